From an optimization exercise on the open Yosys and OpenROAD flow, aimed at small area, a short achievable clock period and few clock cycles; shortcuts taken in it are not production practice.
Only simulation tests tie the RTL to the original design; equivalence was not proved.
Runs are listed by start time; runs that overlapped did not see each other's results, and the first one shown may already differ from the original design.
Some runs may be left out. An edit can pass the tests and still lose a function that they never use.
Power and IR drop assume default switching activity.

`flow/design.v`:
```
module ffCalc (
	input clk,					 
	input strobe,				 
	input [3:0] token,			 
	output ready,				 
	output [3:0] answer			 
);
	parameter token_ADD	= 4'hA;
	parameter token_SUB	= 4'hB;
	parameter token_MUL	= 4'hC;
	parameter token_DIV	= 4'hD;
	parameter token_EQU	= 4'hE;
	parameter token_CLR	= 4'hF;
	parameter pend_ADD = 2'd0;  
	parameter pend_SUB = 2'd1;  
	parameter pend_MUL = 2'd2;  
	parameter pend_DIV = 2'd3;  
	reg [3:0] sum;
	reg [3:0] term;
	reg neg;
	reg [3:0] digit;
	reg [1:0] pend;
	reg has_op;
	wire clear = strobe & (token_CLR==token);
	wire is_number = ~token[3] | (token[2:1]==2'b00);
	wire is_op = token[3] & (token[2:1]!=2'b00);  
	wire is_func = is_op & ~(token[2] & token[1]);  
	wire [3:0] total = neg ? (sum - term) : (sum + term);
	reg [3:0] folded;
	always @* begin
		case (pend)
			pend_MUL : folded = term * digit;
			pend_DIV : folded = (digit == 4'd0) ? 4'hF : term / digit;
			default  : folded = digit;
		endcase
	end
	always @(posedge clk) begin
		if (strobe) digit <= token;
	end
	always @(posedge clk) begin
		if (clear) begin
			sum <= 4'd0;
			term <= 4'd0;
			neg <= 1'b0;
			pend <= pend_ADD;
			has_op <= 1'b0;
		end else if (strobe) begin
			if (is_number) begin
				if (~pend[1]) begin
					sum <= total;
					neg <= pend[0];
				end
			end else if (is_op) begin
				term <= folded;
				pend <= token[1:0] + 2'd2;  
				if (is_func) has_op <= 1'b1;
			end
		end
	end
	assign ready = 1'b1;
	assign answer = has_op ? total : 4'd0;
endmodule
```
`flow/run.sh`:
```
#!/bin/bash
# synth_recipe.tcl (not shown) runs the flow's synth.tcl, then flattens the netlist and writes it again
# the make line also repeats each setting of config.mk as NAME=value (left out here)
make -C /OpenROAD-flow-scripts/flow DESIGN_CONFIG=/design/flow/config.mk WORK_HOME=/design/flow/orfs CLKGATE_MAP_FILE= SYNTH_SCRIPT=/design/flow/synth_recipe.tcl finish
```
`flow/config.mk`:
```
export PLATFORM = sky130hd
export DESIGN_NAME = ffCalc
export DESIGN_NICKNAME = ffCalc
export VERILOG_FILES = /design/flow/design.v
export SDC_FILE = /design/flow/constraint.sdc
export NUM_CORES = 4
export LEC_CHECK = 0
export CAP_MARGIN = 20
export CORE_MARGIN = 2
export CORE_UTILIZATION = 40
export SLEW_MARGIN = 20
```
`flow/constraint.sdc`:
```
create_clock -name core_clock -period 6.0 [get_ports {clk}]
set_input_delay 1.2000 -clock core_clock [delete_from_list [all_inputs] [get_ports {clk}]]
set_output_delay 1.2000 -clock core_clock [all_outputs]
set_load 0.01 [all_outputs]
```
==> out/metrics.yaml, run 1 <==
drc_errors: 0
grtUsageTotal: 0.1604
synth_compound_area_frac: 0.1731
hold_viol: 0
synthMuxAreaShare: 0.04933
fmax_mhz: 224.0
grt-ovfl-total: 0
syn-num-nets: 186
synth_top_family_by_area: "adder cells"
skew_ps: 1.755
worst_pin_slew_ps: 586.1
drtPass1Iterations: 4
mostFrequentLayoutCell: "ha_1"
max_stage_delay_ps: 600
fill_cells: 329
synth_area_sq_um: 1395
clk-insertion-delay-late_ps: 290
cts.sinks: 16
core_sq_um: 3337
drtIter0Drc: 21
grt_max_degree: 11
leakage_nw: 0.6992
via_per_inst: 5.441
diodes: 0
ios: 11
whs_ps: 531.4
mostFrequentLayoutCells: "ha_1 (24), inv_1 (14), nor2_1 (14), dfxtp_1 (12)"
worstSetupStartpointType: "flop"
wirelength_mm: 2.910
postSynthAreaPerCell_sq_um: 9.001
die_h_um: 63.06
fin_nets: 197
synthAdderAreaFrac: 0.2296
cp.required_ps: 6180
rsz0062_at_grt: "no"
ys.flop_type: "dfxtp_1"
cp.arrival_ps: 4640
crit_path_end_kind: "flop"
grt_pass1_wl_mm: 5.037
start_util: 0.4181
area_delta_synth_final_pct: 12.02
seq_area_sq_um: 360.3
cts_tree: "built"
synthXorXnorAreaFrac: 0.09148
async_flop_share: 0
finalSetupViolCount: 0
totalPowerFinal_mw: 0.6786
final_antenna_net_count: 0
yosysWarnings: 1
die_w_um: 63.06
synth_cells: 155
hold_buffers: 0
dr_total_vias: 1148
cts_buffer_depth: 2
cp_common_cell: "ha_1"
htreeDepth: 1
cts_resized: 0
path_class: "flop to flop"
multi_input_area_sq_um: 965.9
ys_seq_elements: 16
io_buffers: 9
synth_cell_types: 39
gp_congestion: 0.8705
row_count: 21
drive_above_1_share: 0.06061
holdCritStartpoint: "sum[0]$_SDFFE_PP0P_"
peakVddDrop_mv: 0.3513
status: "complete, no violations"
p_per_area_nw_per_um2: 434.2
setup-tns-final_ps: 0
final_util: 0.4683
slowest_stage: "edfxtp_1"
wl_per_cell_um: 13.79
synth-edff-count: 4
timing.rr.start: "digit[0]$_DFFE_PP_"
synthSimpleGateAreaFrac: 0.1462
slew_headroom: 0.6085
placed_area_sq_um: 1526
seq_area_frac_synth: 0.2583
cp_max_fo: 10
crit_path_start: "digit[0]$_DFFE_PP_"
postCtsSetupRepairBufs: 0
antenna_found_initial: 0
worstPathCellList: "inv_1, ha_1, a21oi_1, ha_1, o21a_1, o211ai_1, o21ai_0, ha_1, o21a_1, o21ai_0, a21oi_1, mux2_2, ha_1, a2111oi_0, or3_1, a21oi_1"
grt_pass1_vias: 1094
cts_buffers: 3
path_clk_slew_ps: 100
clock_tree.root_cell: "clkbuf_4"
drv_slew: 0
dieArea_sq_um: 3976
post-route-period-util: 0.7439
finalInstanceArea_sq_um: 1563
period_minus_slack_ps: 4463
hp-class: "flop to flop"
post-dp-hpwl_mm: 2.335
drv_cap: 0
[area by class of cell]
type,count,area share
multi-input cells,122,0.6181
flip-flops and latches,16,0.2306
repair buffers,9,0.05765
well taps,46,0.03683
inverters,14,0.03363
clock buffers,4,0.02322
[synthesized netlist by cell type, types with 2 or more instances]
cell | n | area, sq um
a211oi_1 | 2 | 15.01
a21o_1 | 2 | 15.01
a21oi_1 | 9 | 45.04
a221oi_1 | 3 | 26.28
a31oi_1 | 3 | 18.77
and2_1 | 3 | 18.77
dfxtp_1 | 12 | 240.2
edfxtp_1 | 4 | 120.1
ha_1 | 24 | 300.3
inv_1 | 14 | 52.55
mux2_2 | 3 | 33.78
mux2i_1 | 2 | 20.02
nand2_1 | 11 | 41.29
nor2_1 | 14 | 52.55
nor2b_1 | 4 | 25.02
o211ai_1 | 2 | 15.01
o21a_1 | 3 | 22.52
o21ai_0 | 8 | 40.04
or3_1 | 2 | 12.51
xnor2_1 | 11 | 96.34
[critical path: cells and delay by family (launching register included)]
family                   cells  cell delay [ps]
AO/OA/AOI/OAI                9             1800
multiplexers                 1              380
buffers and inverters        1              160
flip-flops                   1              600
adder cells (fa/ha/maj)      4             1220
AND/OR/NAND/NOR              1              170
[state kept, by name (all words and copies together), names as in the netlist]
register,count
digit,4
sum,4
term,4
pend,2
has_op,1
neg,1
[through the flow]
step	std cells	setup slack (ps)
2_1_floorplan	155	2004
3_3_place_gp	207	1789
3_5_place_dp	207	1585
4_1_cts	211	1545
5_1_grt	211	1103
6_report	211	1537
[per-layer routing]
| layer | up-vias | GRT usage | share of wire |
|---|---|---|---|
| li1 | 569 | - | - |
| met1 | 539 | 0.2133 | 0.47 |
| met2 | 34 | 0.2699 | 0.47 |
| met3 | 6 | 0.02321 | 0.052 |
| met4 | 0 | 0.04444 | 0.011 |
| met5 | - | 0 | 0 |
[report_power, final]
part           leakage [nW]  switching (mW)  internal [mW]
registers             0.140          0.0355          0.140
clock network        0.0210          0.0351         0.0370
logic                 0.538           0.195          0.235
total                 0.699           0.266          0.413
[logic make-up after synthesis]
kind of cell,count (synthesis)
mux,6
fa+ha+maj,25
buf+inv,17
flops,16
other cells,1
simple gates,40
compound gates,37
xor+xnor,13
[worst paths after layout]
path | depth (start not counted) | endpoint | slack, ps
max | 16 | term[0]$_SDFFE_PP0P_ | 1540
min | 2 | sum[0]$_SDFFE_PP0P_ | 530
min reg2reg | 2 | sum[0]$_SDFFE_PP0P_ | 530
max reg2reg | 16 | term[0]$_SDFFE_PP0P_ | 1540
Testbench counts, summed over its fixed seeds: cycles 35,318.
==> inputs of run 2 (changes only) <==
--- a/flow/design.v
+++ b/flow/design.v
@@ -18,24 +18,19 @@
 	reg [3:0] sum;
 	reg [3:0] term;
 	reg neg;
-	reg [3:0] digit;
 	reg [1:0] pend;
 	reg has_op;
 	wire clear = strobe & (token_CLR==token);
 	wire is_number = ~token[3] | (token[2:1]==2'b00);
-	wire is_op = token[3] & (token[2:1]!=2'b00);  
-	wire is_func = is_op & ~(token[2] & token[1]);  
+	wire is_func = token[3] & (token[2:1]!=2'b00) & ~(token[2] & token[1]);  
 	wire [3:0] total = neg ? (sum - term) : (sum + term);
 	reg [3:0] folded;
 	always @* begin
 		case (pend)
-			pend_MUL : folded = term * digit;
-			pend_DIV : folded = (digit == 4'd0) ? 4'hF : term / digit;
-			default  : folded = digit;
+			pend_MUL : folded = term * token;
+			pend_DIV : folded = (token == 4'd0) ? 4'hF : term / token;
+			default  : folded = token;
 		endcase
-	end
-	always @(posedge clk) begin
-		if (strobe) digit <= token;
 	end
 	always @(posedge clk) begin
 		if (clear) begin
@@ -46,14 +41,14 @@
 			has_op <= 1'b0;
 		end else if (strobe) begin
 			if (is_number) begin
+				term <= folded;
 				if (~pend[1]) begin
 					sum <= total;
 					neg <= pend[0];
 				end
-			end else if (is_op) begin
-				term <= folded;
+			end else if (is_func) begin
 				pend <= token[1:0] + 2'd2;  
-				if (is_func) has_op <= 1'b1;
+				has_op <= 1'b1;
 			end
 		end
 	end
==> out/metrics.yaml, run 2 <==
synth_area_sq_um: 1315  # -5.7%
grt_pass1_vias: 1081  # -1.2%
period_minus_slack_ps: 5139  # +675.5 ps
placed_area_sq_um: 1438  # -5.8%
slew_headroom: 0.6552  # +0.04678
synth-edff-count: 0  # -4
cts_resized: 0  # unchanged
seq_area_frac_synth: 0.1827  # -0.07561
wl_per_cell_um: 13.76  # -0.21%
fin_nets: 198  # +0.51%
cp.required_ps: 6170  # about the same
finalNonFillerCells: 211  # unchanged
ys_seq_elements: 12  # -4
drt-met1-wl_mm: 1.405  # +2.6%
drc_errors: 0  # unchanged
io_buffers: 9  # unchanged
skew_ps: 4.169  # +2.414 ps
cts_tree: "built"
yosysTopAreaCellShare: 0.2188  # +0.003593
path_clk_slew_ps: 90  # about the same
fmax_mhz: 194.6  # -13%
cts.sinks: 12  # -4
dp_worst_setup_slack_ps: 593.6  # -991.6 ps
mostFrequentLayoutCells: "ha_1 (23), nor2_1 (16), inv_1 (14)"
path_class: "primary input to flop"
post-dp-hpwl_mm: 2.323  # -0.52%
via_per_inst: 5.336  # -1.9%
drv_slew: 0  # unchanged
rsz0062_at_grt: "no"
yosysWarnings: 1  # unchanged
yosysTopAreaCell: "ha_1"
ios: 11  # unchanged
die_w_um: 61.34  # -2.7%
worst_pin_slew_ps: 515.5  # -70.59 ps
dr_wl_met2_mm: 1.350  # -0.37%
synth_common_cells: "ha_1 (23), nor2_1 (16), inv_1 (14)"
start_util: 0.4272  # +0.009163
yosysMostFrequentCell: "ha_1"
diodes: 0  # unchanged
status: "complete, no violations"
yosys-top-cells-area: "ha_1 (22%), dfxtp_1 (18%), xnor2_1 (8.0%)"
async_flop_share: 0  # unchanged
final_antenna_net_count: 0  # unchanged
cts_buffers: 3  # unchanged
gp_congestion: 0.7719  # -11%
antenna_found_initial: 0  # unchanged
grt-ovfl-total: 0  # unchanged
p_per_area_nw_per_um2: 449.3  # +3.5%
r2r_cells: 14  # -2
drtPass1Iterations: 4  # unchanged
cp.arrival_ps: 5310  # +670 ps
worstHoldPathCells: 2  # unchanged
dieArea_sq_um: 3762  # -5.4%
hold_buffers: 0  # unchanged
mostFrequentLayoutCell: "ha_1"
drtIter0Drc: 26  # +24%
area_delta_synth_final_pct: 12.08  # about the same
htreeDepth: 1  # unchanged
hold_viol: 0  # unchanged
drv_cap: 0  # unchanged
core_sq_um: 3078  # -7.8%
finalInstanceArea_sq_um: 1474  # -5.7%
totalPowerFinal_mw: 0.6623  # -2.4%
hp-class: "flop to flop"
grt_pass1_wl_mm: 5.064  # +0.54%
dr_total_vias: 1126  # -1.9%
drive_above_1_share: 0.09581  # +0.03520
ys.flop_type: "dfxtp_1"
post-route-period-util: 0.8565  # +0.1126
dr.max_layer_used: "met4"
postCtsSetupRepairBufs: 0  # unchanged
worstSetupStartpointType: "primary input"
clk-insertion-delay-late_ps: 290  # about the same
setup-tns-final_ps: 0  # unchanged
grtUsageTotal: 0.1832  # +0.02279
wl_met3_um: 106  # -30%
wirelength_mm: 2.904  # -0.21%
leakage_nw: 0.6426  # -8.1%
peakVddDrop_mv: 0.2639  # -25%
clock_tree.root_cell: "clkbuf_4"
postSynthAreaPerCell_sq_um: 8.430  # -6.3%
crit_path_end_kind: "flop"
cp_max_fo: 10  # unchanged
post-place-cells: 207  # unchanged
synth_cells: 156  # +0.65%
syn-num-nets: 186  # unchanged
cts_buffer_depth: 2  # unchanged
reg.largest.list: "sum x4, term x4, pend x2"
row_count: 20  # -4.8%
die_h_um: 61.34  # -2.7%
grt_max_degree: 12  # +1
finalSetupViolCount: 0  # unchanged
synth_cell_types: 41  # +5.1%
setup_ws_ps: 861.0  # -675.5 ps
run 2: changes by cell type in the layout (fill, tap and decap cells not counted), sizes merged, moves of 3 or more:
cell	delta
nor2	+3
a21oi	+4
o21ai	+3
edfxtp	-4
run 2: final timing paths:
| kind | slack (ps) | end | from |
|---|---|---|---|
| min reg2reg | 500 | sum[2]$_SDFFE_PP0P_ | sum[2]$_SDFFE_PP0P_ |
| min | 500 | sum[2]$_SDFFE_PP0P_ | sum[2]$_SDFFE_PP0P_ |
| max | 860 | term[0]$_SDFFE_PP0P_ | token[2] |
| max reg2reg | 2110 | term[0]$_SDFFE_PP0P_ | term[3]$_SDFFE_PP0P_ |
run 2: where the power goes:
part           switching (mW)  internal, mW  leakage (nW)
Clock                  0.0330        0.0370        0.0210
Sequential             0.0354         0.110         0.101
Combinational           0.210         0.237         0.521
Total                   0.278         0.384         0.643
run 2: cells by family after synthesis:
| kind of cell | count (synthesis) | share of synthesized area |
|---|---|---|
| mux | 5 | 0.04186 |
| compound gates | 39 | 0.1903 |
| other cells | 1 | 0.002852 |
| xor+xnor | 14 | 0.1037 |
| flops | 12 | 0.1827 |
| fa+ha+maj | 24 | 0.2341 |
| buf+inv | 18 | 0.06850 |
| simple gates | 43 | 0.1760 |
run 2: critical path, stage by stage:
cell and delay (ps):
clkdlybuf4s50_1 790, nor3_4 90, a21oi_1 160, a21oi_1 70, ha_1 320, o21ai_0 120
a211oi_2 360, mux2_2 390, ha_1 300, o21ai_0 120, a21oi_2 260, mux2_2 370
ha_1 260, o311ai_0 370, a21oi_1 110
run 2: per-layer routing:
layer | vias to the layer above | GRT usage
met4 | 0 | 0.07295
li1 | 568 | -
met5 | - | 0
met1 | 527 | 0.2532
met3 | 5 | 0.01891
met2 | 26 | 0.2933
run 2: layout make-up:
type	count	area, sq um
multi-input combinational	126	984.7
fill	313	1604
timing repair buffer	11	105.1
sequential	12	240.2
clock buffer	4	36.28
inverter	14	52.55
tap	44	55.05
run 2: stage by stage:
| stage | utilization | hold WS (ps) |
|---|---|---|
| after floorplan | - | 458.0 |
| after global placement | 0.4671 | 479.7 |
| after detailed placement | 0.4671 | 484.1 |
| after CTS | 0.4789 | 498.0 |
| after global routing | 0.4789 | 521.8 |
| final | 0.4789 | 495.5 |
Testbench counts for the RTL of run 2, summed over its fixed seeds: cycles 35,318.
==> inputs of run 3 (changes only) <==
--- a/flow/design.v
+++ b/flow/design.v
@@ -3,7 +3,7 @@
 	input strobe,				 
 	input [3:0] token,			 
 	output ready,				 
-	output [3:0] answer			 
+	output reg [3:0] answer		 
 );
 	parameter token_ADD	= 4'hA;
 	parameter token_SUB	= 4'hB;
@@ -23,13 +23,174 @@
 	wire clear = strobe & (token_CLR==token);
 	wire is_number = ~token[3] | (token[2:1]==2'b00);
 	wire is_func = token[3] & (token[2:1]!=2'b00) & ~(token[2] & token[1]);  
-	wire [3:0] total = neg ? (sum - term) : (sum + term);
+	wire [4:0] total5 = {sum, 1'b1} + {term ^ {4{neg}}, neg};
+	wire [3:0] total = total5[4:1];
+	function [3:0] mul3(input [3:0] t);
+		case (t)
+			4'd0: mul3 = 4'd0;
+			4'd1: mul3 = 4'd3;
+			4'd2: mul3 = 4'd6;
+			4'd3: mul3 = 4'd9;
+			4'd4: mul3 = 4'd12;
+			4'd5: mul3 = 4'd15;
+			4'd6: mul3 = 4'd2;
+			4'd7: mul3 = 4'd5;
+			4'd8: mul3 = 4'd8;
+			4'd9: mul3 = 4'd11;
+			4'd10: mul3 = 4'd14;
+			4'd11: mul3 = 4'd1;
+			4'd12: mul3 = 4'd4;
+			4'd13: mul3 = 4'd7;
+			4'd14: mul3 = 4'd10;
+			4'd15: mul3 = 4'd13;
+		endcase
+	endfunction
+	function [3:0] mul5(input [3:0] t);
+		case (t)
+			4'd0: mul5 = 4'd0;
+			4'd1: mul5 = 4'd5;
+			4'd2: mul5 = 4'd10;
+			4'd3: mul5 = 4'd15;
+			4'd4: mul5 = 4'd4;
+			4'd5: mul5 = 4'd9;
+			4'd6: mul5 = 4'd14;
+			4'd7: mul5 = 4'd3;
+			4'd8: mul5 = 4'd8;
+			4'd9: mul5 = 4'd13;
+			4'd10: mul5 = 4'd2;
+			4'd11: mul5 = 4'd7;
+			4'd12: mul5 = 4'd12;
+			4'd13: mul5 = 4'd1;
+			4'd14: mul5 = 4'd6;
+			4'd15: mul5 = 4'd11;
+		endcase
+	endfunction
+	function [3:0] mul7(input [3:0] t);
+		case (t)
+			4'd0: mul7 = 4'd0;
+			4'd1: mul7 = 4'd7;
+			4'd2: mul7 = 4'd14;
+			4'd3: mul7 = 4'd5;
+			4'd4: mul7 = 4'd12;
+			4'd5: mul7 = 4'd3;
+			4'd6: mul7 = 4'd10;
+			4'd7: mul7 = 4'd1;
+			4'd8: mul7 = 4'd8;
+			4'd9: mul7 = 4'd15;
+			4'd10: mul7 = 4'd6;
+			4'd11: mul7 = 4'd13;
+			4'd12: mul7 = 4'd4;
+			4'd13: mul7 = 4'd11;
+			4'd14: mul7 = 4'd2;
+			4'd15: mul7 = 4'd9;
+		endcase
+	endfunction
+	function [3:0] div3(input [3:0] t);
+		case (t)
+			4'd0: div3 = 4'd0;
+			4'd1: div3 = 4'd0;
+			4'd2: div3 = 4'd0;
+			4'd3: div3 = 4'd1;
+			4'd4: div3 = 4'd1;
+			4'd5: div3 = 4'd1;
+			4'd6: div3 = 4'd2;
+			4'd7: div3 = 4'd2;
+			4'd8: div3 = 4'd2;
+			4'd9: div3 = 4'd3;
+			4'd10: div3 = 4'd3;
+			4'd11: div3 = 4'd3;
+			4'd12: div3 = 4'd4;
+			4'd13: div3 = 4'd4;
+			4'd14: div3 = 4'd4;
+			4'd15: div3 = 4'd5;
+		endcase
+	endfunction
+	function [3:0] div5(input [3:0] t);
+		case (t)
+			4'd0: div5 = 4'd0;
+			4'd1: div5 = 4'd0;
+			4'd2: div5 = 4'd0;
+			4'd3: div5 = 4'd0;
+			4'd4: div5 = 4'd0;
+			4'd5: div5 = 4'd1;
+			4'd6: div5 = 4'd1;
+			4'd7: div5 = 4'd1;
+			4'd8: div5 = 4'd1;
+			4'd9: div5 = 4'd1;
+			4'd10: div5 = 4'd2;
+			4'd11: div5 = 4'd2;
+			4'd12: div5 = 4'd2;
+			4'd13: div5 = 4'd2;
+			4'd14: div5 = 4'd2;
+			4'd15: div5 = 4'd3;
+		endcase
+	endfunction
+	function [3:0] div6(input [3:0] t);
+		case (t)
+			4'd0: div6 = 4'd0;
+			4'd1: div6 = 4'd0;
+			4'd2: div6 = 4'd0;
+			4'd3: div6 = 4'd0;
+			4'd4: div6 = 4'd0;
+			4'd5: div6 = 4'd0;
+			4'd6: div6 = 4'd1;
+			4'd7: div6 = 4'd1;
+			4'd8: div6 = 4'd1;
+			4'd9: div6 = 4'd1;
+			4'd10: div6 = 4'd1;
+			4'd11: div6 = 4'd1;
+			4'd12: div6 = 4'd2;
+			4'd13: div6 = 4'd2;
+			4'd14: div6 = 4'd2;
+			4'd15: div6 = 4'd2;
+		endcase
+	endfunction
+	function [3:0] div7(input [3:0] t);
+		case (t)
+			4'd0: div7 = 4'd0;
+			4'd1: div7 = 4'd0;
+			4'd2: div7 = 4'd0;
+			4'd3: div7 = 4'd0;
+			4'd4: div7 = 4'd0;
+			4'd5: div7 = 4'd0;
+			4'd6: div7 = 4'd0;
+			4'd7: div7 = 4'd1;
+			4'd8: div7 = 4'd1;
+			4'd9: div7 = 4'd1;
+			4'd10: div7 = 4'd1;
+			4'd11: div7 = 4'd1;
+			4'd12: div7 = 4'd1;
+			4'd13: div7 = 4'd1;
+			4'd14: div7 = 4'd2;
+			4'd15: div7 = 4'd2;
+		endcase
+	endfunction
+	wire [3:0] digit = token;
+	reg [3:0] prod;
+	reg [3:0] quot;
+	always @* begin
+		if (digit[3]) begin
+			prod = digit[0] ? {term[3] ^ term[0], term[2:0]} : {term[0], 3'd0};
+			quot = digit[0] ? {3'd0, term[3] & (term[2:0] != 3'd0)} : {3'd0, term[3]};
+		end else begin
+			case (digit[2:0])
+				3'd0 : begin prod = 4'd0;                quot = 4'hF; end  
+				3'd1 : begin prod = term;                quot = term; end
+				3'd2 : begin prod = {term[2:0], 1'b0};   quot = {1'b0, term[3:1]}; end
+				3'd3 : begin prod = mul3(term);          quot = div3(term); end
+				3'd4 : begin prod = {term[1:0], 2'd0};   quot = {2'd0, term[3:2]}; end
+				3'd5 : begin prod = mul5(term);          quot = div5(term); end
+				3'd6 : begin prod = {mul3(term), 1'b0};  quot = div6(term); end
+				default : begin prod = mul7(term);       quot = div7(term); end
+			endcase
+		end
+	end
 	reg [3:0] folded;
 	always @* begin
 		case (pend)
-			pend_MUL : folded = term * token;
-			pend_DIV : folded = (token == 4'd0) ? 4'hF : term / token;
-			default  : folded = token;
+			pend_MUL : folded = prod;
+			pend_DIV : folded = quot;
+			default  : folded = digit;
 		endcase
 	end
 	always @(posedge clk) begin
@@ -52,6 +213,8 @@
 			end
 		end
 	end
+	always @(posedge clk) begin
+		answer <= has_op ? total : 4'd0;
+	end
 	assign ready = 1'b1;
-	assign answer = has_op ? total : 4'd0;
 endmodule
--- a/flow/config.mk
+++ b/flow/config.mk
@@ -5,6 +5,7 @@
 export SDC_FILE = /design/flow/constraint.sdc
 export NUM_CORES = 4
 export LEC_CHECK = 0
+export ABC_AREA = 1
 export CAP_MARGIN = 20
 export CORE_MARGIN = 2
 export CORE_UTILIZATION = 40
==> out/metrics.yaml, run 3 <==
cts_buffer_depth: 2  # unchanged
yosys-top-cells-area: "dfxtp_1 (22%), nand2_1 (14%), nand3_1 (9.5%)"
async_flop_share: 0  # unchanged
slew_headroom: 0.5502  # -0.1050
mostFrequentLayoutCell: "nand2_1"
timing.rr.start: "term[0]$_SDFFE_PP0P_"
drv_slew: 0  # unchanged
yosysTopAreaCellShare: 0.2181  # -0.0007813
grt_pass1_wl_mm: 6.320  # +25%
fill_cells: 393  # +26%
yosysTopAreaCell: "dfxtp_1"
synth-edff-count: 0  # unchanged
clock_tree.root_cell: "clkbuf_8"
rsz0062_at_grt: "no"
dr.max_layer_used: "met4"
start_util: 0.4074  # -0.01988
die_h_um: 64.60  # +5.3%
post-route-period-util: 0.4756  # -0.3809
p_int_mw: 0.3748  # -2.4%
core_sq_um: 3606  # +17%
cts_tree: "built"
wl_met3_um: 248  # +130%
period_minus_slack_ps: 2853  # -2286 ps
peakVddDrop_mv: 0.1593  # -40%
finalSetupViolCount: 0  # unchanged
synth_cells: 239  # +53%
synthSimpleGateAreaFrac: 0.3680  # +0.1919
whs_ps: 506.0  # +10.47 ps
ys_seq_elements: 16  # +4
drtPass1Iterations: 4  # unchanged
crit_path_end_kind: "flop"
status: "complete, no violations"
skew_ps: 4.063  # -0.1057 ps
hold_viol: 0  # unchanged
pwr-share-seq: 0.306  # +0.087
clk-insertion-delay-late_ps: 250  # -40 ps
yosysWarnings: 1  # unchanged
area_delta_synth_final_pct: 11.41
gp_congestion: 0.9252  # +20%
worst_pin_slew_ps: 673.8  # +158.3 ps
io_buffers: 9  # unchanged
synth_area_sq_um: 1469  # +12%
yosysMostFrequentCell: "nand2_1"
cts_resized: 0  # unchanged
wl_per_cell_um: 12.74  # -7.4%
cts_buffers: 3  # unchanged
grt_pass1_vias: 1426  # +32%
fin_nets: 261  # +32%
grtUsageTotal: 0.1889  # +0.005788
synthAdderAreaFrac: 0.07666  # -0.1574
drv_cap: 0  # unchanged
diodes: 0  # unchanged
wirelength_mm: 3.734  # +29%
p_per_area_nw_per_um2: 421.2  # -6.3%
cp.required_ps: 6200  # +30 ps
setup-tns-final_ps: 0  # unchanged
max_stage_delay_ps: 730  # -60 ps
htreeDepth: 1  # unchanged
path_clk_slew_ps: 70  # -20 ps
drc_errors: 0  # unchanged
postSynthAreaPerCell_sq_um: 6.146  # -27%
drive_above_1_share: 0.06122  # -0.03458
p_comb_frac: 0.556  # -0.119
synth_common_cells: "nand2_1 (54), nand3_1 (28), nor2_1 (28)"
cp.arrival_ps: 3050  # -2260 ps
synthMuxAreaShare: 0  # -0.04186
hold_buffers: 0  # unchanged
seq_area_frac_synth: 0.2181  # +0.03537
synthXorXnorAreaFrac: 0.05366  # -0.05005
p_clk_frac: 0.139  # +0.033
synth_compound_area_frac: 0.1789  # -0.01142
synth_cell_types: 30  # -27%
drtIter0Drc: 119  # +360%
drt-met1-wl_mm: 1.742  # +24%
row_count: 22  # +10%
die_w_um: 64.60  # +5.3%
grt_max_degree: 21  # +9
post-dp-hpwl_mm: 2.743  # +18%
reg.largest.list: "answer x4, sum x4, term x4"
dieArea_sq_um: 4173  # +11%
ys.flop_type: "dfxtp_1"
hold-path-endpoint: "sum[1]$_SDFFE_PP0P_"
worstSetupStartpointType: "primary input"
r2r_cells: 14  # unchanged
slowest_stage: "clkdlybuf4s50_1"
cp_max_fo: 13  # +3
worstPathCellList: "clkdlybuf4s50_1, inv_1, nor2_1, nand3_1, nand3_1, nand2_1, nand2_1, nand2_1, nand4_1, nand2_1, inv_1"
leakage_nw: 0.7858  # +22%
grt-ovfl-total: 0  # unchanged
final_antenna_net_count: 0  # unchanged
path_class: "primary input to flop"
cts.sinks: 16  # +4
fmax_mhz: 350.5  # +80%
p_sw_frac: 0.4562  # +0.03614
worstHoldPathCells: 2  # unchanged
via_per_inst: 5.358  # +0.41%
holdCritStartpoint: "sum[1]$_SDFFE_PP0P_"
antenna_found_initial: 0  # unchanged
postCtsSetupRepairBufs: 0  # unchanged
syn-num-nets: 254  # +37%
dr_total_vias: 1570  # +39%
ios: 11  # unchanged
mostFrequentLayoutCells: "nand2_1 (54), nand3_1 (28), nor2_1 (28), inv_1 (27), dfxtp_1 (16)"
r2r_end: "term[3]$_SDFFE_PP0P_"
r2r_setup_slack_ps: 3870  # +1760 ps
dr_wl_met2_mm: 1.727  # +28%
cp_common_cell: "nand2_1"
synth_top_family_by_area: "simple AND/OR/NAND/NOR gates"
hp-class: "flop to flop"
power.switching_mw: 0.3145  # +13%
[run 3: cell count changes after synthesis, moves of 6 or more]
cell and delta:
inv_1 +13, o211ai_1 +6, nand3_1 +26, xor2_1 +6, nor2_1 +12, ha_1 -14
xnor2_1 -10, nand2_1 +45, buf_2 +6
[run 3: worst max-delay path by stage]
stage | from | end | slack (ps)
after floorplan | token[2] | term[0]$_SDFFE_PP0P_ | 3860
after global placement | token[0] | term[3]$_SDFFE_PP0P_ | 2980
after detailed placement | token[0] | term[3]$_SDFFE_PP0P_ | 2950
after CTS | token[0] | term[3]$_SDFFE_PP0P_ | 3220
after global routing | token[0] | term[3]$_SDFFE_PP0P_ | 2960
final | token[0] | term[3]$_SDFFE_PP0P_ | 3150
[run 3: per-layer routing]
metal  vias up  GRT usage
met2        56     0.3099
met4         0    0.04255
met5         -          0
li1        804          -
met3         2    0.03646
met1       708     0.2567
[run 3: final cells by class]
| cell class | count | area (sq um) | share of cell area |
|---|---|---|---|
| multi-input combinational | 186 | 998.5 | 0.6101 |
| sequential | 16 | 320.3 | 0.1957 |
| inverter | 30 | 112.6 | 0.06881 |
| timing repair buffer | 9 | 90.09 | 0.05505 |
| tap | 48 | 60.06 | 0.03670 |
| clock buffer | 4 | 55.05 | 0.03364 |
[run 3: stage by stage]
stage	total power [mW]	cells	utilization	instance area (sq um)	setup WS, ps
global route	0.7618	293	0.4539	1637	2961
floorplan	0.4976	239	-	1469	3859
finish	0.6893	293	0.4539	1637	3147
detailed placement	0.5922	289	0.4386	1582	2955
global placement	0.5929	289	0.4386	1582	2977
CTS	0.6933	293	0.4539	1637	3218
[run 3: kinds of logic after synthesis]
logic type,count (synthesis)
AOI/OAI and AO/OA,44
xor gates and xnor gates,9
adders and majority gates,9
buffers and inverters,37
DFF,16
other,1
and+or+nand+nor,123
[run 3: worst max-delay path, delay by kind of cell]
kind	cells	cell delay, ps
buffers and inverters	3	1030
AND/OR/NAND/NOR	8	800
[run 3: power by group through the flow]
| stage | Clock (mW) | Combinational [mW] | Sequential, mW |
|---|---|---|---|
| floorplan | 0 | 0.312 | 0.186 |
| global placement | 0 | 0.380 | 0.213 |
| detailed placement | 0 | 0.380 | 0.212 |
| CTS | 0.0993 | 0.384 | 0.210 |
| global route | 0.102 | 0.443 | 0.217 |
| finish | 0.0956 | 0.383 | 0.211 |
Testbench counts for the RTL of run 3, summed over its fixed seeds: cycles 35,318.
==> inputs of run 4 (changes only) <==
==> flow/design.v (replaced) <==
module ffCalc (
	input clk,					 
	input strobe,				 
	input [3:0] token,			 
	output ready,				 
	output reg [3:0] answer		 
);
	parameter token_ADD	= 4'hA;
	parameter token_SUB	= 4'hB;
	parameter token_MUL	= 4'hC;
	parameter token_DIV	= 4'hD;
	parameter token_EQU	= 4'hE;
	parameter token_CLR	= 4'hF;
	parameter pend_NEW   = 2'd0;  
	parameter pend_FIRST = 2'd1;  
	parameter pend_MUL   = 2'd2;  
	parameter pend_DIV   = 2'd3;  
	reg [3:0] term;
	reg neg;
	reg [1:0] pend;
	wire clear = strobe & (token_CLR==token);
	wire is_number = ~token[3] | (token[2:1]==2'b00);
	wire is_equal = (token_EQU==token);
	wire is_addsub = (token[3:1]==3'b101);  
	wire is_first = (pend_FIRST==pend);
	wire [4:0] total5 = {answer, 1'b1} + {term ^ {4{neg}}, neg};
	wire [3:0] total = total5[4:1];
	wire [3:0] prod;
	wire [3:0] quot;
	FoldMul fold_mul(.term(term), .digit(token), .prod(prod));
	FoldDiv fold_div(.term(term), .digit(token), .quot(quot));
	reg [3:0] folded;
	always @* begin
		case (pend)
			pend_MUL : folded = prod;
			pend_DIV : folded = quot;
			default  : folded = token;
		endcase
	end
	always @(posedge clk) begin
		if (strobe & token[3] & (token[2] | token[1]))  
			pend <= {~token[1], token[2] & token[0]};
	end
	always @(posedge clk) begin
		if (strobe & is_number) term <= folded;
	end
	always @(posedge clk) begin
		if (clear) neg <= 1'b0;
		else if (strobe & is_addsub) neg <= token[0];  
	end
	always @(posedge clk) begin
		if (clear | (strobe & is_equal & is_first)) answer <= 4'd0;
		else if (strobe & (is_addsub | is_equal)) answer <= total;
	end
	assign ready = 1'b1;
endmodule
module FoldMul (
	input [3:0] term,
	input [3:0] digit,
	output [3:0] prod
);
	assign prod = term * digit;
endmodule
module FoldDiv (
	input [3:0] term,
	input [3:0] digit,
	output reg [3:0] quot
);
	function [3:0] div3(input [3:0] t);
		case (t)
			4'd0: div3 = 4'd0;
			4'd1: div3 = 4'd0;
			4'd2: div3 = 4'd0;
			4'd3: div3 = 4'd1;
			4'd4: div3 = 4'd1;
			4'd5: div3 = 4'd1;
			4'd6: div3 = 4'd2;
			4'd7: div3 = 4'd2;
			4'd8: div3 = 4'd2;
			4'd9: div3 = 4'd3;
			4'd10: div3 = 4'd3;
			4'd11: div3 = 4'd3;
			4'd12: div3 = 4'd4;
			4'd13: div3 = 4'd4;
			4'd14: div3 = 4'd4;
			4'd15: div3 = 4'd5;
		endcase
	endfunction
	function [3:0] div5(input [3:0] t);
		case (t)
			4'd0: div5 = 4'd0;
			4'd1: div5 = 4'd0;
			4'd2: div5 = 4'd0;
			4'd3: div5 = 4'd0;
			4'd4: div5 = 4'd0;
			4'd5: div5 = 4'd1;
			4'd6: div5 = 4'd1;
			4'd7: div5 = 4'd1;
			4'd8: div5 = 4'd1;
			4'd9: div5 = 4'd1;
			4'd10: div5 = 4'd2;
			4'd11: div5 = 4'd2;
			4'd12: div5 = 4'd2;
			4'd13: div5 = 4'd2;
			4'd14: div5 = 4'd2;
			4'd15: div5 = 4'd3;
		endcase
	endfunction
	function [3:0] div6(input [3:0] t);
		case (t)
			4'd0: div6 = 4'd0;
			4'd1: div6 = 4'd0;
			4'd2: div6 = 4'd0;
			4'd3: div6 = 4'd0;
			4'd4: div6 = 4'd0;
			4'd5: div6 = 4'd0;
			4'd6: div6 = 4'd1;
			4'd7: div6 = 4'd1;
			4'd8: div6 = 4'd1;
			4'd9: div6 = 4'd1;
			4'd10: div6 = 4'd1;
			4'd11: div6 = 4'd1;
			4'd12: div6 = 4'd2;
			4'd13: div6 = 4'd2;
			4'd14: div6 = 4'd2;
			4'd15: div6 = 4'd2;
		endcase
	endfunction
	function [3:0] div7(input [3:0] t);
		case (t)
			4'd0: div7 = 4'd0;
			4'd1: div7 = 4'd0;
			4'd2: div7 = 4'd0;
			4'd3: div7 = 4'd0;
			4'd4: div7 = 4'd0;
			4'd5: div7 = 4'd0;
			4'd6: div7 = 4'd0;
			4'd7: div7 = 4'd1;
			4'd8: div7 = 4'd1;
			4'd9: div7 = 4'd1;
			4'd10: div7 = 4'd1;
			4'd11: div7 = 4'd1;
			4'd12: div7 = 4'd1;
			4'd13: div7 = 4'd1;
			4'd14: div7 = 4'd2;
			4'd15: div7 = 4'd2;
		endcase
	endfunction
	always @* begin
		if (digit[3]) begin
			quot = digit[0] ? {3'd0, term[3] & (term[2:0] != 3'd0)} : {3'd0, term[3]};
		end else begin
			case (digit[2:0])
				3'd0 : quot = 4'hF;  
				3'd1 : quot = term;
				3'd2 : quot = {1'b0, term[3:1]};
				3'd3 : quot = div3(term);
				3'd4 : quot = {2'd0, term[3:2]};
				3'd5 : quot = div5(term);
				3'd6 : quot = div6(term);
				default : quot = div7(term);
			endcase
		end
	end
endmodule
==> flow/flow/run.sh (new file) <==
#!/bin/bash
# Layout flow: the standard synthesis, then the combinational logic is
# mapped again with an area-oriented ABC script (registers, their names and
# cell types are kept), then the standard layout from floorplan to finish,
# with the port buffers made of buf_2 cells.
set -euo pipefail
WORK=$(pwd)
RES=$WORK/orfs/results/$FLOW_PLATFORM/ffCalc/base
LIB=$FLOW_HOME/platforms/sky130hd/lib/sky130_fd_sc_hd__tt_025C_1v80.lib

# 1. standard synthesis
bash standard.sh $RES/1_2_yosys.v > $WORK/1_synth.log 2>&1
cp $RES/1_2_yosys.v $WORK/1_2_yosys.standard.v

# 2. re-map the combinational logic
DONT_USE=$(sed -n 's/^export DONT_USE_CELLS += //p; /^    sky130/p' $FLOW_HOME/platforms/sky130hd/config.mk | tr -d '\\' | tr -s ' \n' ' ')
DU_ARGS=""
for c in $DONT_USE; do DU_ARGS="$DU_ARGS -dont_use $c"; done
cat > $WORK/remap.ys <<EOT
read_liberty -ignore_miss_func $LIB
blackbox sky130_fd_sc_hd__dfxtp_1 sky130_fd_sc_hd__edfxtp_1
read_verilog $WORK/1_2_yosys.standard.v
hierarchy -top $FLOW_TOP
flatten
opt_clean
abc -liberty $LIB $DU_ARGS -script $WORK/flow/area.abc
opt_clean -purge
rename -hide w:*.*
hilomap -singleton -hicell sky130_fd_sc_hd__conb_1 HI -locell sky130_fd_sc_hd__conb_1 LO
stat -liberty $LIB
write_verilog -noattr -nohex -nodec $WORK/1_2_yosys.remap.v
EOT
yosys -s $WORK/remap.ys > $WORK/2_remap.log 2>&1
if grep -q 'assign .* >> ' $WORK/1_2_yosys.remap.v; then echo "remap left unmapped logic" >&2; exit 1; fi
cp $WORK/1_2_yosys.remap.v $RES/1_2_yosys.v
touch $RES/1_2_yosys.v

# 3. standard layout from the re-mapped netlist
bash standard.sh "BUFFER_PORTS_ARGS=-buffer_cell sky130_fd_sc_hd__buf_2" finish > $WORK/3_layout.log 2>&1
==> flow/flow/area.abc (new file) <==
strash
&get -n
&fraig -x
&put
scorr
dc2
strash
dc2
strash
&get -n
&dch -f
&nf -R 1000
&put
==> flow/standard.sh (new file) <==
#!/bin/bash
# synth_recipe.tcl (not shown) runs the flow's synth.tcl, then flattens the netlist and writes it again
# the make line also repeats each setting of config.mk as NAME=value (left out here)
make -C /OpenROAD-flow-scripts/flow DESIGN_CONFIG=/design/flow/config.mk WORK_HOME=/design/flow/orfs CLKGATE_MAP_FILE= SYNTH_SCRIPT=/design/flow/synth_recipe.tcl "${@:-finish}"
--- a/flow/config.mk
+++ b/flow/config.mk
@@ -7,6 +7,8 @@
 export LEC_CHECK = 0
 export ABC_AREA = 1
 export CAP_MARGIN = 20
-export CORE_MARGIN = 2
-export CORE_UTILIZATION = 40
+export CORE_AREA = 2.3 2.72 62.56 62.56
+export DIE_AREA = 0 0 64.6 64.6
+export SETUP_SLACK_MARGIN = 3.4
 export SLEW_MARGIN = 20
+export SYNTH_HIERARCHICAL = 1
removed: flow/run.sh
==> out/metrics.yaml, run 4 <==
status: "complete, no violations"
r2r_cells: 8  # -6
cp.arrival_ps: 2580  # -470 ps
slowest_stage: "a221o_1"
cp_common_cell: "xnor2_1"
critPathTopFamily: "compound AO/OA/AOI/OAI gates"
reg.largest.list: "answer x4, term x4, pend x2"
cts_buffer_depth: 2  # unchanged
clock_tree.root_cell: "clkbuf_8"
die_w_um: 64.60  # unchanged
start_util: 0.2647  # -0.1426
finalNonFillerCells: 192  # -34%
row_count: 22  # unchanged
grtUsageTotal: 0.1256  # -0.06335
wirelength_mm: 2.470  # -34%
path_class: "primary input to flop"
cts_buffers: 3  # unchanged
antenna_found_initial: 0  # unchanged
p_per_area_nw_per_um2: 275.9  # -34%
drc_errors: 0  # unchanged
dr_total_vias: 1004  # -36%
fmax_mhz: 383.8  # +9.5%
synth_area_sq_um: 954.7  # -35%
ios: 11  # unchanged
skew_ps: 7.306  # +3.243 ps
postSynthAreaPerCell_sq_um: 7.401  # +20%
hp-class: "flop to flop"
r2r_setup_slack_ps: 3690  # -180 ps
grt_max_degree: 18  # -14%
mostFrequentLayoutCell: "nand2_1"
worstPathCellList: "buf_6, nand4_1, nand3_1, nand2_2, a31oi_1, a221oi_2, xnor2_1, xnor2_1, a221o_1"
die_h_um: 64.60  # unchanged
mostFrequentLayoutCells: "nand2_1 (23), nor2_1 (14), a21oi_1 (10), xnor2_1 (10), o21ai_0 (9)"
dieArea_sq_um: 4173  # unchanged
worst_pin_slew_ps: 610.7  # -63.05 ps
grt-ovfl-total: 0  # unchanged
worstHoldPathCells: 2  # unchanged
fill_cells: 393  # unchanged
area_delta_synth_final_pct: 20.31
hold_viol: 0  # unchanged
cts.sinks: 11  # -5
seq_area_sq_um: 280.3  # -12%
grt_pass1_wl_mm: 4.084  # -35%
r2r_end: "term[3]$_DFFE_PP_"
syn-num-nets: 135  # -47%
final_antenna_net_count: 0  # unchanged
period_minus_slack_ps: 2605  # -248.0 ps
drive_above_1_share: 0.1181  # +0.05683
worstSetupStartpointType: "primary input"
gp_congestion: 0.8416  # -9.0%
crit_path_end_kind: "flop"
synth_cells: 129  # -46%
rsz0062_at_grt: "yes"
multi_input_area_sq_um: 656.9  # -34%
max_stage_delay_ps: 300  # -430 ps
crit_buf_inv: 1  # -2
drtIter0Drc: 55  # -54%
io_buffers: 9  # unchanged
post-dp-hpwl_mm: 1.732  # -37%
hold_buffers: 0  # unchanged
yosysWarnings: 8  # +7
post-route-period-util: 0.4342  # -0.04134
path_clk_slew_ps: 50  # -20 ps
fin_nets: 151  # -42%
cp_max_fo: 14  # +1
drtPass1Iterations: 4  # unchanged
cts_tree: "built"
hold-path-endpoint: "answer[3]$_SDFFE_PP0P_"
setup-tns-final_ps: 0  # unchanged
post-place-cells: 186  # -36%
wl_per_cell_um: 12.86  # +0.95%
slew_headroom: 0.5928  # +0.04265
peakVddDrop_mv: 0.08153  # -49%
timing.rr.start: "term[0]$_DFFE_PP_"
via_per_inst: 5.229  # -2.4%
drv_slew: 0  # unchanged
clk-insertion-delay-late_ps: 240  # about the same
drv_cap: 0  # unchanged
core_sq_um: 3606  # unchanged
cp.required_ps: 5980  # -220 ps
holdCritStartpoint: "answer[3]$_SDFFE_PP0P_"
leakage_nw: 0.4054  # -48%
finalSetupViolCount: 0  # unchanged
diodes: 0  # unchanged
grt_pass1_vias: 855  # -40%
htreeDepth: 1  # unchanged
## run 4: repair_timing
| item | 4_1_cts | 5_1_grt |
|---|---|---|
| pin swaps | 5 | 2 |
| endpoints found under the setup margin | 2 | 2 |
| setup buffers | 2 | 0 |
| hold endpoints to repair | 0 | 0 |
| resized for setup | 9 | 0 |
## run 4: worst max path at each step
stage	cells after the start	slack [ps]	start	to
finish	9	3390	token[1]	term[3]$_DFFE_PP_
global route	9	3260	token[1]	term[3]$_DFFE_PP_
CTS	9	3420	token[2]	term[3]$_DFFE_PP_
detailed placement	8	2940	token[2]	term[3]$_DFFE_PP_
global placement	9	2950	token[0]	term[0]$_DFFE_PP_
floorplan	8	3350	token[2]	term[3]$_DFFE_PP_
## run 4: area by class of cell
type	instances	share of cell area
Inverter	7	0.02397
Tap cell	48	0.05229
Sequential cell	11	0.2440
Timing Repair Buffer	11	0.06863
Multi-Input combinational cell	111	0.5719
Clock buffer	4	0.03922
## run 4: where the power goes
group	switching (mW)	internal [mW]	total, mW
Combinational	0.0626	0.0617	0.124
Clock	0.0266	0.0466	0.0732
Sequential	0.0243	0.0951	0.119
## run 4: per-stage QoR
step	utilization	cell area, sq um	setup WS, ps	power (mW)	hold slack (ps)
global route	0.3185	1149	3258	0.3393	533.0
global placement	0.2939	1060	2948	0.2410	484.0
detailed placement	0.2939	1060	2942	0.2426	490.5
finish	0.3185	1149	3395	0.3169	493.1
CTS	0.3185	1149	3418	0.3191	499.4
floorplan	-	954.7	3348	0.2099	506.5
## run 4: per-layer routing
metal / routed length (um) / vias up / track usage
met4: 63 / 0 / 0.05585
li1: - / 511 / -
met3: 121 / 6 / 0.02083
met1: 1257 / 453 / 0.1853
met2: 1027 / 34 / 0.1771
met5: 0 / - / 0
## run 4: tightest hold or removal path, delay by kind of cell (launching register included)
| family | cells | cell delay (ps) |
|---|---|---|
| AO/OA/AOI/OAI | 1 | 60 |
| AND/OR/NAND/NOR | 1 | 50 |
| flip-flops | 1 | 330 |
Testbench counts for the RTL of run 4, summed over its fixed seeds: cycles 35,318.
==> inputs of run 5 (changes only) <==
==> flow/flow/area.abc (replaced) <==
strash
&get -n
&fraig -x
&put
scorr
dc2
strash
dc2
strash
&get -n
&dch -f
&nf -R 1000
&put
&get -n
&dch -f
&nf
&put
--- a/flow/config.mk
+++ b/flow/config.mk
@@ -9,6 +9,6 @@
 export CAP_MARGIN = 20
 export CORE_AREA = 2.3 2.72 62.56 62.56
 export DIE_AREA = 0 0 64.6 64.6
-export SETUP_SLACK_MARGIN = 3.4
+export SETUP_SLACK_MARGIN = 3.5
 export SLEW_MARGIN = 20
 export SYNTH_HIERARCHICAL = 1
==> out/metrics.yaml, run 5 <==
clock_tree.root_cell: "clkbuf_8"
fill_cells: 386  # -1.8%
worstPathCellList: "buf_4, and4_4, a21o_1, o221ai_2, xnor2_1, xnor2_1, o21ai_0"
die_h_um: 64.60  # unchanged
status: "complete, no violations"
post-route-period-util: 0.4000  # -0.03424
peakVddDrop_mv: 0.08336  # +2.3%
cts_buffers: 3  # unchanged
wirelength_mm: 2.306  # -6.6%
whs_ps: 532.6  # +39.49 ps
postSynthAreaPerCell_sq_um: 7.766  # +4.9%
pwr-share-seq: 0.380  # +0.003
drv_slew: 0  # unchanged
p_clk_frac: 0.233  # +0.002
grt_util_met3: 0.02083  # unchanged
grt_use_met2: 0.2083  # +0.03125
hold-path-endpoint: "answer[0]$_SDFFE_PP0P_"
io_buffers: 9  # unchanged
drtIter0Drc: 57  # +3.6%
cp.arrival_ps: 2370  # -210 ps
p_comb_frac: 0.387  # -0.005
drv_cap: 0  # unchanged
grt_pass1_vias: 892  # +4.3%
clk-insertion-delay-late_ps: 230  # about the same
cts_buffer_depth: 2  # unchanged
die_w_um: 64.60  # unchanged
timing.rr.start: "term[2]$_DFFE_PP_"
hold_buffers: 0  # unchanged
syn-num-nets: 127  # -5.9%
slowest_stage: "and4_4"
dr_total_vias: 956  # -4.8%
leakage_nw: 0.3820  # -5.8%
ios: 11  # unchanged
wl_per_cell_um: 12.67  # -1.5%
synth_area_sq_um: 939.7  # -1.6%
totalPowerFinal_mw: 0.3097  # -2.3%
finalInstanceArea_sq_um: 1120  # -2.5%
r2r_end: "term[3]$_DFFE_PP_"
postCtsSetupRepairBufs: 0  # -2
skew_ps: 5.667  # -1.639 ps
row_count: 22  # unchanged
grt_max_degree: 19  # +1
cp_max_fo: 16  # +2
post-dp-hpwl_mm: 1.656  # -4.4%
area_delta_synth_final_pct: 19.17
hp-class: "flop to flop"
period_minus_slack_ps: 2400  # -205.5 ps
cts.sinks: 11  # unchanged
antenna_found_initial: 0  # unchanged
dieArea_sq_um: 4173  # unchanged
p_sw_frac: 0.3448  # -0.01350
holdCritStartpoint: "answer[0]$_SDFFE_PP0P_"
p_per_area_nw_per_um2: 276.5  # +0.24%
path_class: "primary input to flop"
grt-ovfl-total: 0  # unchanged
max_stage_delay_ps: 260  # -40 ps
placed_area_sq_um: 1045  # -1.4%
worstSetupStartpointType: "primary input"
mostFrequentLayoutCell: "nand2_1"
grtUsageTotal: 0.1136  # -0.01196
fmax_mhz: 416.7  # +8.6%
p_int_mw: 0.2029  # -0.22%
crit_path_end_kind: "flop"
final_antenna_net_count: 0  # unchanged
diodes: 0  # unchanged
start_util: 0.2606  # -0.004164
via_per_inst: 5.253  # +0.45%
path_clk_slew_ps: 50  # about the same
htreeDepth: 1  # unchanged
r2r_setup_slack_ps: 3930  # +240 ps
drtPass1Iterations: 4  # unchanged
finalSetupViolCount: 0  # unchanged
setup-tns-final_ps: 0  # unchanged
rsz0062_at_grt: "yes"
r2r_cells: 6  # -2
yosysWarnings: 8  # unchanged
cp.required_ps: 5970  # about the same
drive_above_1_share: 0.1194  # +0.001347
mostFrequentLayoutCells: "nand2_1 (20), a21oi_1 (13), nor2_1 (10), xnor2_1 (10), o21ai_0 (9)"
worstHoldPathCells: 2  # unchanged
fin_nets: 141  # -6.6%
hold_viol: 0  # unchanged
cts_tree: "built"
gp_congestion: 0.8186  # -2.7%
drc_errors: 0  # unchanged
met1_usage: 0.1378  # -0.04748
synth_cells: 121  # -6.2%
reg.largest.list: "answer x4, term x4, pend x2"
cp_common_cell: "xnor2_1"
busiest_layer: "met2"
power.switching_mw: 0.1068  # -6.0%
grt_pass1_wl_mm: 3.801  # -6.9%
core_sq_um: 3606  # unchanged
-- run 5: worst max path at each step --
stage / cells past startpoint / slack, ps / to / start
global route: 7 / 3490 / term[0]$_DFFE_PP_ / token[0]
finish: 7 / 3600 / term[3]$_DFFE_PP_ / token[2]
global placement: 7 / 3340 / term[3]$_DFFE_PP_ / token[1]
CTS: 7 / 3520 / term[3]$_DFFE_PP_ / token[1]
floorplan: 6 / 3630 / term[3]$_DFFE_PP_ / token[1]
detailed placement: 7 / 3230 / term[3]$_DFFE_PP_ / token[1]
-- run 5: layout make-up --
type                    instances  area (sq um)  share of cell area
well taps                      48         60.06             0.05363
flip-flops and latches         11         280.3              0.2503
clock buffers                   4         45.04             0.04022
inverters                       4         15.01             0.01341
repair buffers                  9         53.80             0.04804
multi-input cells             106         665.6              0.5944
-- run 5: timing repair --
action,CTS,global route
setup endpoints to repair,1,1
pin swaps,0,1
cloned,0,0
gates resized for setup,2,5
-- run 5: stage by stage --
stage,utilization,setup slack [ps],instances
4_1_cts,0.3036,3522,182
3_3_place_gp,0.2897,3338,178
6_report,0.3105,3600,182
3_5_place_dp,0.2897,3232,178
5_1_grt,0.3105,3492,182
2_1_floorplan,-,3633,121
-- run 5: power by group through the flow --
stage | clock network, mW | registers [mW] | logic [mW]
final | 0.0723 | 0.118 | 0.120
after global routing | 0.0770 | 0.120 | 0.133
after CTS | 0.0732 | 0.118 | 0.117
after detailed placement | 0 | 0.119 | 0.116
after global placement | 0 | 0.117 | 0.113
after floorplan | 0 | 0.118 | 0.0858
-- run 5: critical path, delay by kind of cell --
kind	cells	cell delay, ps
simple gates	1	260
buf+inv	1	170
compound gates	3	380
xor+xnor	2	350
-- run 5: routing by layer --
layer	share of wire	wire length (um)	up-vias
met5	0	0	-
met1	0.44	1017	451
li1	-	-	473
met3	0.056	130	2
met4	0.0065	15	0
met2	0.50	1143	30
==> inputs of run 6 (changes only) <==
--- a/flow/flow/run.sh
+++ b/flow/flow/run.sh
@@ -36,4 +36,4 @@
 touch $RES/1_2_yosys.v
 
 # 3. standard layout from the re-mapped netlist
-bash standard.sh "BUFFER_PORTS_ARGS=-buffer_cell sky130_fd_sc_hd__buf_2" finish > $WORK/3_layout.log 2>&1
+bash standard.sh "BUFFER_PORTS_ARGS=-buffer_cell sky130_fd_sc_hd__buf_1" finish > $WORK/3_layout.log 2>&1
--- a/flow/config.mk
+++ b/flow/config.mk
@@ -8,6 +8,7 @@
 export ABC_AREA = 1
 export CAP_MARGIN = 20
 export CORE_AREA = 2.3 2.72 62.56 62.56
+export CTS_BUF_LIST = sky130_fd_sc_hd__clkbuf_2
 export DIE_AREA = 0 0 64.6 64.6
 export SETUP_SLACK_MARGIN = 3.5
 export SLEW_MARGIN = 20
==> out/metrics.yaml, run 6 <==
status: "complete, no violations"
dieArea_sq_um: 4173  # unchanged
area_delta_synth_final_pct: 13.58
finalSetupViolCount: 0  # unchanged
finalNonFillerCells: 182  # unchanged
drtPass1Iterations: 4  # unchanged
die_h_um: 64.60  # unchanged
dr_total_vias: 916  # -4.2%
setup_ws_ps: 3616  # +15.85 ps
p_clk_frac: 0.152  # -0.081
die_w_um: 64.60  # unchanged
p_comb_frac: 0.417  # +0.030
mostFrequentLayoutCells: "nand2_1 (20), a21oi_1 (13), nor2_1 (10), xnor2_1 (10), o21ai_0 (9)"
final_antenna_net_count: 0  # unchanged
wl_per_cell_um: 12.14  # -4.2%
synth_cells: 121  # unchanged
cts_buffers: 3  # unchanged
fmax_mhz: 419.4  # +0.66%
slew_headroom: 0.6566
antenna_found_initial: 0  # unchanged
start_util: 0.2606  # unchanged
final_util: 0.2960  # -0.01457
postCtsSetupRepairBufs: 0  # unchanged
leakage_nw: 0.3537  # -7.4%
yosysWarnings: 8  # unchanged
pwr-share-seq: 0.431  # +0.051
drv_slew: 0  # unchanged
grt_max_degree: 19  # unchanged
row_count: 22  # unchanged
skew_ps: 13.49  # +7.827 ps
whs_ps: 546.8  # +14.15 ps
peakVddDrop_mv: 0.07440  # -11%
crit_path_end_kind: "flop"
setup-tns-final_ps: 0  # unchanged
hp-class: "flop to flop"
drtIter0Drc: 38  # -33%
core_sq_um: 3606  # unchanged
ios: 11  # unchanged
drv_cap: 0  # unchanged
postSynthAreaPerCell_sq_um: 7.766  # unchanged
p_sw_frac: 0.3719  # +0.02712
wl_met3_um: 84  # -35%
mostFrequentLayoutCell: "nand2_1"
grtUsageTotal: 0.1176  # +0.003989
multi_input_area_sq_um: 646.9  # -2.8%
post-place-cells: 178  # unchanged
cts_buffer_depth: 2  # unchanged
path_class: "primary input to flop"
hold_viol: 0  # unchanged
grt-ovfl-total: 0  # unchanged
p_int_mw: 0.1703  # -16%
drc_errors: 0  # unchanged
synth_area_sq_um: 939.7  # unchanged
fill_cells: 376  # -2.6%
post-route-period-util: 0.3973  # -0.002642
dr_wl_met2_mm: 1.039  # -9.1%
via_per_inst: 5.033  # -4.2%
seq_area_sq_um: 280.3  # unchanged
dp_worst_setup_slack_ps: 2962  # -270.0 ps
grt_pass1_vias: 829  # -7.1%
placed_area_sq_um: 1033  # -1.1%
reg.largest.list: "answer x4, term x4, pend x2"
crit_end: "term[3]$_DFFE_PP_"
r2r_cells: 6  # unchanged
fin_nets: 141  # unchanged
clock_tree.root_cell: "clkbuf_2"
totalPowerFinal_mw: 0.2711  # -12%
post-dp-hpwl_mm: 1.577  # -4.8%
finalInstanceArea_sq_um: 1067  # -4.7%
drt-met1-wl_mm: 1.085  # +6.7%
rsz0062_at_grt: "no"
crit_path_start: "token[1]"
cts_tree: "built"
wirelength_mm: 2.210  # -4.2%
p_per_area_nw_per_um2: 254.0  # -8.1%
power.switching_mw: 0.1008  # -5.6%
grt_pass1_wl_mm: 3.960  # +4.2%
cts.sinks: 11  # unchanged
diodes: 0  # unchanged
hold_buffers: 0  # unchanged
gp_congestion: 0.7885  # -3.7%
io_buffers: 9  # unchanged
cp.arrival_ps: 2370  # about the same
cp_max_fo: 18  # +2
htreeDepth: 1  # unchanged
dr.max_layer_used: "met3"
r2r_end: "term[3]$_DFFE_PP_"
syn-num-nets: 127  # unchanged
cp.required_ps: 5990  # +20 ps
path_clk_slew_ps: 120  # +70 ps
drive_above_1_share: 0.05970  # -0.05970
r2r_setup_slack_ps: 3950  # +20 ps
worstSetupStartpointType: "primary input"
period_minus_slack_ps: 2384  # -15.85 ps
worst_pin_slew_ps: 515.1
timing.rr.start: "term[2]$_DFFE_PP_"
clk-insertion-delay-late_ps: 250  # +20 ps
run 6: changes by cell type in the layout (fill, tap and decap cells not counted), moves of 3 or more:
cell	change
buf_2	-7
buf_1	+6
clkbuf_2	+4
clkbuf_4	+3
clkbuf_8	-3
run 6: worst min-delay path by stage:
stage                                 from                endpoint  slack, ps  cells after the start
floorplan           answer[0]$_SDFFE_PP0P_  answer[0]$_SDFFE_PP0P_        550                      2
global placement    answer[3]$_SDFFE_PP0P_  answer[3]$_SDFFE_PP0P_        520                      1
detailed placement  answer[3]$_SDFFE_PP0P_  answer[3]$_SDFFE_PP0P_        530                      1
CTS                 answer[0]$_SDFFE_PP0P_  answer[0]$_SDFFE_PP0P_        550                      2
global route        answer[3]$_SDFFE_PP0P_  answer[3]$_SDFFE_PP0P_        590                      1
finish              answer[3]$_SDFFE_PP0P_  answer[3]$_SDFFE_PP0P_        550                      1
run 6: per-layer routing:
layer,vias up,track usage
met5,-,0
met4,0,0.02660
met3,0,0.01042
met2,26,0.1862
met1,417,0.1729
li1,473,-
run 6: critical path, stage by stage:
cell and delay [ps]:
clkbuf_4 220, and4_4 270, a21o_1 120, xor2_1 220, a21oi_1 110, xnor2_1 150
o21ai_0 80
run 6: timing repair:
item / CTS / global route
endpoints found under the setup margin: 4 / 3
gates resized for setup: 3 / 6
pin swaps: 0 / 1
hold endpoints to repair: 0 / 0
run 6: layout make-up:
type	instances	share of cell area
Inverter	4	0.01407
Multi-Input combinational cell	106	0.6061
Sequential cell	11	0.2626
Clock buffer	4	0.01876
Tap cell	48	0.05627
Timing Repair Buffer	9	0.04220
run 6: power by group through the flow:
stage	logic (mW)	registers, mW	clock network, mW
after floorplan	0.0858	0.118	0
after global placement	0.111	0.118	0
after detailed placement	0.112	0.119	0
after CTS	0.113	0.117	0.0419
after global routing	0.131	0.120	0.0451
final	0.113	0.117	0.0412
==> inputs of run 7 (changes only) <==
--- a/flow/flow/run.sh
+++ b/flow/flow/run.sh
@@ -2,7 +2,7 @@
 # Layout flow: the standard synthesis, then the combinational logic is
 # mapped again with an area-oriented ABC script (registers, their names and
 # cell types are kept), then the standard layout from floorplan to finish,
-# with the port buffers made of buf_2 cells.
+# with the port buffers made of buf_1 cells.
 set -euo pipefail
 WORK=$(pwd)
 RES=$WORK/orfs/results/$FLOW_PLATFORM/ffCalc/base
--- a/flow/config.mk
+++ b/flow/config.mk
@@ -10,6 +10,6 @@
 export CORE_AREA = 2.3 2.72 62.56 62.56
 export CTS_BUF_LIST = sky130_fd_sc_hd__clkbuf_2
 export DIE_AREA = 0 0 64.6 64.6
-export SETUP_SLACK_MARGIN = 3.5
+export SETUP_SLACK_MARGIN = 3.6
 export SLEW_MARGIN = 20
 export SYNTH_HIERARCHICAL = 1
==> out/metrics.yaml, run 7 <==
pwr-share-seq: 0.429  # -0.002
htreeDepth: 1  # unchanged
p_clk_frac: 0.151  # about the same
dieArea_sq_um: 4173  # unchanged
wl_per_cell_um: 12.23  # +0.68%
fin_nets: 141  # unchanged
cts_tree: "built"
hold_buffers: 0  # unchanged
peakVddDrop_mv: 0.06859  # -7.8%
reg.largest.list: "answer x4, term x4, pend x2"
hold_viol: 0  # unchanged
fmax_mhz: 429.4  # +2.4%
gp_congestion: 0.7885  # unchanged
die_h_um: 64.60  # unchanged
max_stage_delay_ps: 260  # about the same
cts.sinks: 11  # unchanged
power.switching_mw: 0.1013  # +0.45%
drtIter0Drc: 42  # +11%
p_sw_frac: 0.3716  # -0.0003840
mostFrequentLayoutCells: "nand2_1 (20), a21oi_1 (13), nor2_1 (10), xnor2_1 (10), o21ai_0 (9)"
die_w_um: 64.60  # unchanged
cp.required_ps: 5990  # about the same
synth_area_sq_um: 939.7  # unchanged
core_sq_um: 3606  # unchanged
grt_pass1_vias: 845  # +1.9%
post-route-period-util: 0.3882  # -0.009193
area_delta_synth_final_pct: 15.71
synth_cells: 121  # unchanged
period_minus_slack_ps: 2329  # -55.16 ps
mostFrequentLayoutCell: "nand2_1"
final_antenna_net_count: 0  # unchanged
leakage_nw: 0.3596  # +1.7%
drive_above_1_share: 0.07463  # +0.01493
p_comb_frac: 0.421  # +0.004
postCtsSetupRepairBufs: 0  # unchanged
grt-ovfl-total: 0  # unchanged
wirelength_mm: 2.225  # +0.68%
ios: 11  # unchanged
drv_slew: 0  # unchanged
fill_cells: 377  # +0.27%
skew_ps: 14.34  # +0.8470 ps
grtUsageTotal: 0.1191  # +0.001466
worst_pin_slew_ps: 517.4  # +2.310 ps
p_per_area_nw_per_um2: 250.7  # -1.3%
grt_max_degree: 19  # unchanged
slew_headroom: 0.6551  # -0.001540
status: "complete, no violations"
io_buffers: 9  # unchanged
drc_errors: 0  # unchanged
slowest_stage: "and4_4"
cp.arrival_ps: 2320  # -50 ps
start_util: 0.2606  # unchanged
syn-num-nets: 127  # unchanged
whs_ps: 546.8  # +0.001000 ps
path_clk_slew_ps: 120  # about the same
post-dp-hpwl_mm: 1.577  # unchanged
setup_ws_ps: 3671  # +55.16 ps
setup-tns-final_ps: 0  # unchanged
path_class: "primary input to flop"
drtPass1Iterations: 4  # unchanged
cts_buffer_depth: 2  # unchanged
grt_pass1_wl_mm: 3.995  # +0.88%
via_per_inst: 5.115  # +1.6%
clock_tree.root_cell: "clkbuf_2"
hp-class: "flop to flop"
worstSetupStartpointType: "primary input"
dr_total_vias: 931  # +1.6%
p_int_mw: 0.1713  # +0.61%
dp_worst_setup_slack_ps: 2962  # unchanged
clk-insertion-delay-late_ps: 250  # about the same
rsz0062_at_grt: "yes"
crit_path_end_kind: "flop"
diodes: 0  # unchanged
antenna_found_initial: 0  # unchanged
row_count: 22  # unchanged
cp_max_fo: 18  # unchanged
cts_buffers: 3  # unchanged
postSynthAreaPerCell_sq_um: 7.766  # unchanged
cp_common_cell: "xnor2_1"
worstPathCellList: "buf_6, and4_4, a21o_1, o221ai_1, xnor2_1, xnor2_1, o21ai_0"
finalSetupViolCount: 0  # unchanged
drv_cap: 0  # unchanged
yosysWarnings: 8  # unchanged
[run 7: area by class of cell]
class	count	area (sq um)	share of cell area
well taps	48	60.06	0.05524
multi-input cells	106	659.4	0.6064
inverters	4	15.01	0.01381
flip-flops and latches	11	280.3	0.2578
repair buffers	9	52.55	0.04833
clock buffers	4	20.02	0.01841
[run 7: metrics by stage]
stage | area [sq um] | std cells | power [mW] | utilization
after global routing | 1087 | 182 | 0.2983 | 0.3015
final | 1087 | 182 | 0.2726 | 0.3015
after detailed placement | 1033 | 178 | 0.2308 | 0.2866
after global placement | 1033 | 178 | 0.2289 | 0.2866
after CTS | 1062 | 182 | 0.2722 | 0.2946
after floorplan | 939.7 | 121 | 0.2039 | -
[run 7: worst max-delay path, delay by kind of cell]
family                 cells  cell delay (ps)
AO/OA/AOI/OAI              3              350
AND/OR/NAND/NOR            1              260
XOR/XNOR                   2              350
buffers and inverters      1              140
[run 7: worst paths after layout]
check	slack (ps)	cells past startpoint	startpoint	endpoint
setup / recovery	3670	7	token[1]	term[3]$_DFFE_PP_
hold reg to reg	550	1	answer[3]$_SDFFE_PP0P_	answer[3]$_SDFFE_PP0P_
setup reg to reg	3940	6	term[2]$_DFFE_PP_	term[3]$_DFFE_PP_
hold / removal	550	1	answer[3]$_SDFFE_PP0P_	answer[3]$_SDFFE_PP0P_
[run 7: power by group through the flow]
stage	clock, mW	combinational (mW)	sequential [mW]
final	0.0411	0.115	0.117
after global routing	0.0451	0.133	0.120
after CTS	0.0419	0.113	0.117
after detailed placement	0	0.112	0.119
after global placement	0	0.111	0.118
after floorplan	0	0.0858	0.118
[run 7: routing by layer]
layer / vias up / track usage / part of all wire
met4: 0 / 0.02926 / 0
met1: 432 / 0.1740 / 0.50
li1: 475 / - / -
met3: 0 / 0.01042 / 0.035
met2: 24 / 0.1888 / 0.47
met5: - / 0 / 0
[run 7: what timing repair did]
item                                    CTS  global route
endpoints found under the setup margin    7             4
gates resized for setup                   5             9
pin swaps                                 1             1
==> inputs of run 8 (changes only) <==
--- a/flow/config.mk
+++ b/flow/config.mk
@@ -10,6 +10,6 @@
 export CORE_AREA = 2.3 2.72 62.56 62.56
 export CTS_BUF_LIST = sky130_fd_sc_hd__clkbuf_2
 export DIE_AREA = 0 0 64.6 64.6
-export SETUP_SLACK_MARGIN = 3.6
+export SETUP_SLACK_MARGIN = 3.5
 export SLEW_MARGIN = 20
 export SYNTH_HIERARCHICAL = 1
==> out/metrics.yaml, run 8 <==
status: "complete, no violations"
drive_above_1_share: 0.05970  # -0.01493
leakage_nw: 0.3537  # -1.6%
drv_cap: 0  # unchanged
seq_area_sq_um: 280.3  # unchanged
grt_pass1_wl_mm: 3.960  # -0.88%
r2r_end: "term[3]$_DFFE_PP_"
p_sw_frac: 0.3719  # +0.0003840
wl_per_cell_um: 12.14  # -0.67%
r2r_cells: 6  # unchanged
pwr-share-seq: 0.431  # +0.002
totalPowerFinal_mw: 0.2711  # -0.55%
drtIter0Drc: 38  # -9.5%
cts.sinks: 11  # unchanged
post-route-period-util: 0.3973  # +0.009193
start_util: 0.2606  # unchanged
clk-insertion-delay-late_ps: 250  # about the same
drv_slew: 0  # unchanged
htreeDepth: 1  # unchanged
io_buffers: 9  # unchanged
synth_cells: 121  # unchanged
antenna_found_initial: 0  # unchanged
hold_viol: 0  # unchanged
postCtsSetupRepairBufs: 0  # unchanged
worstSetupStartpointType: "primary input"
cts_buffers: 3  # unchanged
hp-class: "flop to flop"
skew_ps: 13.49  # -0.8470 ps
cts_tree: "built"
postSynthAreaPerCell_sq_um: 7.766  # unchanged
reg.largest.list: "answer x4, term x4, pend x2"
busiest_layer: "met2"
grt_use_met2: 0.1862  # -0.002604
peakVddDrop_mv: 0.07440  # +8.5%
cp.arrival_ps: 2370  # +50 ps
timing.rr.start: "term[2]$_DFFE_PP_"
rsz0062_at_grt: "no"
worst_pin_slew_ps: 515.1  # -2.310 ps
fmax_mhz: 419.4  # -2.3%
mostFrequentLayoutCell: "nand2_1"
final_antenna_net_count: 0  # unchanged
grtUsageTotal: 0.1176  # -0.001466
cts_buffer_depth: 2  # unchanged
clock_tree.root_cell: "clkbuf_2"
crit_path_start: "token[1]"
cp_max_fo: 18  # unchanged
gp_congestion: 0.7885  # unchanged
drc_errors: 0  # unchanged
p_int_mw: 0.1703  # -0.61%
met1_usage: 0.1729  # -0.001067
worstPathCellList: "clkbuf_4, and4_4, a21o_1, xor2_1, a21oi_1, xnor2_1, o21ai_0"
mostFrequentLayoutCells: "nand2_1 (20), a21oi_1 (13), nor2_1 (10), xnor2_1 (10), o21ai_0 (9)"
wirelength_mm: 2.210  # -0.67%
post-dp-hpwl_mm: 1.577  # unchanged
diodes: 0  # unchanged
dieArea_sq_um: 4173  # unchanged
max_stage_delay_ps: 270  # about the same
crit_path_end_kind: "flop"
period_minus_slack_ps: 2384  # +55.16 ps
ios: 11  # unchanged
power.switching_mw: 0.1008  # -0.45%
path_class: "primary input to flop"
slowest_stage: "and4_4"
cp.required_ps: 5990  # about the same
fill_cells: 376  # -0.27%
path_clk_slew_ps: 120  # about the same
p_per_area_nw_per_um2: 254.0  # +1.3%
yosysWarnings: 8  # unchanged
setup-tns-final_ps: 0  # unchanged
drtPass1Iterations: 4  # unchanged
row_count: 22  # unchanged
area_delta_synth_final_pct: 13.58
grt-ovfl-total: 0  # unchanged
multi_input_area_sq_um: 646.9  # -1.9%
grt_pass1_vias: 829  # -1.9%
r2r_setup_slack_ps: 3950  # about the same
via_per_inst: 5.033  # -1.6%
finalSetupViolCount: 0  # unchanged
p_clk_frac: 0.152  # about the same
dr_total_vias: 916  # -1.6%
fin_nets: 141  # unchanged
slew_headroom: 0.6566  # +0.001540
core_sq_um: 3606  # unchanged
die_h_um: 64.60  # unchanged
syn-num-nets: 127  # unchanged
synth_area_sq_um: 939.7  # unchanged
p_comb_frac: 0.417  # -0.004
grt_util_met3: 0.01042  # unchanged
grt_max_degree: 19  # unchanged
die_w_um: 64.60  # unchanged
crit_end: "term[3]$_DFFE_PP_"
## run 8: changes by cell type in the layout (fill, tap and decap cells not counted), sizes merged
cell | before | now
clkbuf | 5 | 7
buf | 8 | 6
## run 8: power groups by stage
stage,Combinational [mW],Sequential [mW],Clock (mW)
2_1_floorplan,0.0858,0.118,0
3_3_place_gp,0.111,0.118,0
3_5_place_dp,0.112,0.119,0
4_1_cts,0.113,0.117,0.0419
5_1_grt,0.131,0.120,0.0451
6_report,0.113,0.117,0.0412
## run 8: worst min path at each step
stage | from | end | slack (ps) | cells past startpoint
after detailed placement | answer[3]$_SDFFE_PP0P_ | answer[3]$_SDFFE_PP0P_ | 530 | 1
after global placement | answer[3]$_SDFFE_PP0P_ | answer[3]$_SDFFE_PP0P_ | 520 | 1
after global routing | answer[3]$_SDFFE_PP0P_ | answer[3]$_SDFFE_PP0P_ | 590 | 1
final | answer[3]$_SDFFE_PP0P_ | answer[3]$_SDFFE_PP0P_ | 550 | 1
after floorplan | answer[0]$_SDFFE_PP0P_ | answer[0]$_SDFFE_PP0P_ | 550 | 2
after CTS | answer[0]$_SDFFE_PP0P_ | answer[0]$_SDFFE_PP0P_ | 550 | 2
## run 8: area by class of cell
type	instances	share of cell area
Multi-Input combinational cell	106	0.6061
Sequential cell	11	0.2626
Tap cell	48	0.05627
Timing Repair Buffer	9	0.04220
Clock buffer	4	0.01876
Inverter	4	0.01407
## run 8: repair_timing
item                       CTS  global route
pin swaps                    0             1
gates resized for setup      3             6
hold buffers                 0             0
setup endpoints to repair    4             3
## run 8: metal layers
layer / share of wire / routed length (um)
met1: 0.49 / 1085
met2: 0.47 / 1039
met3: 0.038 / 84
met4: 0 / 0
met5: 0 / 0
## run 8: stage by stage
stage | hold WS [ps] | instances | setup slack [ps] | area, sq um | util
floorplan | 549.5 | 121 | 3633 | 939.7 | -
global placement | 518.6 | 178 | 3037 | 1033 | 0.2866
detailed placement | 526.1 | 178 | 2962 | 1033 | 0.2866
CTS | 553.2 | 182 | 3515 | 1057 | 0.2932
global route | 589.4 | 182 | 3515 | 1067 | 0.2960
finish | 546.8 | 182 | 3616 | 1067 | 0.2960
## run 8: worst max-delay path: cells and delay by family
kind            cells  cell delay, ps
compound gates      3             310
xor+xnor            2             370
buf+inv             1             220
simple gates        1             270

==> re-timing with driven ports <==
Ports are ideal in the flow. The routed layouts listed here were re-timed in OpenROAD. Step 1 assumes that a clkbuf_16 drives the clock port and a buf_2 every other input. Step 2 adds t to the input delays and takes it off the output delays; t is the mean of the earliest and latest rising clock arrival at the registers after step 1. Input paths then give back, and output paths get back, about the clock's delay inside the block. a / b / c = ideal / step 1 / step 2; a / b = the first two.
run | t, ns | setup slack, ns | worst setup path at the end | worst slew at a driven data input, ns
run 1 | 0.307 | 1.537 / 1.537 / 1.537 | register to register | 0.03
run 2 | 0.307 | 0.861 / 0.859 / 0.552 | input to register | 0.03
run 3 | 0.271 | 3.147 / 3.148 / 2.877 | input to register | 0.03
run 4 | 0.259 | 3.395 / 3.387 / 3.128 | input to register | 0.04
run 5 | 0.252 | 3.600 / 3.598 / 3.347 | input to register | 0.04
run 6 | 0.259 | 3.616 / 3.612 / 3.353 | input to register | 0.03
run 7 | 0.259 | 3.671 / 3.653 / 3.394 | input to register | 0.04
run 8 | 0.259 | 3.616 / 3.612 / 3.353 | input to register | 0.03
After both steps every run listed still meets setup and hold. For run 2, which loses most, drivers alone change the setup slack by -0.002 ns; drivers and shift together by -0.309 ns.
